Source: an optimization exercise on an open RTL-to-GDS flow (aim: small area). Production flows keep margins and buffers that such runs may drop. Only simulation tests tie the RTL to the original design; equivalence was not proved. The runs stand in the order in which they began. Some may have run side by side, so a run need not build on the results above it, and the first need not be the original design. The series may have gaps, and a smaller design here may also do less where the tests do not look. The clock cells of runs 5 and 7 to 9 come from the design's own scripts or RTL, not from TritonCTS. The flow treats the clock pin as an ideal source. Dropping or thinning the clock tree relies on that and would not hold on a real chip. Power and IR drop assume default switching activity.

<file path="flow/run.sh">
#!/bin/bash
# synth_recipe.tcl (not shown) runs the flow's synth.tcl, then flattens the netlist and writes it again
# the make line also repeats each setting of config.mk as NAME=value (left out here)
make -C /OpenROAD-flow-scripts/flow DESIGN_CONFIG=/design/flow/config.mk WORK_HOME=/design/flow/orfs CLKGATE_MAP_FILE= SYNTH_SCRIPT=/design/flow/synth_recipe.tcl finish
</file>
<file path="flow/config.mk">
export PLATFORM = sky130hd
export DESIGN_NAME = demo
export DESIGN_NICKNAME = demo
export VERILOG_FILES = /design/flow/design.v
export SDC_FILE = /design/flow/constraint.sdc
export NUM_CORES = 4
export LEC_CHECK = 0
export CAP_MARGIN = 20
export CORE_MARGIN = 2
export CORE_UTILIZATION = 40
export SLEW_MARGIN = 20
</file>
<file path="flow/constraint.sdc">
create_clock -name core_clock -period 5.0 [get_ports {clk}]
set_input_delay 1.0000 -clock core_clock [delete_from_list [all_inputs] [get_ports {clk}]]
set_output_delay 1.0000 -clock core_clock [all_outputs]
set_load 0.01 [all_outputs]
</file>
<file path="flow/design.v">
module demo(input clk, rst_n, reset,
                        input [3:0] input_ones, input [3:0] input_tens, input confirm1,confirm2,
								output reg [3:0] COM, output reg[6:0] seg,
                        output reg[3:0] score, output reg[3:0] remaining_guesses,
                        output reg beep);
  wire CLK_div_rise;
  divfreq F0(clk, rst_n, CLK_div_rise);
  reg[3:0] range_max_ones;
  reg[3:0] range_max_tens;
  reg[3:0] range_min_ones;
  reg[3:0] range_min_tens;
  reg [7:0] secret_number;
  reg [7:0] guess;
  reg seg_A,seg_B,seg_C,seg_D;
  integer flag,flag2,flag3;
  integer rand_num_tens, rand_num_ones;
	always@(seg_A,seg_B,seg_C,seg_D)
		begin
			case({seg_A,seg_B,seg_C,seg_D})
				4'b0000: seg[6:0] = 7'b0000001;
				4'b0001:	seg[6:0] = 7'b1001111;
				4'b0010:	seg[6:0] = 7'b0010010;
				4'b0011:	seg[6:0] = 7'b0000110;
				4'b0100:	seg[6:0] = 7'b1001100;
				4'b0101:	seg[6:0] = 7'b0100100;
				4'b0110:	seg[6:0] = 7'b0100000;
				4'b0111:	seg[6:0] = 7'b0001111;
				4'b1000:	seg[6:0] = 7'b0000000;
				4'b1001:	seg[6:0] = 7'b0000100;
				default: seg[6:0] = 7'b1111111;
			endcase
		end
	always@(posedge clk)
		begin
			if(!rst_n)
				COM <= 4'b1110;
			else if(CLK_div_rise)
				begin
					if(COM == 4'b1111)
						COM <= 4'b1110;
					else
						COM[3:0] <= {COM[2:0],1'b1};
				end
		end
  always @(posedge clk) 
	begin
		if(!rst_n)
			{seg_A,seg_B,seg_C,seg_D} = 4'b0000;
		else
		case(COM[3:0])
			4'b1110:	{seg_A,seg_B,seg_C,seg_D} = range_min_tens;
			4'b1101: {seg_A,seg_B,seg_C,seg_D} = range_min_ones;
			4'b1011: {seg_A,seg_B,seg_C,seg_D} = range_max_tens;
			4'b0111: {seg_A,seg_B,seg_C,seg_D} = range_max_ones;
		endcase
	end
 always @(posedge clk ) begin
  if (!rst_n)
	begin
		flag = 0;
		flag2 = 0;
		flag3 = 0;
		beep = 0;
		guess = 8'b0;
		secret_number <= 8'b0;
		remaining_guesses <= 4'b0;
		range_max_ones <= 4'b0;
		range_max_tens <= 4'b0;
		range_min_ones <= 4'b0;
		range_min_tens <= 4'b0;
		score <= 4'b0;
	end
  else begin
	rand_num_tens = 7;
	rand_num_ones = 7;
   if ( reset || flag ==1 ) 
		begin
			flag =0;
			secret_number[3:0] <= rand_num_ones;
			secret_number[7:4] <= rand_num_tens;
			remaining_guesses <= 4'b0010;
			range_max_ones[3:0] <= 4'b1001;
			range_max_tens[3:0] <= 4'b1001;
			range_min_ones[3:0] <= 4'b0000;
			range_min_tens[3:0] <= 4'b0000;
			beep = 0;
		end		
	if (confirm1 && ~flag2 ) 
		begin
			guess[3:0] = input_ones;
			flag2=1;
			flag3=0;
		end
	if (confirm2 && ~flag3 ) 
		begin
			guess[7:4] = input_ones;
			flag3=1;
		end												
	if (flag2 && flag3 )
		begin
			if (guess > secret_number)
				begin
					range_max_ones <= guess[3:0];
					range_max_tens <= guess[7:4];
				end 
		else if (guess < secret_number) 
				begin
					range_min_ones <= guess[3:0];
					range_min_tens <= guess[7:4];
				end 
		else if (guess == secret_number)
				begin
					score <= score + 1'b1;
					flag = 1;
				end
			remaining_guesses <= remaining_guesses - 1'b1;
			flag2=0;
		end
	if (score == 4'b0101 || remaining_guesses == 4'b0000) 
		begin
			beep =1;
		end 
	else 
		begin
			beep =0;
		end
	if (confirm1 && reset && score >= 4'b0101 && beep ==1)
		begin
			beep =0;
			score <= 4'b0000;
		end
  end
end
endmodule
module divfreq (input CLK, input rst_n, output CLK_div_rise);
		reg [24:0] Count;
		reg CLK_div;
		assign CLK_div_rise = (Count > 25000) && !CLK_div;
		always@(posedge CLK)
			begin 
				if (!rst_n)
					begin
						Count <= 25'b0;
						CLK_div <= 1'b0;
					end
				else if (Count> 25000)  
					begin 
						Count <=25'b0;
						CLK_div <= ~CLK_div;
					end
				else 
				Count<= Count + 1'b1;
			end
endmodule
</file>
==> metrics.md, run 1 <==
| Metric | Value |
|---|---|
| Clock Tree Root | `clkbuf_16` |
| Synth area leader | `dfxtp_1` |
| Adder-cell share of the synthesized area | `3.60%` |
| Avg Synthesized Cell Area | `10.0 um^2` |
| Share of cells above drive strength 1 | `7.95%` |
| Crit path max fanout | `15` |
| Worst slack, placed | `399 ps` |
| Area of the multi-input gates | `2660 um^2` |
| DR WL/cell | `12.8 um` |
| Max stage delay on crit path | `580 ps` |
| Clk pin slew, worst setup/hold paths | `60 ps` |
| Antenna-violating nets left | `0` |
| Worst Path Required | `5270 ps` |
| Drt first pass iters | `5` |
| Hold depth | `1` |
| Lkg Pwr | `2.95 nW` |
| CTS H-Tree Depth | `4` |
| YS warnings | `2` |
| Post-Route Setup TNS | `0 ps` |
| Post-synthesis compound-gate area fraction | `7.30%` |
| Non-filler cells, final | `890` |
| Total core area | `15300 um^2` |
| Final Util | `47.9%` |
| # fillers | `1396` |
| Slew @ Worst Pin | `952 ps` |
| Cell mode on critical path | `nand2_1` |
| I/O pins | `33` |
| Die width | `129 um` |
| Post-cts sizing count | `0` |
| Longest Clk Path Bufs | `2` |
| Max Slew Vio Count | `0` |
| Worst vdd ir | `0.000283 V` |
| Initial antenna violation count | `0` |
| WS Path Type | `input pin to flip-flop` |
| Layout area overhead | `16.9%` |
| DR top layer | `met4` |
| CP bufs+invs | `1` |
| CTS Hold Buffers Added | `0` |
| CP arrival | `4440 ps` |
| Dominant cell by count in the synthesized netlist | `dfxtp_1` |
| Final WS setup | `832 ps` |
| Post-Synth Simple-Gate Area | `26.4%` |
| Slew Limit Headroom | `36.4%` |
| Placer Congestion | `0.788` |
| CTS tree | `yes` |
| Met3 routed WL | `384 um` |
| Core Rows | `45` |
| Die Y | `129 um` |
| FMAX | `240 MHz` |
| Post-Syn Area | `6250 um^2` |
| FF+latch count, synth | `171` |
| Worst path cell trace | `clkdlybuf4s50_1, nand2_1, a21oi_1, nor2_1, mux2_2, ha_1, o211ai_1, nand2_1, or3_4, a311oi_4, o21bai_1, nand3_1, o21ai_0` |
| Critical path's top delay family | `compound AO/OA/AOI/OAI gates` |
| Period minus WS final | `4170 ps` |
| Number of global-route vias before repair | `4293` |
| Total routed wirelength | `11400 um` |
| Tightest Hold Check Type | `flip-flop to flip-flop` |
| Number of synthesized flops with an enable pin | `0` |
| Multiplexer area fraction after synthesis | `2.64%` |
| Total gr overflow | `0` |
| Worst-Skew Late Latency | `420 ps` |
| CTS buffer count | `17` |
| Residual DRC | `0` |
| All-Layer GR Usage | `14.9%` |
| Post-Syn Instances | `624` |
| Crit end category | `flip-flop` |
| Final Skew | `8.30 ps` |
| Largest family of logic cells by synthesized area | `simple AND/OR/NAND/NOR gates` |
| Predominant post-synthesis flop cell | `dfxtp_1` |
| Cells after DPL | `860` |
| I/O Buffers | `28` |
| Post-synthesis xor/xnor area fraction | `1.96%` |
| Max_cap viols | `0` |
| First-pass GRT wire length | `19800 um` |
| Launching element type of the critical path | `input pin` |
| Vias per cell | `4.86` |
| N_diodes | `0` |
| Most frequent cells after synthesis | `dfxtp_1, and2_1, nor2_1, inv_1, nand2_1` |
| Wire length on met2 | `5390 um` |
| Routed length on met1 | `5470 um` |
| Post-synthesis sequential area ratio | `54.7%` |
| CTS sink count | `171` |
| Period utilization | `83.4%` |
| Post-synth ARST share | `0%` |
| Register area | `3420 um^2` |
| Power Density | `391 nW/um^2` |
| RSZ-0062 raised after global routing | `no` |
| Post-CTS setup buffer count | `0` |
| Synth area leaders | `dfxtp_1, and2_1, ha_1` |
| Synth cell types | `55` |
| WP depth | `13` |
| Via count | `4326` |
| Largest net degree at the start of global routing | `32` |
| Final hold vios | `0` |
| Yosys top cell area share | `54.7%` |
| Starting Density | `41.0%` |
| Die area | `16700 um^2` |
| Status | `finished clean` |
| Worst reg-to-reg path cell count | `13` |
| Initial DRC count | `308` |
| Slowest cell on crit path | `clkdlybuf4s50_1` |
| Hpwl dp | `8030 um` |
| Final Setup Violations | `0` |
| Final #Nets | `699` |
-- layout make-up --
| class | instances | area share [%] |
|---|---|---|
| clock buffers | 23 | 6.68 |
| inverters | 28 | 1.44 |
| multi-input cells | 416 | 36.4 |
| well taps | 211 | 3.61 |
| repair buffers | 34 | 4.45 |
| clock inverters | 7 | 0.582 |
| flip-flops and latches | 171 | 46.8 |
-- worst paths after layout --
path / from / endpoint / slack (ps)
worst min-delay path: flag[16] / flag[16] / 460
worst min register to register: flag[16] / flag[16] / 460
worst max register to register: flag3[15] / range_min_ones[2] / 1120
worst max-delay path: confirm1 / range_min_ones[2] / 830
-- where the power goes --
part | internal (W) | switching (W)
combinational | 0.000114 | 0.000135
sequential | 0.00141 | 0.0000232
clock | 0.000678 | 0.000497
total | 0.00220 | 0.000655
-- cells by family after synthesis --
logic type | count (synthesis)
AO/OA/AOI/OAI | 70
XOR/XNOR | 14
adder cells (fa/ha/maj) | 18
buffers and inverters | 46
flip-flops | 171
multiplexers | 16
other | 1
AND/OR/NAND/NOR | 288
-- layout by cell type, fill, tap and decap left out, types with 10 or more instances in the layout --
| cell type | synthesis | layout |
|---|---|---|
| dfxtp_1 | 171 | 171 |
| and2_1 | 95 | 95 |
| nor2_1 | 50 | 50 |
| inv_1 | 28 | 28 |
| nand2_1 | 28 | 28 |
| clkdlybuf4s50_1 | 0 | 28 |
| nor4_1 | 27 | 27 |
| nand4_1 | 25 | 25 |
| o21ai_0 | 24 | 24 |
| nand3_1 | 20 | 20 |
| ha_1 | 18 | 18 |
| a21oi_1 | 17 | 17 |
| clkbuf_16 | 0 | 17 |
| mux2i_1 | 12 | 12 |
| conb_1 | 1 | 10 |
-- state kept, by name (all words and copies together) (netlist names) --
register,cells
COM,4
F0.CLK_div,1
F0.Count,25
beep,1
flag,32
flag2,32
flag3,32
guess,8
range_max_ones,4
range_max_tens,4
range_min_ones,4
range_min_tens,4
remaining_guesses,4
score,4
secret_number,1
seg,7
seg_A,1
seg_B,1
seg_C,1
seg_D,1
-- routing by layer --
layer  vias to the layer above  global-route usage [%]
li1                       2233                       -
met1                      2015                    18.5
met2                        62                    24.4
met3                        16                    4.67
met4                         0                    5.82
met5                         -                       0
-- through the flow --
step                      power, W  cell area [um^2]  hold WS (ps)
after floorplan            0.00162              6290           430
after global placement     0.00171              6780           443
after detailed placement   0.00171              6780           444
after CTS                  0.00290              7310           464
after global routing       0.00299              7310           480
final                      0.00286              7310           457
==> run 2, diff against run 1 <==
==> flow/design.v (replaced) <==
module demo(input clk, rst_n, reset,
            input [3:0] input_ones, input [3:0] input_tens, input confirm1, confirm2,
            output reg [3:0] COM, output reg [6:0] seg,
            output reg [3:0] score, output reg [3:0] remaining_guesses,
            output reg beep);
  reg [15:0] lf;
  wire step = (lf == 16'b0001001101101011);
  wire fb = ~(lf[8] ^ lf[15]);
  reg [3:0] digit;
  reg [3:0] max_ones, max_tens, min_ones;
  reg [2:0] min_tens;
  reg started;     
  reg won;         
  reg pending;     
  reg [3:0] g1;    
  localparam [111:0] SEGS = 112'b1111111111111111111111111111111111111111110000100000000000011110100000010010010011000000110001001010011110000001;
  always @(*) seg = SEGS[digit*7 +: 7];
  wire start   = reset | won;
  wire compare = confirm2 & (confirm1 | pending);
  wire [3:0] go = confirm1 ? input_ones : g1;
  wire [7:0] guess = {input_ones, go};
  wire gt = started ? (guess > 8'h77) : (guess != 8'h00);
  wire lt = started & (guess < 8'h77);
  wire eq = ~gt & ~lt;
  wire hit = (score == 4'd5) | (remaining_guesses == 4'd0);
  wire clr = confirm1 & reset & (score >= 4'd5);
  always @(posedge clk) begin
    if (!rst_n) begin
      lf <= 16'b1101101001010001;
      COM <= 4'b1110;
      digit <= 4'd0;
      max_ones <= 4'd0; max_tens <= 4'd0; min_ones <= 4'd0; min_tens <= 3'd0;
      started <= 1'b0; won <= 1'b0; pending <= 1'b0;
      score <= 4'd0; remaining_guesses <= 4'd0; beep <= 1'b0;
    end else begin
      if (step) begin
        lf <= 16'd0;
        COM <= {COM[2:0], ~&COM};
      end else
        lf <= {lf[14:0], fb};
      case (COM)
        4'b1110: digit <= {1'b0, min_tens};
        4'b1101: digit <= min_ones;
        4'b1011: digit <= max_tens;
        4'b0111: digit <= max_ones;
        default: ;
      endcase
      if (start) begin
        started <= 1'b1;
        max_ones <= 4'd9; max_tens <= 4'd9; min_ones <= 4'd0; min_tens <= 3'd0;
        remaining_guesses <= 4'd2;
      end
      won <= compare & eq;
      pending <= (confirm1 | pending) & ~confirm2;
      if (compare) begin
        if (gt) begin max_ones <= guess[3:0]; max_tens <= guess[7:4]; end
        if (lt) begin min_ones <= guess[3:0]; min_tens <= guess[6:4]; end
        remaining_guesses <= remaining_guesses - 4'd1;
      end
      if (clr & hit) score <= 4'd0;
      else if (compare & eq) score <= score + 4'd1;
      beep <= hit & ~clr;
    end
    if (confirm1) g1 <= input_ones;
  end
endmodule
==> run 2 against run 1 <==
Critical path depth is 7 lower. Clock power is 79% lower. Wire length is 55% lower. Critical path type is now flip-flop to primary output. First-iteration DRC count is 71% lower. Register-to-register slack better by 2100 ps. Cell count is 56% lower.
==> metrics.md, run 2 <==
| Metric | Value |
|---|---|
| Worst Path Required | `4000 ps` |
| Number of synthesized flops with an enable pin | `0` |
| CTS H-Tree Depth | `2` |
| Synth area leaders | `dfxtp_1, nand2_1, ha_1` |
| Final instance area | `2950 um^2` |
| Final WS setup | `1870 ps` |
| Cells after DPL | `388` |
| Largest register FFs | `16` |
| Non-filler cells, final | `396` |
| Synth cell types | `50` |
| CTS buffer count | `5` |
| YS warnings | `1` |
| CTS tree | `yes` |
| Launching element type of the critical path | `flip-flop` |
| Placed cell areas | `2860 um^2` |
| Dominant cell by count in the synthesized netlist | `dfxtp_1` |
| Share of cells above drive strength 1 | `8.15%` |
| Vias per cell | `5.23` |
| Flop2flop setup slack | `3230 ps` |
| FF+latch count, synth | `55` |
| Worst slack, placed | `1770 ps` |
| Final Skew | `9.90 ps` |
| Post-CTS setup buffer count | `0` |
| Lkg Pwr | `1.11 nW` |
| CP arrival | `2130 ps` |
| CTS sink count | `55` |
| Via count | `2071` |
| Die Y | `83.9 um` |
| Post-synthesis sequential area ratio | `43.1%` |
| Most frequent cells in the layout | `dfxtp_1, nand2_1, clkdlybuf4s50_1` |
| Starting Density | `40.7%` |
| Synth area leader | `dfxtp_1` |
| Status | `finished clean` |
| Longest Clk Path Bufs | `2` |
| FMAX | `319 MHz` |
| WS Path Type | `flip-flop to primary output` |
| Period utilization | `62.7%` |
| I/O Buffers | `28` |
| Crit path max fanout | `6` |
| Max Slew Vio Count | `0` |
| Worst-Skew Late Latency | `310 ps` |
| Slew Limit Headroom | `50.8%` |
| Total routed wirelength | `5180 um` |
| Power Density | `271 nW/um^2` |
| Initial DRC count | `89` |
| Crit end category | `primary output` |
| # fillers | `631` |
| Post-synth ARST share | `0%` |
| RSZ-0062 raised after global routing | `no` |
| Worst reg-to-reg path cell count | `5` |
| Setup crit end | `seg[3]` |
| Hpwl dp | `3640 um` |
| Die area | `7040 um^2` |
| Core Rows | `29` |
| Register area | `1100 um^2` |
| Most frequent cells after synthesis | `dfxtp_1, nand2_1, nor2_1, a21oi_1, o21ai_0` |
| Predominant post-synthesis flop cell | `dfxtp_1` |
| Number of global-route vias before repair | `1933` |
| Placer Congestion | `0.750` |
| Post-Syn Instances | `298` |
| CP startpoint | `digit[1]` |
| All-Layer GR Usage | `15.2%` |
| CTS Hold Buffers Added | `0` |
| Final #Nets | `340` |
| Post-Route Setup TNS | `0 ps` |
| Yosys top cell area share | `43.1%` |
| N_diodes | `0` |
| Slew @ Worst Pin | `737 ps` |
| DR WL/cell | `13.1 um` |
| I/O pins | `33` |
| Total core area | `6280 um^2` |
| Tightest Hold Check Type | `flip-flop to flip-flop` |
| Post-Syn Area | `2550 um^2` |
| Initial antenna violation count | `0` |
| FF-to-FF Start | `g1[2]` |
| FF-to-FF End | `max_tens[3]` |
| Die width | `83.9 um` |
| Total power | `0.000800 W` |
| Final Setup Violations | `0` |
| Worst vdd ir | `0.000149 V` |
| First-pass GRT wire length | `8940 um` |
| Final hold vios | `0` |
| Max_cap viols | `0` |
| Post-cts sizing count | `0` |
| Antenna-violating nets left | `0` |
| Total gr overflow | `0` |
| Period minus WS final | `3130 ps` |
| Clk pin slew, worst setup/hold paths | `110 ps` |
| Layout area overhead | `15.5%` |
| Clock Tree Root | `clkbuf_8` |
| Largest net degree at the start of global routing | `33` |
| Avg Synthesized Cell Area | `8.57 um^2` |
| Register name with the most flops | `lf` |
| Residual DRC | `0` |
| Most common cell after layout, fill and taps aside | `dfxtp_1` |
| Area of the multi-input gates | `1320 um^2` |
| Drt first pass iters | `4` |
run 2: cell count changes after synthesis, sizes merged, moves of 5 or more:
cell	delta
dfxtp	-116
and2	-91
nor4	-27
nor2	-22
nand4	-20
nand3	-18
inv	-13
ha	-9
nand2	+8
mux2i	-7
a21oi	+6
nand3b	+5
xnor2	-5
run 2: through the flow:
step,hold WS [ps],utilization (%)
2_1_floorplan,412,-
3_3_place_gp,425,45.5
3_5_place_dp,432,45.5
4_1_cts,442,47.0
5_1_grt,466,47.0
6_report,436,47.0
run 2: cells by family (layout without fill, tap and decap cells):
group	after synthesis	after routing	synth area share, %
compound gates	69	69	17.1
xor+xnor	5	5	1.72
flops	55	55	43.1
buf+inv	31	52	5.39
mux	9	9	4.02
simple gates	120	120	24.3
fa+ha+maj	9	9	4.41
run 2: layer usage:
metal / global-route usage, % / share of wire, % / vias up
met4: 4.11 / 1.2 / 0
met5: 0 / 0 / -
met3: 3.07 / 4.3 / 6
met1: 20.2 / 49 / 949
met2: 25.0 / 45 / 45
li1: - / - / 1071
run 2: how the worst min path moves through the flow:
stage / from / endpoint / cells after the start
floorplan: lf[11] / lf[12] / 1
global placement: lf[13] / lf[14] / 1
detailed placement: lf[3] / lf[4] / 2
CTS: lf[3] / lf[4] / 2
global route: lf[3] / lf[4] / 2
finish: lf[3] / lf[4] / 2
run 2: cell type report:
type	count	share of cell area (%)
flip-flops and latches	55	37.3
inverters	15	1.91
clock buffers	5	2.33
multi-input cells	212	44.6
well taps	77	3.27
repair buffers	29	9.76
clock inverters	3	0.806
run 2: power breakdown:
part	internal, W	switching (W)
registers	0.000460	0.0000132
logic	0.0000342	0.0000414
clock network	0.000100	0.000151
run 2: critical path, cell delays in order, from the launching register on:
cell,delay (ps)
dfxtp_1,440
inv_1,150
ha_1,210
or2_2,270
a21oi_1,200
a31oi_1,70
clkdlybuf4s50_1,500
==> run 3, diff against run 2 <==
==> flow/flow/run.sh (new file) <==
#!/bin/bash
# Own layout flow: the standard synthesis, then its combinational logic re-mapped by ABC for
# area (registers kept as the standard synthesis made them), then the standard layout steps
# with the ports buffered by the smallest buffer.
set -euo pipefail
W=$(pwd)
R=$W/orfs/results/sky130hd/demo/base
LIB=$FLOW_HOME/platforms/sky130hd/lib/sky130_fd_sc_hd__tt_025C_1v80.lib

bash standard.sh synth > $W/synth.log 2>&1

cp $R/1_2_yosys.v $W/std_netlist.v
LIBF=$LIB IN_V=$W/std_netlist.v OUT_V=$W/remap_raw.v ABC_SCRIPT=$W/flow/remap.abc \
  DONT_USE="sky130_fd_sc_hd__probe_p_8 sky130_fd_sc_hd__probec_p_8 sky130_fd_sc_hd__lpflow_*" \
  yosys -c $W/flow/remap.tcl > $W/remap.log 2>&1
python3 $W/flow/fixports.py $W/remap_raw.v $W/remap.v > $W/fixports.log 2>&1
cp $W/remap.v $R/1_2_yosys.v
rm -f $R/1_synth.odb $R/1_synth.sdc

bash standard.sh "BUFFER_PORTS_ARGS=-buffer_cell sky130_fd_sc_hd__buf_1" finish > $W/layout.log 2>&1
==> flow/flow/fixports.py (new file) <==
# Replace "assign PORT = {nets};" aliases left by the remap with the port bits themselves.
import re, sys
src = open(sys.argv[1]).read()
sub = {}
def decl_width(name):
    m = re.search(r'output\s+\[(\d+):(\d+)\]\s+' + re.escape(name) + r'\s*;', src)
    return (int(m.group(1)), int(m.group(2))) if m else None
out_lines = []
for line in src.split('\n'):
    m = re.match(r'\s*assign\s+(\w+)\s*=\s*(.+);\s*$', line)
    if m:
        port, rhs = m.group(1), m.group(2).strip()
        w = decl_width(port)
        nets = [x.strip() for x in rhs.strip('{}').split(',')] if rhs.startswith('{') else [rhs]
        if w is None:
            assert len(nets) == 1
            names = [port]
        else:
            hi, lo = w
            assert len(nets) == hi - lo + 1, line
            names = ['%s[%d]' % (port, i) for i in range(hi, lo - 1, -1)]
        for n, p in zip(nets, names):
            assert re.fullmatch(r'_\d+_', n), line
            assert n not in sub
            sub[n] = p
        continue
    out_lines.append(line)
res = '\n'.join(out_lines)
for n, p in sub.items():
    res = re.sub(r'\bwire ' + n + r';\n', '', res)
    res = re.sub(r'(?<![\w$\\])' + n + r'(?![\w$])', p, res)
assert 'assign' not in res
open(sys.argv[2], 'w').write(res)
==> flow/flow/remap.abc (new file) <==
strash
&get -n
&st
&synch2
&nf -R 1000
&put
strash
&get -n
&st
&dch -f
&nf -R 1000
&put
topo
==> flow/flow/remap.tcl (new file) <==
yosys -import
set lib $::env(LIBF)
read_liberty -ignore_miss_func $lib
read_verilog $::env(IN_V)
hierarchy -top demo
# keep the sequential cells as they are, turn every other cell into logic
setattr -mod -set keep_hierarchy 1 sky130_fd_sc_hd__df* sky130_fd_sc_hd__edf* sky130_fd_sc_hd__sdf* sky130_fd_sc_hd__sedf* sky130_fd_sc_hd__dl* sky130_fd_sc_hd__conb_1
flatten
yosys rename -hide w:*.*
opt_clean -purge
set du {}
foreach c $::env(DONT_USE) { lappend du -dont_use $c }
abc -liberty $lib {*}$du -script $::env(ABC_SCRIPT)
opt_clean -purge
hilomap -singleton -hicell sky130_fd_sc_hd__conb_1 HI -locell sky130_fd_sc_hd__conb_1 LO
opt_clean -purge
stat -liberty $lib demo
blackbox sky130_fd_sc_hd__*
write_verilog -noattr -nohex -nodec $::env(OUT_V)
==> flow/standard.sh (new file) <==
#!/bin/bash
# synth_recipe.tcl (not shown) runs the flow's synth.tcl, then flattens the netlist and writes it again
# the make line also repeats each setting of config.mk as NAME=value (left out here)
make -C /OpenROAD-flow-scripts/flow DESIGN_CONFIG=/design/flow/config.mk WORK_HOME=/design/flow/orfs CLKGATE_MAP_FILE= SYNTH_SCRIPT=/design/flow/synth_recipe.tcl "${@:-finish}"
removed: flow/run.sh
==> run 3 against run 2 <==
Largest cell class is now registers. Still clean. Clock power increased by 6%. Power decreased by 0.79%. Count of clock-buffer cells in the layout increased by 2. Critical endpoint is now min_ones[3].
==> metrics.md, run 3 <==
| Metric | Value |
|---|---|
| CTS buffer count | `5` |
| YS warnings | `1` |
| Residual DRC | `0` |
| Layout area overhead | `13.6%` |
| Most common cell after layout, fill and taps aside | `dfxtp_1` |
| Die area | `6110 um^2` |
| WS Path Type | `input pin to flip-flop` |
| Max_cap viols | `0` |
| RSZ-0062 raised after global routing | `no` |
| Launching element type of the critical path | `input pin` |
| Avg Synthesized Cell Area | `8.57 um^2` |
| Placer Congestion | `0.728` |
| Lkg Pwr | `0.921 nW` |
| DR WL/cell | `12.5 um` |
| Slew Limit Headroom | `30.4%` |
| Tightest Hold Check Type | `flip-flop to flip-flop` |
| CTS tree | `yes` |
| Total core area | `5410 um^2` |
| Final #Nets | `305` |
| Total gr overflow | `0` |
| Vias per cell | `5.33` |
| Setup crit end | `min_ones[3]` |
| Number of global-route vias before repair | `1677` |
| First-pass GRT wire length | `7610 um` |
| Post-Syn Area | `2200 um^2` |
| Final Setup Violations | `0` |
| Post-cts sizing count | `0` |
| Post-Syn Instances | `257` |
| Clock Tree Root | `clkbuf_8` |
| Drt first pass iters | `4` |
| CTS H-Tree Depth | `2` |
| Placed cell areas | `2400 um^2` |
| Max Slew Vio Count | `0` |
| Largest register FFs | `16` |
| Initial antenna violation count | `0` |
| Status | `finished clean` |
| Via count | `1944` |
| I/O pins | `33` |
| Post-CTS setup buffer count | `0` |
| CTS Hold Buffers Added | `0` |
| Share of cells above drive strength 1 | `3.07%` |
| CTS sink count | `55` |
| Worst reg-to-reg path cell count | `5` |
| Period utilization | `55.0%` |
| Die Y | `78.2 um` |
| Register name with the most flops | `lf` |
| Final Skew | `2.20 ps` |
| Final instance area | `2500 um^2` |
| Total routed wirelength | `4560 um` |
| Worst vdd ir | `0.000193 V` |
| All-Layer GR Usage | `15.4%` |
| Core Rows | `27` |
| Die width | `78.2 um` |
| Largest net degree at the start of global routing | `54` |
| Worst-Skew Late Latency | `300 ps` |
| Slew @ Worst Pin | `1030 ps` |
| Flop2flop setup slack | `2900 ps` |
| Initial DRC count | `103` |
| FF-to-FF End | `min_ones[3]` |
| Starting Density | `40.7%` |
| Crit path max fanout | `11` |
| N_diodes | `0` |
| FF-to-FF Start | `pending` |
| Period minus WS final | `2750 ps` |
| FMAX | `364 MHz` |
| CP startpoint | `confirm1` |
| Worst Path Required | `5250 ps` |
| I/O Buffers | `28` |
| Clk pin slew, worst setup/hold paths | `90 ps` |
| Antenna-violating nets left | `0` |
| CP arrival | `2990 ps` |
| Crit end category | `flip-flop` |
| Most frequent cells in the layout | `dfxtp_1, nand2_1, buf_1` |
| Final hold vios | `0` |
| Power Density | `317 nW/um^2` |
| # fillers | `597` |
| Post-Route Setup TNS | `0 ps` |
| Longest Clk Path Bufs | `2` |
| Hpwl dp | `3080 um` |
==> run 3: area by class of cell <==
cell class                      instances  area (um^2)  area share (%)
Clock buffer                            7         96.3            3.85
Clock inverter                          1         7.51           0.300
Inverter                                4         15.0           0.600
Multi-Input combinational cell        198         1090            43.4
Sequential cell                        55         1100            44.0
Tap cell                               72         90.1            3.60
Timing Repair Buffer                   28          106            4.25
==> run 3: how the worst min path moves through the flow <==
stage                 from  endpoint  slack [ps]  cells past startpoint
finish              lf[14]    lf[15]         440                      1
global route        lf[13]    lf[14]         470                      1
global placement    lf[13]    lf[14]         420                      1
floorplan           lf[11]    lf[12]         410                      1
CTS                  lf[3]     lf[4]         440                      2
detailed placement  lf[14]    lf[15]         420                      1
==> run 3: per-layer routing <==
| layer | vias to the layer above | GRT usage, % | part of all wire [%] |
|---|---|---|---|
| li1 | 1008 | - | - |
| met1 | 892 | 20.9 | 51 |
| met2 | 38 | 24.3 | 43 |
| met3 | 6 | 3.56 | 4.5 |
| met4 | 0 | 5.26 | 1.3 |
| met5 | - | 0 | 0 |
==> run 3: critical path, cell delays in order <==
cell     delay (ps)
buf_1           190
o21ai_0         870
nor3_1          230
nor2_1          430
a22oi_1         160
nor2b_1         110
==> run 3: per-stage QoR <==
stage	hold slack (ps)	util, %	setup slack, ps	std cells	power [W]
finish	442	46.3	2250	365	0.000793
global route	465	46.3	2030	365	0.000830
CTS	443	46.3	2290	365	0.000804
detailed placement	424	44.4	1970	357	0.000538
global placement	421	44.4	1990	357	0.000538
floorplan	412	-	2630	257	0.000514
==> run 3: power breakdown <==
part           switching, W  internal [W]  leakage (nW)  total (W)
Sequential        0.0000129      0.000459         0.453   0.000472
Clock              0.000140      0.000126        0.0505   0.000266
Combinational     0.0000343     0.0000209         0.418  0.0000551
==> run 4, diff against run 3 <==
==> flow/design.v (replaced) <==
module demo(input clk, rst_n, reset,
            input [3:0] input_ones, input [3:0] input_tens, input confirm1, confirm2,
            output [3:0] COM, output [6:0] seg,
            output reg [3:0] score, output reg [3:0] remaining_guesses,
            output reg beep);
  reg [14:0] lf;
  reg tog;
  wire [14:0] TERM = 15'b000010000101001;
  wire [14:0] TMASK = 15'b111110011111111;
  wire term = ((lf ^ TERM) & TMASK) == 15'd0;
  wire step = term & ~tog;
  wire kn = ~rst_n | term;
  wire fb = lf[14] ^ lf[7];
  reg [2:0] cs;
  wire sel0 = ~cs[2] & ~cs[0];
  wire sel1 = ~cs[1] &  cs[0];
  wire sel2 = ~cs[2] &  cs[1];
  wire sel3 =  cs[2] &  cs[0];
  assign COM = {~sel3, ~sel2, ~sel1, ~sel0};
  reg [3:0] digit;
  reg [3:0] max_ones, max_tens, min_ones;
  reg [2:0] min_tens;
  reg started;     
  reg won;         
  reg pending;     
  reg [3:0] g1;    
  wire [3:0] q = digit;
  wire blank = q[3] & (q[2] | q[1]);
  wire n0 = ~q[3] & ~q[2] & ~q[1] & ~q[0];
  wire n1 = ~q[3] & ~q[2] & ~q[1] &  q[0];
  wire n2 = ~q[3] & ~q[2] &  q[1] & ~q[0];
  wire n3 = ~q[3] & ~q[2] &  q[1] &  q[0];
  wire n4 = ~q[3] &  q[2] & ~q[1] & ~q[0];
  wire n5 = ~q[3] &  q[2] & ~q[1] &  q[0];
  wire n6 = ~q[3] &  q[2] &  q[1] & ~q[0];
  wire n7 = ~q[3] &  q[2] &  q[1] &  q[0];
  wire n9 =  q[3] & ~q[2] & ~q[1] &  q[0];
  assign seg[6] = blank | n1 | n4;
  assign seg[5] = blank | n5 | n6;
  assign seg[4] = blank | n2;
  assign seg[3] = blank | n1 | n4 | n7;
  assign seg[2] = blank | n1 | n3 | n4 | n5 | n7 | n9;
  assign seg[1] = blank | n1 | n2 | n3 | n7;
  assign seg[0] = blank | n0 | n1 | n7;
  wire start   = reset | won;
  wire compare = confirm2 & (confirm1 | pending);
  wire [3:0] go = confirm1 ? input_ones : g1;
  wire [3:0] gt_ = input_ones;
  wire t7 = gt_[2] & gt_[1] & gt_[0];
  wire gt77 = gt_[3] | (t7 & go[3]);
  wire lt77 = ~gt_[3] & ~(t7 & (go[3] | (go[2] & go[1] & go[0])));
  wire nz = |{gt_, go};
  wire gt = started ? gt77 : nz;
  wire lt = started & lt77;
  wire eq = ~gt & ~lt;
  wire hit = (score == 4'd5) | (remaining_guesses == 4'd0);
  wire clr = confirm1 & reset & (score[3] | (score[2] & (score[1] | score[0])));
  wire ld_max = compare & gt;
  wire ld_min = compare & lt;
  wire lm = rst_n & ld_max;
  wire hm = rst_n & ~ld_max & ~start;
  wire sm = rst_n & ~ld_max & start;
  wire ln = rst_n & ld_min;
  wire hn = rst_n & ~ld_min & ~start;
  wire [3:0] nmax_o = ({4{lm}} & go)  | ({4{hm}} & max_ones) | {sm, 2'b00, sm};
  wire [3:0] nmax_t = ({4{lm}} & gt_) | ({4{hm}} & max_tens) | {sm, 2'b00, sm};
  wire [3:0] nmin_o = ({4{ln}} & go)  | ({4{hn}} & min_ones);
  wire [2:0] nmin_t = ({3{ln}} & gt_[2:0]) | ({3{hn}} & min_tens);
  wire selh = cs[1] & ~cs[0];
  wire e0 = rst_n & sel0, e1 = rst_n & sel1, e2 = rst_n & sel2, e3 = rst_n & sel3,
       eh = rst_n & selh;
  wire [3:0] ndigit = ({4{e0}} & {1'b0, min_tens}) | ({4{e1}} & min_ones) |
                      ({4{e2}} & max_tens) | ({4{e3}} & max_ones) | ({4{eh}} & digit);
  always @(posedge clk) begin
    if (!rst_n) begin
      cs <= 3'b000;
      tog <= 1'b0;
      started <= 1'b0; won <= 1'b0; pending <= 1'b0;
      score <= 4'd0; remaining_guesses <= 4'd0; beep <= 1'b0;
    end else begin
      if (step) cs <= {cs[1] & cs[0], cs[0], ~cs[2]};
      tog <= tog ^ term;
      if (start) started <= 1'b1;
      if (compare) remaining_guesses <= remaining_guesses - 4'd1;
      else if (start) remaining_guesses <= 4'd2;
      won <= compare & eq;
      pending <= (confirm1 | pending) & ~confirm2;
      if (clr & hit) score <= 4'd0;
      else if (compare & eq) score <= score + 4'd1;
      beep <= hit & ~clr;
    end
    if (confirm1) g1 <= input_ones;
    digit <= ndigit;
    max_ones <= nmax_o; max_tens <= nmax_t; min_ones <= nmin_o; min_tens <= nmin_t;
    lf <= {~lf[13:0], fb} & {15{~kn}};
  end
endmodule
--- a/flow/flow/run.sh
+++ b/flow/flow/run.sh
@@ -19,2 +19,3 @@
 
-bash standard.sh "BUFFER_PORTS_ARGS=-buffer_cell sky130_fd_sc_hd__buf_1" finish > $W/layout.log 2>&1
+bash standard.sh "BUFFER_PORTS_ARGS=-buffer_cell sky130_fd_sc_hd__buf_1" \
+  "CTS_ARGS=-sink_clustering_enable -repair_clock_nets -buf_list sky130_fd_sc_hd__clkbuf_8 -root_buf sky130_fd_sc_hd__clkbuf_8 -dont_use_dummy_load" finish > $W/layout.log 2>&1
==> flow/flow/remap.abc (replaced) <==
&get -n
&st
&deepsyn -T 60
&nf -R 1000
&put
topo
==> run 4 against run 3 <==
Still clean on timing, DRC and antenna. Sequential share of layout area is 5.6 points higher. Design area is 13% lower. Core utilization is 0.16 points higher. Area after synthesis is 12% lower. Die area is 12% lower. Clock power is about 20% lower. Clock skew is 12 ps higher. Critical path type unchanged. Highest routed layer unchanged.
==> metrics.md, run 4 <==
| Metric | Value |
|---|---|
| Tightest Hold Check Type | `flip-flop to flip-flop` |
| First-pass GRT wire length | `6430 um` |
| WP depth | `9` |
| CTS buffer count | `5` |
| Worst vdd ir | `0.000178 V` |
| Placer Congestion | `0.735` |
| Initial DRC count | `64` |
| Die width | `73.5 um` |
| Hold depth | `1` |
| Most frequent cells in the layout | `dfxtp_1, nor2_1, buf_1` |
| Final Skew | `13.9 ps` |
| Max_cap viols | `0` |
| Max Slew Vio Count | `0` |
| Total gr overflow | `0` |
| YS warnings | `1` |
| Worst path cell trace | `buf_1, mux2_1, nand2b_1, nand2_1, a211oi_1, and3_1, and2_0, o21bai_1, a21oi_1` |
| Clock Tree Root | `clkbuf_8` |
| Starting Density | `41.1%` |
| Slew Limit Headroom | `55.2%` |
| Slew @ Worst Pin | `665 ps` |
| Share of cells above drive strength 1 | `2.59%` |
| Post-CTS setup buffer count | `0` |
| Slowest cell on crit path | `mux2_1` |
| WS Path Type | `input pin to flip-flop` |
| Worst slack, placed | `1910 ps` |
| Via count | `1522` |
| Power Density | `336 nW/um^2` |
| Worst-Skew Late Latency | `300 ps` |
| Total core area | `4690 um^2` |
| CP bufs+invs | `1` |
| DR WL/cell | `13.6 um` |
| Worst reg-to-reg path cell count | `5` |
| Die Y | `73.5 um` |
| Largest register FFs | `15` |
| RSZ-0062 raised after global routing | `no` |
| Avg Synthesized Cell Area | `9.75 um^2` |
| Most common cell after layout, fill and taps aside | `dfxtp_1` |
| Initial antenna violation count | `0` |
| I/O pins | `33` |
| Hpwl dp | `2720 um` |
| N_diodes | `0` |
| Drt first pass iters | `4` |
| Launching element type of the critical path | `input pin` |
| Die area | `5400 um^2` |
| Worst Path Required | `5230 ps` |
| Total routed wirelength | `3900 um` |
| Max stage delay on crit path | `420 ps` |
| Post-cts sizing count | `0` |
| Period minus WS final | `2750 ps` |
| All-Layer GR Usage | `15.7%` |
| Final Setup Violations | `0` |
| Antenna-violating nets left | `0` |
| Final hold vios | `0` |
| Post-Syn Area | `1930 um^2` |
| Crit end category | `flip-flop` |
| Final #Nets | `247` |
| Register name with the most flops | `lf` |
| Longest Clk Path Bufs | `2` |
| Post-Syn Instances | `198` |
| CP arrival | `2980 ps` |
| CTS tree | `yes` |
| Critical path's top delay family | `simple AND/OR/NAND/NOR gates` |
| I/O Buffers | `28` |
| Vias per cell | `5.32` |
| Layout area overhead | `12.9%` |
| Number of global-route vias before repair | `1351` |
| Residual DRC | `0` |
| FMAX | `363 MHz` |
| Crit path max fanout | `10` |
| Clk pin slew, worst setup/hold paths | `80 ps` |
| Core Rows | `25` |
| Post-Route Setup TNS | `0 ps` |
| CTS Hold Buffers Added | `0` |
| Status | `finished clean` |
| Lkg Pwr | `0.823 nW` |
| Period utilization | `55.0%` |
| CTS H-Tree Depth | `2` |
| Largest net degree at the start of global routing | `16` |
| CTS sink count | `54` |
| Final WS setup | `2250 ps` |
-- run 4: worst paths after layout --
check                           slack, ps           to      from
worst max register to register       3070  max_ones[2]   pending
worst max-delay path                 2250     score[3]  confirm1
worst min-delay path                  380       lf[10]     lf[9]
worst min register to register        380       lf[10]     lf[9]
-- run 4: final cells by class --
cell class	count	area [um^2]
clock buffer	5	68.8
fill	479	2510
inverter	8	30.0
multi-input combinational	136	820
sequential	54	1080
tap	54	67.6
timing repair buffer	29	113
-- run 4: per-layer routing --
layer	GRT usage, %	vias to the layer above	wire (um)
met5	0	-	0
met4	7.27	0	79
met3	3.43	7	158
met2	23.4	33	1720
met1	21.5	685	1940
li1	-	797	-
-- run 4: where the power goes --
| group | total, W | switching [W] | leakage (nW) | internal (W) |
|---|---|---|---|---|
| combinational | 0.0000522 | 0.0000318 | 0.342 | 0.0000204 |
| sequential | 0.000466 | 0.0000141 | 0.445 | 0.000452 |
| clock | 0.000214 | 0.000123 | 0.0359 | 0.0000906 |
-- run 4: metrics by stage --
| step | hold slack (ps) | cells | util, % | cell area, um^2 | total power, W |
|---|---|---|---|---|---|
| global placement | 373 | 281 | 45.0 | 2110 | 0.000528 |
| CTS | 388 | 286 | 46.5 | 2180 | 0.000741 |
| global route | 403 | 286 | 46.5 | 2180 | 0.000768 |
| floorplan | 368 | 198 | - | 1930 | 0.000507 |
| detailed placement | 376 | 281 | 45.0 | 2110 | 0.000529 |
| finish | 385 | 286 | 46.5 | 2180 | 0.000732 |
==> run 5, diff against run 4 <==
--- a/flow/flow/run.sh
+++ b/flow/flow/run.sh
@@ -19,3 +19,3 @@
 
-bash standard.sh "BUFFER_PORTS_ARGS=-buffer_cell sky130_fd_sc_hd__buf_1" \
-  "CTS_ARGS=-sink_clustering_enable -repair_clock_nets -buf_list sky130_fd_sc_hd__clkbuf_8 -root_buf sky130_fd_sc_hd__clkbuf_8 -dont_use_dummy_load" finish > $W/layout.log 2>&1
+FLOW_CLKBUF=sky130_fd_sc_hd__clkbuf_8 bash standard.sh "BUFFER_PORTS_ARGS=-buffer_cell sky130_fd_sc_hd__buf_1" \
+  "PRE_CTS_TCL=$W/flow/clkbuf.tcl" finish > $W/layout.log 2>&1
==> flow/flow/clkbuf.tcl (new file) <==
# Clock distribution in place of TritonCTS (sourced as the PRE_CTS hook): split the registers
# into four groups (halves by x, then halves by y), drive each group from one clock buffer
# placed at its centre, and let the clock port drive only those four buffers.
set block [ord::get_db_block]
set clknet [$block findNet clk]
set master [[ord::get_db] findMaster $::env(FLOW_CLKBUF)]
set sinks {}
foreach it [$clknet getITerms] {
  set loc [[$it getInst] getLocation]
  lappend sinks [list $it [lindex $loc 0] [lindex $loc 1]]
}
proc halves {lst idx} {
  set s [lsort -integer -index $idx $lst]
  set h [expr {[llength $s] / 2}]
  return [list [lrange $s 0 [expr {$h - 1}]] [lrange $s $h end]]
}
set groups {}
foreach half [halves $sinks 1] { foreach q [halves $half 2] { lappend groups $q } }
set k 0
foreach g $groups {
  set buf [odb::dbInst_create $block $master clkbuf_leaf_$k]
  set net [odb::dbNet_create $block clknet_leaf_$k]
  $net setSigType CLOCK
  set xs 0; set ys 0
  foreach s $g {
    set it [lindex $s 0]
    incr xs [lindex $s 1]; incr ys [lindex $s 2]
    $it disconnect
    $it connect $net
  }
  [$buf findITerm A] connect $clknet
  [$buf findITerm X] connect $net
  set n [llength $g]
  $buf setLocation [expr {$xs / $n}] [expr {$ys / $n}]
  $buf setPlacementStatus PLACED
  puts "clock buffer $k ($::env(FLOW_CLKBUF)) drives $n registers"
  incr k
}
set_propagated_clock [all_clocks]
# the tree is built: make the step's clock_tree_synthesis call a no-op
rename clock_tree_synthesis {}
proc clock_tree_synthesis {args} { puts "clock tree already built by clkbuf.tcl" }
==> run 5 against run 4 <==
Still clean. Setup slack lost 150 ps. Critical path depth unchanged. Register-to-register slack lost 60 ps. Via count rose by 0.46%. First-iteration DRC count decreased by 4.7%. Synthesized cell count unchanged.
==> metrics.md, run 5 <==
| Metric | Value |
|---|---|
| FMAX | `344 MHz` |
| WS Path Type | `input pin to flip-flop` |
| Initial antenna violation count | `0` |
| Share of cells above drive strength 1 | `2.16%` |
| Hpwl dp | `2720 um` |
| Drt first pass iters | `4` |
| Final Skew | `3.62 ps` |
| Final #Nets | `246` |
| Max stage delay on crit path | `420 ps` |
| All-Layer GR Usage | `14.4%` |
| Max_cap viols | `0` |
| Residual DRC | `0` |
| Max Slew Vio Count | `0` |
| Total core area | `4690 um^2` |
| Crit end category | `flip-flop` |
| Antenna-violating nets left | `0` |
| Power Density | `322 nW/um^2` |
| Most frequent cells in the layout | `dfxtp_1, nor2_1, buf_1` |
| Post-CTS setup buffer count | `0` |
| RSZ-0062 raised after global routing | `no` |
| Period utilization | `58.1%` |
| Total routed wirelength | `3870 um` |
| Net switching power | `0.000151 W` |
| Cells after DPL | `281` |
| Lkg Pwr | `0.816 nW` |
| Tightest Hold Check Type | `flip-flop to flip-flop` |
| DR WL/cell | `13.6 um` |
| Slew @ Worst Pin | `691 ps` |
| Vias per cell | `5.36` |
| Core Rows | `25` |
| CP arrival | `2990 ps` |
| YS warnings | `1` |
| Post-Route Setup TNS | `0 ps` |
| Final hold vios | `0` |
| Worst path cell trace | `buf_1, mux2_1, nand2b_1, nand2_1, a211oi_1, and3_1, and2_0, o21bai_1, a21oi_1` |
| N_diodes | `0` |
| Comb power frac | `7.5%` |
| Post-cts sizing count | `0` |
| Flop2flop setup slack | `3010 ps` |
| Sw frac | `21.7%` |
| Largest register FFs | `15` |
| Layout area overhead | `12.2%` |
| Internal power | `0.000546 W` |
| Crit path max fanout | `10` |
| First-pass GRT wire length | `6410 um` |
| Launching element type of the critical path | `input pin` |
| Initial DRC count | `61` |
| Die area | `5400 um^2` |
| Slew Limit Headroom | `53.5%` |
| Worst-Skew Late Latency | `140 ps` |
| Clk pin slew, worst setup/hold paths | `80 ps` |
| Post-Syn Area | `1930 um^2` |
| I/O pins | `33` |
| Part of the power in registers | `66.9%` |
| Avg Synthesized Cell Area | `9.75 um^2` |
| Number of global-route vias before repair | `1355` |
| Slowest cell on crit path | `mux2_1` |
| Most common cell after layout, fill and taps aside | `dfxtp_1` |
| Status | `finished clean` |
| Worst Path Required | `5080 ps` |
| Placer Congestion | `0.735` |
| Critical path's top delay family | `simple AND/OR/NAND/NOR gates` |
| Starting Density | `41.1%` |
| CTS Hold Buffers Added | `0` |
| Via count | `1529` |
| Total gr overflow | `0` |
| Die width | `73.5 um` |
| Non-filler cells, final | `285` |
| Clock network power share | `25.6%` |
| Period minus WS final | `2900 ps` |
| I/O Buffers | `28` |
| Die Y | `73.5 um` |
| CP bufs+invs | `1` |
| Post-Syn Instances | `198` |
| Final Setup Violations | `0` |
| Largest net degree at the start of global routing | `16` |
| Register name with the most flops | `lf` |
| Worst vdd ir | `0.000187 V` |
## run 5: final timing paths
path | start | depth (start not counted) | end
worst max-delay path | confirm1 | 9 | score[3]
worst min-delay path | lf[9] | 1 | lf[10]
worst max register to register | pending | 5 | max_ones[2]
worst min register to register | lf[9] | 1 | lf[10]
## run 5: cell type report
class / count / area, um^2
multi-input cells: 136 / 820
fillers: 477 / 2530
repair buffers: 29 / 113
inverters: 8 / 30.0
well taps: 54 / 67.6
plain buffers: 4 / 55.1
flip-flops and latches: 54 / 1080
## run 5: worst register-to-register path, stage by stage, from the launching register on
cell and delay, ps:
dfxtp_1 320, o21ai_0 570, nand3b_1 350, nand2_1 200, nor2_1 310, a22o_1 190
## run 5: metal layers
| metal | routed length (um) | track usage (%) |
|---|---|---|
| met1 | 2000 | 21.5 |
| met2 | 1690 | 23.4 |
| met3 | 133 | 1.37 |
| met4 | 43 | 1.62 |
| met5 | 0 | 0 |
## run 5: metrics by stage
step	cell area (um^2)	power [W]	hold slack (ps)	worst slack [ps]	util [%]
finish	2170	0.000698	386	2100	46.2
global route	2170	0.000729	404	1840	46.2
CTS	2170	0.000702	389	2060	46.2
detailed placement	2110	0.000529	376	1910	45.0
global placement	2110	0.000528	373	1950	45.0
floorplan	1930	0.000507	368	2600	-
## run 5: power groups by stage
stage	Clock, W	Combinational (W)	Sequential, W
after CTS	0.000183	0.0000528	0.000467
after floorplan	0	0.0000326	0.000474
after detailed placement	0	0.0000524	0.000476
after global placement	0	0.0000519	0.000476
after global routing	0.000200	0.0000595	0.000469
final	0.000179	0.0000523	0.000466
==> run 6, diff against run 5 <==
--- a/flow/flow/run.sh
+++ b/flow/flow/run.sh
@@ -19,3 +19,3 @@
 
-FLOW_CLKBUF=sky130_fd_sc_hd__clkbuf_8 bash standard.sh "BUFFER_PORTS_ARGS=-buffer_cell sky130_fd_sc_hd__buf_1" \
+FLOW_CLKBUF=sky130_fd_sc_hd__clkbuf_8 FLOW_CLKGROUPS=3 bash standard.sh "BUFFER_PORTS_ARGS=-buffer_cell sky130_fd_sc_hd__buf_1" \
   "PRE_CTS_TCL=$W/flow/clkbuf.tcl" finish > $W/layout.log 2>&1
==> flow/flow/clkbuf.tcl (replaced) <==
# Clock distribution in place of TritonCTS (sourced as the PRE_CTS hook): split the registers
# into FLOW_CLKGROUPS groups (strips by x; 2 x 2 for four groups), drive each group from one
# clock buffer placed at its centre, and let the clock port drive only those buffers.
set block [ord::get_db_block]
set clknet [$block findNet clk]
set master [[ord::get_db] findMaster $::env(FLOW_CLKBUF)]
set k $::env(FLOW_CLKGROUPS)
set sinks {}
foreach it [$clknet getITerms] {
  set loc [[$it getInst] getLocation]
  lappend sinks [list $it [lindex $loc 0] [lindex $loc 1]]
}
set s [lsort -integer -index 1 $sinks]
set n [llength $s]
set groups {}
if {$k == 4} {
  set h [expr {$n / 2}]
  foreach half [list [lrange $s 0 [expr {$h - 1}]] [lrange $s $h end]] {
    set t [lsort -integer -index 2 $half]
    set m [expr {[llength $t] / 2}]
    lappend groups [lrange $t 0 [expr {$m - 1}]] [lrange $t $m end]
  }
} else {
  for {set i 0} {$i < $k} {incr i} {
    lappend groups [lrange $s [expr {$i * $n / $k}] [expr {($i + 1) * $n / $k - 1}]]
  }
}
set j 0
foreach g $groups {
  set buf [odb::dbInst_create $block $master clkbuf_leaf_$j]
  set net [odb::dbNet_create $block clknet_leaf_$j]
  $net setSigType CLOCK
  set xs 0; set ys 0
  foreach e $g {
    set it [lindex $e 0]
    incr xs [lindex $e 1]; incr ys [lindex $e 2]
    $it disconnect
    $it connect $net
  }
  [$buf findITerm A] connect $clknet
  [$buf findITerm X] connect $net
  set m [llength $g]
  $buf setLocation [expr {$xs / $m}] [expr {$ys / $m}]
  $buf setPlacementStatus PLACED
  puts "clock buffer $j ($::env(FLOW_CLKBUF)) drives $m registers"
  incr j
}
set_propagated_clock [all_clocks]
# the tree is built: make the step's clock_tree_synthesis call a no-op
rename clock_tree_synthesis {}
proc clock_tree_synthesis {args} { puts "clock tree already built by clkbuf.tcl" }
--- a/flow/config.mk
+++ b/flow/config.mk
@@ -9,3 +9,3 @@
 export CORE_MARGIN = 2
-export CORE_UTILIZATION = 40
+export CORE_UTILIZATION = 80
 export SLEW_MARGIN = 20
==> run 6 against run 5 <==
The run now fails in global placement (3_3_place_gp). Synthesized cell count stayed put. Area after synthesis stayed put.
==> metrics.md, run 6 <==
| Metric | Value |
|---|---|
| Status | `stopped before the end` |
| Stop stage | `global placement (3_3_place_gp)` |
| Tool error | `[ERROR GPL-0301] Utilization 101.104 % exceeds 100%.` |
| Avg Synthesized Cell Area | `9.75 um^2` |
| YS warnings | `1` |
| Core Rows | `17` |
| I/O Buffers | `28` |
| Post-Syn Area | `1930 um^2` |
| Post-Syn Instances | `198` |
| Die width | `53.1 um` |
| Starting Density | `85.6%` |
| Die Y | `53.1 um` |
| I/O pins | `33` |
==> run 7, diff against run 6 <==
--- a/flow/config.mk
+++ b/flow/config.mk
@@ -8,4 +8,4 @@
 export CAP_MARGIN = 20
-export CORE_MARGIN = 2
-export CORE_UTILIZATION = 80
+export CORE_AREA = 2 2 60 60
+export DIE_AREA = 0 0 62 62
 export SLEW_MARGIN = 20
==> run 7 against run 6 <==
Now clean on timing, DRC and antenna. Area after synthesis did not move. Synthesized cell count did not move.
==> metrics.md, run 7 <==
| Metric | Value |
|---|---|
| CTS Hold Buffers Added | `0` |
| Drt first pass iters | `4` |
| Tightest Hold Check Type | `flip-flop to flip-flop` |
| Worst reg-to-reg path cell count | `7` |
| Residual DRC | `0` |
| FF-to-FF Start | `g1[2]` |
| Final instance area | `2140 um^2` |
| Total core area | `3280 um^2` |
| Final Skew | `12.5 ps` |
| Die width | `62 um` |
| Final hold vios | `0` |
| Initial antenna violation count | `0` |
| Post-Syn Area | `1930 um^2` |
| Worst-Skew Late Latency | `160 ps` |
| Post-cts sizing count | `0` |
| WS Path Type | `input pin to flip-flop` |
| Global routing's busiest layer | `met2` |
| Avg Synthesized Cell Area | `9.75 um^2` |
| Final #Nets | `244` |
| Met1 Resource Use GR | `25.4%` |
| Max Slew Vio Count | `0` |
| Share of cells above drive strength 1 | `1.75%` |
| Final Setup Violations | `0` |
| Register name with the most flops | `lf` |
| CP arrival | `3030 ps` |
| Min-delay src | `lf[9]` |
| Vias per cell | `5.61` |
| I/O Buffers | `28` |
| GR Layer Usage met3 | `1.24%` |
| Total gr overflow | `0` |
| I/O pins | `33` |
| Via count | `1543` |
| Total routed wirelength | `3790 um` |
| Worst path cell trace | `buf_1, mux2_1, nand2b_1, nand2_1, a211oi_1, and3_1, and2_0, o21bai_1, a21oi_1` |
| Met2 Track Usage GR | `38.1%` |
| FMAX | `341 MHz` |
| Critical path's top delay family | `simple AND/OR/NAND/NOR gates` |
| Placer Congestion | `0.789` |
| DR WL/cell | `13.8 um` |
| Worst vdd ir | `0.000291 V` |
| YS warnings | `1` |
| Worst Path Required | `5090 ps` |
| Core Rows | `21` |
| Post-Route Setup TNS | `0 ps` |
| Placed cell areas | `2090 um^2` |
| Crit end category | `flip-flop` |
| Slew @ Worst Pin | `650 ps` |
| Max_cap viols | `0` |
| Crit path max fanout | `10` |
| Clk pin slew, worst setup/hold paths | `90 ps` |
| Slew Limit Headroom | `56.3%` |
| Initial DRC count | `147` |
| Largest register FFs | `15` |
| Starting Density | `58.8%` |
| Die Y | `62 um` |
| All-Layer GR Usage | `20.0%` |
| Hold depth | `1` |
| Layout area overhead | `10.9%` |
| Period utilization | `58.7%` |
| Status | `finished clean` |
| Launching element type of the critical path | `input pin` |
| Slowest cell on crit path | `mux2_1` |
| Lkg Pwr | `0.804 nW` |
| FF-to-FF End | `score[3]` |
| Max stage delay on crit path | `430 ps` |
| Largest net degree at the start of global routing | `19` |
| Most frequent cells in the layout | `dfxtp_1, nor2_1, buf_1` |
| Period minus WS final | `2930 ps` |
| First-pass GRT wire length | `5950 um` |
| Most common cell after layout, fill and taps aside | `dfxtp_1` |
| Flop2flop setup slack | `3010 ps` |
| Hpwl dp | `2830 um` |
| Number of global-route vias before repair | `1352` |
| Power Density | `316 nW/um^2` |
| RSZ-0062 raised after global routing | `no` |
| Die area | `3840 um^2` |
| Post-Syn Instances | `198` |
| CP bufs+invs | `1` |
| N_diodes | `0` |
| Hold Path Sink | `lf[10]` |
| Post-CTS setup buffer count | `0` |
| Antenna-violating nets left | `0` |
## run 7: layout make-up
type,count,area (um^2)
plain buffers,3,41.3
fillers,279,1140
inverters,8,30.0
multi-input cells,136,826
flip-flops and latches,54,1080
well taps,46,57.6
repair buffers,28,105
## run 7: how the worst max path moves through the flow
stage,from,endpoint,cells past startpoint
2_1_floorplan,confirm1,score[3],8
3_3_place_gp,rst_n,min_ones[0],4
3_5_place_dp,rst_n,min_ones[2],4
4_1_cts,rst_n,min_ones[2],4
5_1_grt,confirm1,score[3],9
6_report,confirm1,score[3],9
## run 7: report_power, final
group	internal (W)	leakage, nW	switching [W]
Clock	0.0000559	0.0216	0.000102
Sequential	0.000452	0.445	0.0000142
Combinational	0.0000201	0.338	0.0000319
## run 7: per-stage QoR
stage               worst slack [ps]  hold WS, ps  instances  util, %  total power [W]
floorplan                       2600          368        198        -         0.000507
global placement                1800          371        272     63.7         0.000525
detailed placement              1750          390        272     63.7         0.000528
CTS                             1940          403        275     65.0         0.000681
global route                    1820          414        275     65.2         0.000704
finish                          2070          400        275     65.2         0.000677
## run 7: routing by layer
metal / part of all wire, % / up-vias / wire, um
li1: - / 788 / -
met1: 45 / 725 / 1710
met2: 51 / 26 / 1930
met3: 3.0 / 4 / 115
met4: 0.84 / 0 / 32
met5: 0 / - / 0
==> run 8, diff against run 7 <==
--- a/flow/config.mk
+++ b/flow/config.mk
@@ -8,4 +8,4 @@
 export CAP_MARGIN = 20
-export CORE_AREA = 2 2 60 60
-export DIE_AREA = 0 0 62 62
+export CORE_AREA = 2 2 64 64
+export DIE_AREA = 0 0 66 66
 export SLEW_MARGIN = 20
==> run 8 against run 7 <==
Sequential cell count unchanged. Power decreased by 0.27%. Wire length down 2.1%. Combinational power fell by 0.8%. First-iteration DRC count down 44%. Highest routed layer unchanged.
==> metrics.md, run 8 <==
| Metric | Value |
|---|---|
| I/O Buffers | `28` |
| Crit path max fanout | `10` |
| Setup crit end | `score[3]` |
| Internal power | `0.000528 W` |
| Max_cap viols | `0` |
| Period utilization | `59.1%` |
| RSZ-0062 raised after global routing | `no` |
| Flop2flop setup slack | `3010 ps` |
| Placer Congestion | `0.729` |
| Final Setup Violations | `0` |
| Final hold vios | `0` |
| Comb power frac | `7.7%` |
| Initial DRC count | `83` |
| Layout area overhead | `11.0%` |
| Most common cell after layout, fill and taps aside | `dfxtp_1` |
| Worst-Skew Late Latency | `160 ps` |
| CP arrival | `3050 ps` |
| Starting Density | `52.3%` |
| Final WS setup | `2040 ps` |
| Number of global-route vias before repair | `1401` |
| All-Layer GR Usage | `18.0%` |
| Tightest Hold Check Type | `flip-flop to flip-flop` |
| Post-cts sizing count | `0` |
| Die Y | `66 um` |
| I/O pins | `33` |
| Vias per cell | `5.58` |
| Final hold slack | `387 ps` |
| Clk pin slew, worst setup/hold paths | `100 ps` |
| Residual DRC | `0` |
| Post-Syn Area | `1930 um^2` |
| Die area | `4360 um^2` |
| Antenna-violating nets left | `0` |
| CTS Hold Buffers Added | `0` |
| N_diodes | `0` |
| Slew @ Worst Pin | `655 ps` |
| Total gr overflow | `0` |
| WS Path Type | `input pin to flip-flop` |
| Cells after DPL | `274` |
| YS warnings | `1` |
| Hpwl dp | `2780 um` |
| FMAX | `338 MHz` |
| Drt first pass iters | `5` |
| Final Skew | `4.68 ps` |
| Post-CTS setup buffer count | `0` |
| Worst vdd ir | `0.000360 V` |
| Power Density | `315 nW/um^2` |
| Share of cells above drive strength 1 | `1.75%` |
| Register name with the most flops | `lf` |
| DR WL/cell | `13.4 um` |
| Non-filler cells, final | `277` |
| Core Rows | `22` |
| Status | `finished clean` |
| Most frequent cells in the layout | `dfxtp_1, nor2_1, buf_1` |
| Period minus WS final | `2960 ps` |
| Total routed wirelength | `3710 um` |
| Largest register FFs | `15` |
| First-pass GRT wire length | `6400 um` |
| CP startpoint | `confirm1` |
| Post-Route Setup TNS | `0 ps` |
| Via count | `1546` |
| Largest net degree at the start of global routing | `19` |
| Sw frac | `21.7%` |
| Initial antenna violation count | `0` |
| Total power | `0.000675 W` |
| Worst Path Required | `5100 ps` |
| Part of the power in registers | `69.1%` |
| Worst slack, placed | `1710 ps` |
| Worst reg-to-reg path cell count | `8` |
| Die width | `66 um` |
| Avg Synthesized Cell Area | `9.75 um^2` |
| Slew Limit Headroom | `56.0%` |
| FF-to-FF End | `score[3]` |
| Net switching power | `0.000147 W` |
| Launching element type of the critical path | `input pin` |
| Lkg Pwr | `0.804 nW` |
| Post-Syn Instances | `198` |
| Max Slew Vio Count | `0` |
| Crit end category | `flip-flop` |
| FF-to-FF Start | `g1[3]` |
| Final #Nets | `244` |
| Total core area | `3690 um^2` |
| Clock network power share | `23.2%` |
run 8: metrics by stage:
step           util (%)  instance area, um^2
4_1_cts            57.9                 2140
6_report           58.1                 2140
5_1_grt            58.1                 2140
2_1_floorplan         -                 1930
3_3_place_gp       56.8                 2100
3_5_place_dp       56.8                 2100
run 8: worst max-delay path, cell delays in order:
cell and delay (ps):
buf_1 370, mux2_1 430, nand2b_1 100, nand2_1 70, a211oi_1 420, and3_1 280
and2_0 200, o21bai_1 80, a21oi_1 110
run 8: final cells by class:
type                       instances  area [um^2]
buffer                             3         41.3
sequential                        54         1080
multi-input combinational        136          826
timing repair buffer              28          105
tap                               48         60.1
inverter                           8         30.0
fill                             345         1550
run 8: power by group through the flow:
| stage | combinational (W) | sequential (W) | clock (W) |
|---|---|---|---|
| after floorplan | 0.0000326 | 0.000474 | 0 |
| after global placement | 0.0000501 | 0.000476 | 0 |
| after detailed placement | 0.0000514 | 0.000476 | 0 |
| after CTS | 0.0000517 | 0.000467 | 0.000162 |
| after global routing | 0.0000589 | 0.000470 | 0.000173 |
| final | 0.0000517 | 0.000466 | 0.000157 |
run 8: worst min-delay path by stage:
stage               startpoint      to  slack [ps]  cells after the start
finish                   lf[9]  lf[10]         390                      1
global route             lf[9]  lf[10]         400                      1
CTS                      lf[9]  lf[10]         390                      1
detailed placement       lf[9]  lf[10]         380                      1
global placement         lf[9]  lf[10]         370                      1
floorplan                lf[9]  lf[10]         370                      1
run 8: routing by layer:
metal,vias up,share of wire (%),GRT usage [%]
met5,-,0,0
met4,0,0.73,1.28
met3,4,3.3,1.36
met2,25,48,32.7
met1,727,48,24.3
li1,790,-,-
==> run 9, diff against run 8 <==
--- a/flow/flow/run.sh
+++ b/flow/flow/run.sh
@@ -3,3 +3,6 @@
 # area (registers kept as the standard synthesis made them), then the standard layout steps
-# with the ports buffered by the smallest buffer.
+# with the ports buffered by the smallest buffer and, in place of TritonCTS, three clock
+# buffers that each drive a third of the registers (flow/clkbuf.tcl, the PRE_CTS hook).
+# Each tool's output goes to its own log here: synth.log, remap.log, fixports.log, layout.log
+# (and ORFS's own per-step logs under orfs/logs).
 set -euo pipefail
--- a/flow/config.mk
+++ b/flow/config.mk
@@ -8,4 +8,4 @@
 export CAP_MARGIN = 20
-export CORE_AREA = 2 2 64 64
-export DIE_AREA = 0 0 66 66
+export CORE_AREA = 2 2 60 60
+export DIE_AREA = 0 0 62 62
 export SLEW_MARGIN = 20
==> run 9 against run 8 <==
Setup slack gained 23 ps. Global-route usage grew 2.0 points. Via count decreased by 0.19%. Area after synthesis stayed put. Design area decreased by 0.12%. Clock power about the same. Combinational power rose by 0.8%. Critical path depth unchanged. Die area decreased by 12%. Power is 0.27% higher. Highest routed layer unchanged.
==> metrics.md, run 9 <==
| Metric | Value |
|---|---|
| Lkg Pwr | `0.804 nW` |
| GR Layer Usage met3 | `1.24%` |
| Power Density | `316 nW/um^2` |
| Worst reg-to-reg path cell count | `7` |
| Global routing's busiest layer | `met2` |
| Max Slew Vio Count | `0` |
| Core Rows | `21` |
| Layout area overhead | `10.9%` |
| Comb power frac | `7.7%` |
| Vias per cell | `5.61` |
| Tightest Hold Check Type | `flip-flop to flip-flop` |
| Post-Syn Instances | `198` |
| Status | `finished clean` |
| Post-Route Setup TNS | `0 ps` |
| I/O pins | `33` |
| Most frequent cells in the layout | `dfxtp_1, nor2_1, buf_1` |
| Most common cell after layout, fill and taps aside | `dfxtp_1` |
| Final hold vios | `0` |
| CP arrival | `3030 ps` |
| CTS Hold Buffers Added | `0` |
| Die width | `62 um` |
| Via count | `1543` |
| Total gr overflow | `0` |
| N_diodes | `0` |
| Crit end category | `flip-flop` |
| Final Setup Violations | `0` |
| Placer Congestion | `0.789` |
| Worst-Skew Late Latency | `160 ps` |
| Total power | `0.000677 W` |
| Antenna-violating nets left | `0` |
| Net switching power | `0.000148 W` |
| DR WL/cell | `13.8 um` |
| Total core area | `3280 um^2` |
| Internal power | `0.000528 W` |
| RSZ-0062 raised after global routing | `no` |
| All-Layer GR Usage | `20.0%` |
| Number of global-route vias before repair | `1352` |
| Launching element type of the critical path | `input pin` |
| Part of the power in registers | `68.9%` |
| Worst vdd ir | `0.000291 V` |
| Post-CTS setup buffer count | `0` |
| Final #Nets | `244` |
| Final Util | `65.2%` |
| Sw frac | `21.9%` |
| Total routed wirelength | `3790 um` |
| I/O Buffers | `28` |
| Hold depth | `1` |
| Slew @ Worst Pin | `650 ps` |
| Initial DRC count | `147` |
| Residual DRC | `0` |
| Avg Synthesized Cell Area | `9.75 um^2` |
| Period minus WS final | `2930 ps` |
| Largest net degree at the start of global routing | `19` |
| Clock network power share | `23.4%` |
| Drt first pass iters | `4` |
| Final Skew | `12.5 ps` |
| Hpwl dp | `2830 um` |
| Largest register FFs | `15` |
| Max_cap viols | `0` |
| Post-Syn Area | `1930 um^2` |
| Final hold slack | `400 ps` |
| Die area | `3840 um^2` |
| Met1 Resource Use GR | `25.4%` |
| Post-cts sizing count | `0` |
| WS Path Type | `input pin to flip-flop` |
| Register name with the most flops | `lf` |
| Share of cells above drive strength 1 | `1.75%` |
| Slew Limit Headroom | `56.3%` |
| Met2 Track Usage GR | `38.1%` |
| Initial antenna violation count | `0` |
| Period utilization | `58.7%` |
| Clk pin slew, worst setup/hold paths | `90 ps` |
| Die Y | `62 um` |
| Worst Path Required | `5090 ps` |
| Starting Density | `58.8%` |
| First-pass GRT wire length | `5950 um` |
| FMAX | `341 MHz` |
| YS warnings | `1` |
| Crit path max fanout | `10` |
[run 9: final timing paths]
path	from	endpoint	slack, ps
worst max register to register	g1[2]	score[3]	3010
worst min-delay path	lf[9]	lf[10]	400
worst min register to register	lf[9]	lf[10]	400
worst max-delay path	confirm1	score[3]	2070
[run 9: layer usage]
layer | vias to the layer above | routed length, um
met5 | - | 0
met4 | 0 | 32
met3 | 4 | 115
met2 | 26 | 1930
met1 | 725 | 1710
li1 | 788 | -
[run 9: area by class of cell]
type                    count  area, um^2
fillers                   279        1140
plain buffers               3        41.3
inverters                   8        30.0
well taps                  46        57.6
repair buffers             28         105
multi-input cells         136         826
flip-flops and latches     54        1080
[run 9: power groups by stage]
| stage | sequential, W | clock (W) | combinational [W] |
|---|---|---|---|
| floorplan | 0.000474 | 0 | 0.0000326 |
| global placement | 0.000475 | 0 | 0.0000497 |
| detailed placement | 0.000477 | 0 | 0.0000515 |
| CTS | 0.000467 | 0.000162 | 0.0000518 |
| global route | 0.000470 | 0.000176 | 0.0000590 |
| finish | 0.000467 | 0.000158 | 0.0000521 |
[run 9: critical path: stages]
cell and delay (ps):
buf_1 350, mux2_1 430, nand2b_1 90, nand2_1 70, a211oi_1 430, and3_1 260, and2_0 200, o21bai_1 80
a21oi_1 100
[run 9: per-stage QoR]
stage | worst slack [ps] | instances | cell area, um^2
after floorplan | 2600 | 198 | 1930
after global placement | 1800 | 272 | 2090
after detailed placement | 1750 | 272 | 2090
after CTS | 1940 | 275 | 2130
after global routing | 1820 | 275 | 2140
final | 2070 | 275 | 2140

what the ideal ports hide:
Ports are ideal in the flow. The routed layouts listed here were re-timed in OpenROAD.
Step 1 sets driving cells, clkbuf_16 on the clock port and buf_2 on the other inputs (assumed; they add their load-dependent delay and slew).
Step 2 times the ports against the registers' clock, not the clock port: input delays grow and output delays shrink by t, the midpoint of the rising clock arrivals with the driver on.
Three values: ideal, step 1, step 2; two values: the first two.
run | shift t [ns] | setup WS [ns] | worst hold slack (ns) | latest minus earliest clock arrival (ns) | slew at the worst register clock pin (ns)
run 1 | 0.459 | 0.832 / 0.848 / 0.389 | 0.457 / 0.457 / 0.457 | 0.008 / 0.008 | 0.06 / 0.06
run 2 | 0.331 | 1.867 / 1.843 / 1.791 | 0.436 / 0.436 / 0.436 | 0.010 / 0.010 | 0.11 / 0.11
run 3 | 0.327 | 2.252 / 2.257 / 1.930 | 0.442 / 0.442 / 0.442 | 0.003 / 0.002 | 0.09 / 0.09
run 4 | 0.322 | 2.248 / 2.252 / 1.930 | 0.385 / 0.385 / 0.385 | 0.014 / 0.014 | 0.09 / 0.09
run 5 | 0.197 | 2.096 / 2.129 / 1.932 | 0.386 / 0.386 / 0.386 | 0.004 / 0.004 | 0.08 / 0.08
run 7 | 0.199 | 2.066 / 2.082 / 1.884 | 0.400 / 0.400 / 0.400 | 0.012 / 0.013 | 0.11 / 0.11
run 8 | 0.199 | 2.043 / 2.063 / 1.865 | 0.387 / 0.387 / 0.387 | 0.005 / 0.005 | 0.10 / 0.10
run 9 | 0.199 | 2.066 / 2.082 / 1.884 | 0.400 / 0.400 / 0.400 | 0.012 / 0.013 | 0.11 / 0.11
After both steps every run listed still meets setup and hold. The setup slack of run 1, which loses most, moves by +0.016 ns with the drivers and by -0.443 ns with both steps.
